From an optimization exercise on the open Yosys and OpenROAD flow, aimed at small area; shortcuts taken in it are not production practice.
The RTL was checked by simulation tests, not by an equivalence proof against the original design.
Order is by start time. A run may have started before the one above it ended, and the first run may already hold edits.
Not every run is shown, and edits may drop behaviour that the tests do not exercise.
Power and IR drop assume default switching activity.

## design/flow/config.mk

```make
export PLATFORM = sky130hd
export DESIGN_NAME = cpu
export DESIGN_NICKNAME = cpu
export VERILOG_FILES = /design/flow/design.v
export SDC_FILE = /design/flow/constraint.sdc
export NUM_CORES = 4
export LEC_CHECK = 0
export CAP_MARGIN = 20
export CORE_MARGIN = 2
export CORE_UTILIZATION = 45
export PLACE_DENSITY = 0.6
export SLEW_MARGIN = 20
```

## design/flow/constraint.sdc

```tcl
create_clock -name core_clock -period 8.0 [get_ports {CLK}]
set_input_delay 1.6000 -clock core_clock [delete_from_list [all_inputs] [get_ports {CLK}]]
set_output_delay 1.6000 -clock core_clock [all_outputs]
set_load 0.01 [all_outputs]
```

## design/flow/design.v

```verilog
module sm (
  output reg [3:0] q,
  input [3:0] d,           
  input start,
  input stop,
  input CLK,
  input RSTN
  );
  always @(posedge CLK or negedge RSTN)
  begin
    if (!RSTN) begin
      q <= d;              
    end
    else begin
      casex ({q,start,stop})
      6'b0000_1_x: q <= 4'b0001;
      6'b0001_x_x: q <= 4'b0010;
      6'b0010_x_x: q <= 4'b0100;
      6'b0100_x_x: q <= 4'b1000;
      6'b1000_x_0: q <= 4'b0001;
      6'b1000_x_1: q <= 4'b0000;
      endcase
    end
  end
endmodule
module count16rle(
  output reg [15:0] q,
  input [15:0] def,     
  input [15:0] d,
  input load,
  input inc,
  input CLK,
  input RSTN
  );
  always @(posedge CLK or negedge RSTN)
  begin
    if (!RSTN) begin
      q <= def;         
    end
    else begin
      if (load) begin
        q <= d;
      end
      else if (inc) begin
        q <= q+1;
      end
    end
  end
endmodule
module reg16 (
  output reg [15:0] q,
  input [15:0] d,
  input load,
  input CLK,
  input RSTN
  );
  always @(posedge CLK or negedge RSTN)
  begin
    if (!RSTN) begin
      q <= 0;
    end
    else if (load) begin
      q <= d;
    end		
  end
endmodule
module regfile (
  output reg [15:0] q0,
  output reg [15:0] q1,
  output reg [15:0] q2,
  output reg [15:0] q3,
  output reg [15:0] q4,
  output reg [15:0] q5,
  output reg [15:0] q6,
  output reg [15:0] q7,
  input [15:0] d,
  input load,
  input [2:0] wsel,
  input CLK,
  input RSTN
  );
  always @(posedge CLK or negedge RSTN)
  begin
    if (!RSTN) begin
      {q0,q1,q2,q3,q4,q5,q6,q7} <= 128'b0;
    end
    else if (load) begin
      case (wsel)
      3'b000 : q0 <= d;
      3'b001 : q1 <= d;
      3'b010 : q2 <= d;
      3'b011 : q3 <= d;
      3'b100 : q4 <= d;
      3'b101 : q5 <= d;
      3'b110 : q6 <= d;
      3'b111 : q7 <= d;
      endcase
    end
  end
endmodule
module muxreg16 (
  output reg [15:0] q,
  input [15:0] d0,
  input [15:0] d1,
  input [15:0] d2,
  input [15:0] d3,
  input [15:0] d4,
  input [15:0] d5,
  input [15:0] d6,
  input [15:0] d7,
  input load,
  input [2:0] sel,
  input CLK,
  input RSTN
  );
  always @(posedge CLK or negedge RSTN)
  begin
    if (!RSTN) begin
      q <= 0;
    end
    else if (load) begin
      case (sel)
      3'b000 : q <= d0;
      3'b001 : q <= d1;
      3'b010 : q <= d2;
      3'b011 : q <= d3;
      3'b100 : q <= d4;
      3'b101 : q <= d5;
      3'b110 : q <= d6;
      3'b111 : q <= d7;
      endcase
    end		
  end
endmodule
module alu (
  output reg [15:0] q,
  input [15:0] sr1,
  input [15:0] sr2,
  input [15:0] pc,
  input [15:0] ir,
  input CLK,
  input RSTN
  );
  wire [15:0] imm = {{8{ir[7]}},ir[7:0]};
  always @(posedge CLK or negedge RSTN)
  begin
    if (!RSTN) begin
      q <= 0;
    end
    else begin
      casex (ir)
		16'b11_xxx_xxx_xxxxxxxx:  
		  q <= sr1 + imm; 
		16'b00_xxx_xxx_xxx_00100:  
		  q <= (sr1>sr2) ? 16'b1111111111111111 : 16'b0000000000000000;
		16'b00_xxx_xxx_xxx_00101:  
		  q <= sr1 * sr2;
		16'b10_010_xxx_xxxxxxxx:  
		  q <= (sr1) ? pc : imm + pc;
		16'b00_xxx_xxx_xxx_00010:  
		  q <= sr1 + sr2;
		16'b01_xxx_000_xxxxxxxx:   
        q <= imm;
      16'b10_000_000_xxxxxxxx:    
        q <= pc + imm;
		16'b10_001_xxx_xxxxxxxx:
		  q <= (!sr1) ? pc : imm + pc;  
      endcase
    end
  end
endmodule
module cpu (
  output [7:0]  led,
  output [15:0] seg0,
  output [15:0] seg1,
  output [15:0] seg2,
  output [15:0] seg3,
  output [15:0] seg4,
  output [15:0] seg5,
  output [15:0] seg6,
  output [15:0] seg7,
  output [15:0] seg8,
  output [15:0] seg9,
  output [15:0] sega,
  output [15:0] segb,
  output [15:0] segc,
  output [15:0] segd,
  output [15:0] sege,
  output [15:0] segf,
  output [7:0]  imem_addr,    
  input  [15:0] imem_rdata,   
  output [7:0]  dmem_addr,    
  output [15:0] dmem_wdata,   
  output        dmem_we,      
  input  [15:0] dmem_rdata,   
  input  start,
  input  stop,
  input  CLK,
  input  RSTN
  );
  wire [3:0] ph0;
  wire  [15:0] w_imem0;
  wire [15:0] w_dmem0;
  wire [15:0] w_pc0, w_ir0, w_sr1_0, w_sr2_0, w_alu0, w_dr0;
  wire [15:0] r0_0, r1_0, r2_0, r3_0, r4_0, r5_0, r6_0, r7_0;
  wire write_dr0, write_dmem0, write_pc0, write_reg0;
  wire [15:0] w_d0;
  wire [3:0] ph1;
  wire  [15:0] w_imem1;
  wire [15:0] w_dmem1;
  wire [15:0] w_pc1, w_ir1, w_sr1_1, w_sr2_1, w_alu1, w_dr1;
  wire [15:0] r0_1, r1_1, r2_1, r3_1, r4_1, r5_1, r6_1, r7_1;
  wire write_dr1, write_dmem1, write_pc1, write_reg1;
  wire [15:0] w_d1;
  wire [3:0] ph2;
  wire  [15:0] w_imem2;
  wire [15:0] w_dmem2;
  wire [15:0] w_pc2, w_ir2, w_sr1_2, w_sr2_2, w_alu2, w_dr2;
  wire [15:0] r0_2, r1_2, r2_2, r3_2, r4_2, r5_2, r6_2, r7_2;
  wire write_dr2, write_dmem2, write_pc2, write_reg2;
  wire [15:0] w_d2;
  wire [3:0] ph3;
  wire  [15:0] w_imem3;
  wire [15:0] w_dmem3; 
  wire [15:0] w_pc3, w_ir3, w_sr1_3, w_sr2_3, w_alu3, w_dr3;
  wire [15:0] r0_3, r1_3, r2_3, r3_3, r4_3, r5_3, r6_3, r7_3;
  wire write_dr3, write_dmem3, write_pc3, write_reg3;
  wire [15:0] w_d3;
  assign led = {4'b0000, ph3[3:0]};  
  assign seg0 = r0_3;
  assign seg1 = r1_3;
  assign seg2 = r2_3;
  assign seg3 = r3_3;
  assign seg4 = r4_3;
  assign seg5 = r5_3;
  assign seg6 = r6_3;
  assign seg7 = r7_3;
  assign seg8 = w_pc3;
  assign seg9 = w_ir3;
  assign sega = w_sr1_3;
  assign segb = w_sr2_3;
  assign segc = w_alu3;
  assign segd = w_d3;
  assign sege = 16'h0000;
  assign segf = 16'h0000;
  assign write_dr0 = ph0[2] && 
          (w_ir0[15:14]==2'b00) && (w_ir0[7:0]==8'b00000001);
  assign write_dmem0 = ph0[2] && 
          (w_ir0[15:11]==5'b00000) && (w_ir0[4:0]==5'b00000); 
  assign write_pc0 = ph0[3] && 
          ((w_ir0[15:8]==8'b10000000)
			 || (w_ir0[15:11]==5'b10010)
          || (w_ir0[15:11]==5'b10001)); 
  assign write_reg0 = ph0[3] && (
          ((w_ir0[15:14]==2'b00) && (w_ir0[7:0]==8'b00000001))
          || ((w_ir0[15:14]==2'b00) && (w_ir0[4:0]==5'b00010))
			 || ((w_ir0[15:14]==2'b00) && (w_ir0[4:0]==5'b00100)) 
			 || ((w_ir0[15:14]==2'b00) && (w_ir0[4:0]==5'b00101))
			 || (w_ir0[15:14]==2'b11)
			 || ((w_ir0[15:14]==2'b01) && (w_ir0[10:8]==3'b000))); 
  assign w_d0 = ((w_ir0[15:14]==2'b00) && 
          (w_ir0[7:0]==8'b00000001)) ? w_dr0 : w_alu0; 
  assign write_dr1 = ph1[2] && (w_ir1[15:14]==2'b00) && (w_ir1[7:0]==8'b00000001);  
  assign write_dmem1 = ph1[2] && (w_ir1[15:11]==5'b00000) && (w_ir1[4:0]==5'b00000);  
  assign write_pc1 = ph1[3] && ((w_ir1[15:8]==8'b10000000)
                     || (w_ir1[15:11]==5'b10010)
                     || (w_ir1[15:11]==5'b10001));  
  assign write_reg1 = ph1[3] && (
                        ((w_ir1[15:14]==2'b00) && (w_ir1[7:0]==8'b00000001))
                     || ((w_ir1[15:14]==2'b00) && (w_ir1[4:0]==5'b00010))
							|| ((w_ir1[15:14]==2'b00) && (w_ir1[4:0]==5'b00100)) 
							|| ((w_ir1[15:14]==2'b00) && (w_ir1[4:0]==5'b00101))
							|| (w_ir1[15:14]==2'b11)
							|| ((w_ir1[15:14]==2'b01) && (w_ir1[10:8]==3'b000)));  
  assign w_d1 = ((w_ir1[15:14]==2'b00) && (w_ir1[7:0]==8'b00000001)) ? w_dr1 : w_alu1;  
  assign write_dr2 = ph2[2] && (w_ir2[15:14]==2'b00) && (w_ir2[7:0]==8'b00000001);  
  assign write_dmem2 = ph2[2] && (w_ir2[15:11]==5'b00000) && (w_ir2[4:0]==5'b00000);  
  assign write_pc2 = ph2[3] && ((w_ir2[15:8]==8'b10000000)
                     || (w_ir2[15:11]==5'b10010)
                     || (w_ir2[15:11]==5'b10001));  
  assign write_reg2 = ph2[3] && (
                        ((w_ir2[15:14]==2'b00) && (w_ir2[7:0]==8'b00000001))
                     || ((w_ir2[15:14]==2'b00) && (w_ir2[4:0]==5'b00010))
							|| ((w_ir2[15:14]==2'b00) && (w_ir2[4:0]==5'b00100)) 
							|| ((w_ir2[15:14]==2'b00) && (w_ir2[4:0]==5'b00101))
							|| (w_ir2[15:14]==2'b11)
							|| ((w_ir2[15:14]==2'b01) && (w_ir2[10:8]==3'b000)));  
  assign w_d2 = ((w_ir2[15:14]==2'b00) && (w_ir2[7:0]==8'b00000001)) ? w_dr2 : w_alu2;  
  assign write_dr3 = ph3[2] && (w_ir3[15:14]==2'b00) && (w_ir3[7:0]==8'b00000001);  
  assign write_dmem3 = ph3[2] && (w_ir3[15:11]==5'b00000) && (w_ir3[4:0]==5'b00000);  
  assign write_pc3 = ph3[3] && ((w_ir3[15:8]==8'b10000000)
                     || (w_ir3[15:11]==5'b10010)
                     || (w_ir3[15:11]==5'b10001));  
  assign write_reg3 = ph3[3] && (
                        ((w_ir3[15:14]==2'b00) && (w_ir3[7:0]==8'b00000001))
                     || ((w_ir3[15:14]==2'b00) && (w_ir3[4:0]==5'b00010))
							|| ((w_ir3[15:14]==2'b00) && (w_ir3[4:0]==5'b00100)) 
							|| ((w_ir3[15:14]==2'b00) && (w_ir3[4:0]==5'b00101))
							|| (w_ir3[15:14]==2'b11)
							|| ((w_ir3[15:14]==2'b01) && (w_ir3[10:8]==3'b000)));  
  assign w_d3 = ((w_ir3[15:14]==2'b00) && (w_ir3[7:0]==8'b00000001)) ? w_dr3 : w_alu3;  
  wire [15:0] w_pc;         
  wire [15:0] w_imem;       
  wire [15:0] w_sr1,w_sr2;  
  wire [15:0] w_dmem;       
  wire write_dmem;          
  assign w_pc = (ph0[0]) ? w_pc0 :         
                (ph1[0]) ? w_pc1 : 
					 (ph2[0]) ? 
                 w_pc2 : w_pc3;
  assign write_dmem = (write_dmem0) || 
                      (write_dmem1) || 
                      (write_dmem2) || 
							 (write_dmem3);
  assign w_sr1 = (write_dmem0) ? w_sr1_0 : 
                 (write_dmem1) ? w_sr1_1 : 
                 (write_dmem2) ? w_sr1_2 : 
                 (write_dmem3) ? w_sr1_3 : 
                 (write_dr0) ? w_sr1_0 :    
                 (write_dr1) ? w_sr1_1 : 
                 (write_dr2) ? w_sr1_2 : 
                  w_sr1_3;
  assign w_sr2 = (write_dmem0) ? w_sr2_0 : 
                 (write_dmem1) ? w_sr2_1 : 
					  (write_dmem2) ? 
                  w_sr2_2 : w_sr2_3;       
  assign imem_addr  = w_pc[7:0];
  assign w_imem     = imem_rdata;
  assign dmem_addr  = w_sr1[7:0];
  assign dmem_wdata = w_sr2;
  assign dmem_we    = write_dmem;
  assign w_dmem     = dmem_rdata;
  sm sm0 (
    .q(ph0), 
	 .d(4'b0000),        
    .start(start), 
    .stop(stop), 
    .CLK(CLK), 
    .RSTN(RSTN)
  );
  sm sm1 (
    .q(ph1),            
	 .d(4'b1000),
    .start(start), 
    .stop(stop), 
    .CLK(CLK), 
    .RSTN(RSTN)
  );
  sm sm2 (
    .q(ph2), 
	 .d(4'b0100),        
    .start(start), 
    .stop(stop), 
    .CLK(CLK), 
    .RSTN(RSTN)
  );
  sm sm3 (
    .q(ph3), 
	 .d(4'b0010),        
    .start(start), 
    .stop(stop), 
    .CLK(CLK), 
    .RSTN(RSTN)
  );
  count16rle pc0 (
    .q(w_pc0),
	 .def(16'b0000000000001000),  
    .load(write_pc0),
    .inc(ph0[0]),
    .d(w_alu0), 
    .CLK(CLK),
    .RSTN(RSTN)
  );
  count16rle pc1 (
    .q(w_pc1),
	 .def(16'b0000000000010000),  
    .load(write_pc1),
    .inc(ph1[0]),
    .d(w_alu1), 
    .CLK(CLK),
    .RSTN(RSTN)
  );
  count16rle pc2 (
    .q(w_pc2),
	 .def(16'b0000000000011000),  
    .load(write_pc2),
    .inc(ph2[0]),
    .d(w_alu2), 
    .CLK(CLK),
    .RSTN(RSTN)
  );
  count16rle pc3 (
    .q(w_pc3),
	 .def(16'b0000000000000000),  
    .load(write_pc3),
    .inc(ph3[0]),
    .d(w_alu3), 
    .CLK(CLK),
    .RSTN(RSTN)
  );
  reg16 ir0 ( 
    .q(w_ir0),  
    .load(ph0[0]), 
    .d(w_imem), 
    .CLK(CLK),
    .RSTN(RSTN)
  );
  reg16 ir1 ( 
    .q(w_ir1),  
    .load(ph1[0]), 
    .d(w_imem), 
    .CLK(CLK),
    .RSTN(RSTN)
  );
  reg16 ir2 ( 
    .q(w_ir2),  
    .load(ph2[0]), 
    .d(w_imem), 
    .CLK(CLK),
    .RSTN(RSTN)
  );
  reg16 ir3 ( 
    .q(w_ir3),  
    .load(ph3[0]), 
    .d(w_imem), 
    .CLK(CLK),
    .RSTN(RSTN)
  );
  regfile regfile0 (
    .q0(r0_0),
    .q1(r1_0),
    .q2(r2_0),
    .q3(r3_0),
    .q4(r4_0),
    .q5(r5_0),
    .q6(r6_0),
    .q7(r7_0),
    .load(write_reg0), 
    .wsel(w_ir0[13:11]), 
    .d(w_d0), 
    .CLK(CLK),
    .RSTN(RSTN)
  );
  regfile regfile1 (
    .q0(r0_1),
    .q1(r1_1),
    .q2(r2_1),
    .q3(r3_1),
    .q4(r4_1),
    .q5(r5_1),
    .q6(r6_1),
    .q7(r7_1),
    .load(write_reg1), 
    .wsel(w_ir1[13:11]), 
    .d(w_d1), 
    .CLK(CLK),
    .RSTN(RSTN)
  );
  regfile regfile2 (
    .q0(r0_2),
    .q1(r1_2),
    .q2(r2_2),
    .q3(r3_2),
    .q4(r4_2),
    .q5(r5_2),
    .q6(r6_2),
    .q7(r7_2),
    .load(write_reg2), 
    .wsel(w_ir2[13:11]), 
    .d(w_d2), 
    .CLK(CLK),
    .RSTN(RSTN)
  );
  regfile regfile3 (
    .q0(r0_3),
    .q1(r1_3),
    .q2(r2_3),
    .q3(r3_3),
    .q4(r4_3),
    .q5(r5_3),
    .q6(r6_3),
    .q7(r7_3),
    .load(write_reg3), 
    .wsel(w_ir3[13:11]), 
    .d(w_d3), 
    .CLK(CLK),
    .RSTN(RSTN)
  );
  muxreg16 sr1_0 (
    .q(w_sr1_0),
    .load(ph0[1]),
    .d0(r0_0),
    .d1(r1_0),
    .d2(r2_0),
    .d3(r3_0),
    .d4(r4_0),
    .d5(r5_0),
    .d6(r6_0),
    .d7(r7_0),
    .sel(w_ir0[10:8]),
    .CLK(CLK),
    .RSTN(RSTN)
  );
  muxreg16 sr1_1 (
    .q(w_sr1_1),
    .load(ph1[1]),
    .d0(r0_1),
    .d1(r1_1),
    .d2(r2_1),
    .d3(r3_1),
    .d4(r4_1),
    .d5(r5_1),
    .d6(r6_1),
    .d7(r7_1),
    .sel(w_ir1[10:8]),
    .CLK(CLK),
    .RSTN(RSTN)
  );
  muxreg16 sr1_2 (
    .q(w_sr1_2),
    .load(ph2[1]),
    .d0(r0_2),
    .d1(r1_2),
    .d2(r2_2),
    .d3(r3_2),
    .d4(r4_2),
    .d5(r5_2),
    .d6(r6_2),
    .d7(r7_2),
    .sel(w_ir2[10:8]),
    .CLK(CLK),
    .RSTN(RSTN)
  );
  muxreg16 sr1_3 (
    .q(w_sr1_3),
    .load(ph3[1]),
    .d0(r0_3),
    .d1(r1_3),
    .d2(r2_3),
    .d3(r3_3),
    .d4(r4_3),
    .d5(r5_3),
    .d6(r6_3),
    .d7(r7_3),
    .sel(w_ir3[10:8]),
    .CLK(CLK),
    .RSTN(RSTN)
  );
  muxreg16 sr2_0 (
    .q(w_sr2_0),
    .load(ph0[1]),
    .d0(r0_0),
    .d1(r1_0),
    .d2(r2_0),
    .d3(r3_0),
    .d4(r4_0),
    .d5(r5_0),
    .d6(r6_0),
    .d7(r7_0),
    .sel(w_ir0[7:5]),
    .CLK(CLK),
    .RSTN(RSTN)
  );
  muxreg16 sr2_1 (
    .q(w_sr2_1),
    .load(ph1[1]),
    .d0(r0_1),
    .d1(r1_1),
    .d2(r2_1),
    .d3(r3_1),
    .d4(r4_1),
    .d5(r5_1),
    .d6(r6_1),
    .d7(r7_1),
    .sel(w_ir1[7:5]),
    .CLK(CLK),
    .RSTN(RSTN)
  );
  muxreg16 sr2_2 (
    .q(w_sr2_2),
    .load(ph2[1]),
    .d0(r0_2),
    .d1(r1_2),
    .d2(r2_2),
    .d3(r3_2),
    .d4(r4_2),
    .d5(r5_2),
    .d6(r6_2),
    .d7(r7_2),
    .sel(w_ir2[7:5]),
    .CLK(CLK),
    .RSTN(RSTN)
  );
  muxreg16 sr2_3 (
    .q(w_sr2_3),
    .load(ph3[1]),
    .d0(r0_3),
    .d1(r1_3),
    .d2(r2_3),
    .d3(r3_3),
    .d4(r4_3),
    .d5(r5_3),
    .d6(r6_3),
    .d7(r7_3),
    .sel(w_ir3[7:5]),
    .CLK(CLK),
    .RSTN(RSTN)
  );
  alu alu0 (
    .q(w_alu0),
    .sr1(w_sr1_0),
    .sr2(w_sr2_0),
    .pc(w_pc0),
    .ir(w_ir0),
    .CLK(CLK),
    .RSTN(RSTN)
  );
  alu alu1 (
    .q(w_alu1),
    .sr1(w_sr1_1),
    .sr2(w_sr2_1),
    .pc(w_pc1),
    .ir(w_ir1),
    .CLK(CLK),
    .RSTN(RSTN)
  );
  alu alu2 (
    .q(w_alu2),
    .sr1(w_sr1_2),
    .sr2(w_sr2_2),
    .pc(w_pc2),
    .ir(w_ir2),
    .CLK(CLK),
    .RSTN(RSTN)
  );
  alu alu3 (
    .q(w_alu3),
    .sr1(w_sr1_3),
    .sr2(w_sr2_3),
    .pc(w_pc3),
    .ir(w_ir3),
    .CLK(CLK),
    .RSTN(RSTN)
  );
  reg16 dr0 ( 
    .q(w_dr0),
    .load(write_dr0),
    .d(w_dmem),
    .CLK(CLK),
    .RSTN(RSTN)
  );
  reg16 dr1 ( 
    .q(w_dr1),
    .load(write_dr1),
    .d(w_dmem),
    .CLK(CLK),
    .RSTN(RSTN)
  );
  reg16 dr2 ( 
    .q(w_dr2),
    .load(write_dr2),
    .d(w_dmem),
    .CLK(CLK),
    .RSTN(RSTN)
  );
  reg16 dr3 ( 
    .q(w_dr3),
    .load(write_dr3), 
    .d(w_dmem),
    .CLK(CLK),
    .RSTN(RSTN)
  );
endmodule
```

## design/flow/run.sh

```bash
#!/bin/bash
# synth_recipe.tcl (not shown) runs the flow's synth.tcl, then flattens the netlist and writes it again
# the make line also repeats each setting of config.mk as NAME=value (left out here)
make -C /OpenROAD-flow-scripts/flow DESIGN_CONFIG=/design/flow/config.mk WORK_HOME=/design/flow/orfs CLKGATE_MAP_FILE= SYNTH_SCRIPT=/design/flow/synth_recipe.tcl finish
```

==> run_results.csv, run 1 <==
group,metric,value,unit
detailed_routing,routedWlPerCell,27.6,µm
sta,finalHoldViolCount,0,
sta,slew_headroom,0.0917,
setup_path,path_class,"reg -> reg",
setup_path,worstPathArrival,7680,ps
layout,areaGrowthSynthToFinish,12.5,%
detailed_routing,final_antenna_net_count,0,
detailed_routing,drt_pre_antenna_iters,8,
logic_synthesis,ys_top_cells_by_area,"dfrtp_1 33%, fa_1 9.5%, ha_1 7.6%",
sta,setup_violations,0,
worst_hold_path,holdCritPathClass,"reg -> reg",
place,place_hpwl,202,mm
logic_synthesis,synth-seq-area-share,0.331,
sta,finalSetupTns,0,ps
grt,grt_start_max_net_pins,160,
grt,antenna_found_initial,26,
setup_path,crit_path_end_kind,"flip-flop",
sta,fmax,141,MHz
layout,fin_nets,8690,
worst_hold_path,hold_start,"regfile2.q4[15]",
detailed_routing,drc,0,
detailed_routing,drtIter0Drc,7072,
setup_path,reg2reg_depth,18,
clocking,cts_hold_buffers,0,
sta,finalCritPeriodShare,0.884,
pwr,powerDensity,538,mW/mm²
layout,drive_gt1_frac,0.0800,
layout,final_area,0.0776,mm²
detailed_routing,routed_wirelength,278,mm
detailed_routing,avgViaCountPerCell,6.08,
floorplanning,die_w,395,µm
pwr,peakVddDrop,0.426,mV
logic_synthesis,ys.flop_type,"dfrtp_1",
setup_path,cp.required,8610,ps
place,dp_cells,9829,
clocking,path_clk_slew,70,ps
setup_path,worstSetupStartpointType,"flip-flop",
pwr,total_power,0.0418,W
logic_synthesis,synthDistinctLibCells,87,
grt,grt_overflow,0,
clocking,cts.sinks,912,
clocking,clkLatencyLatePin,790,ps
setup_path,timing.rr.end,"alu3.q[15]",
clocking,post_cts_buffers,0,
setup_path,rr_startpoint,"sr1_3.q[1]",
clocking,cts_buffer_depth,3,
sta,worstMarginPinSlew,1360,ps
layout,fin_cells,10000,
logic_synthesis,yosys.area.top_type,"dfrtp_1",
clocking,cts_tree,"built",
grt,grtUsageTotal,0.349,
detailed_routing,vias,61100,
layout,fill_cells,14400,
pwr,cellLeakagePower,34.8,nW
place,portBuffers,296,
floorplanning,ioPinCount,333,
place,place_area,0.0738,mm²
logic_synthesis,syn-cell-area,0.0689,mm²
logic_synthesis,synth_cells,7805,
logic_synthesis,yosysTopAreaCellShare,0.329,
setup_path,cp_max_fo,14,
logic_synthesis,synth_edf_count,0,
grt,grt_pass1_wl,405,mm
worst_hold_path,hold_depth,2,
floorplanning,rows,143,
sta,slew_viol_final,0,
grt,grt_pass1_vias,59100,
clocking,clockRootBuffer,"clkbuf_16",
floorplanning,start_util,0.453,
outcome,status,"complete, no violations",
logic_synthesis,synth.avg_cell_area,8.83,µm²
clocking,ctsResizeCount,0,
floorplanning,die_h,395,µm
floorplanning,coreArea,0.152,mm²
clocking,htreeDepth,3,
sta,fin_crit,7070,ps
logic_synthesis,yosys_warnings,8,
floorplanning,die_area,0.156,mm²
setup_path,r2r_slack,930,ps
place,gp_congestion,0.988,
logic_synthesis,synth-seq-cells,912,
logic_synthesis,async_flop_share,1.00,
sta,rsz0062_at_grt,"false",
job,cap_violations,0,
clocking,numCtsBuffers,107,
sta,skew,73.4,ps
worst_hold_path,min_to,"regfile2.q4[15]",
critical path, cell delays in order, from the launching register on:
cell and delay, ps:
dfrtp_1 1080, clkinv_1 920, nor2_1 340, fa_1 460, ha_1 200, fa_1 470, inv_1 50, fa_1 550
fa_1 430, fa_1 500, inv_1 40, ha_1 320, a21o_1 180, a221oi_1 420, o21ai_0 190, xnor2_1 170
a221o_1 350, a21oi_1 120, o22ai_1 90
stage by stage:
| step | utilization | hold WS, ps | worst slack [ps] |
|---|---|---|---|
| floorplan | - | 450 | 2320 |
| global placement | 0.485 | 467 | 1190 |
| detailed placement | 0.485 | 476 | 1170 |
| CTS | 0.510 | 489 | 1120 |
| global route | 0.510 | 516 | 767 |
| finish | 0.510 | 487 | 926 |
layout by cell type, fill, tap and decap left out, types with 24 or more instances in the layout:
master and instances:
a211oi_1 42, a21o_1 127, a21oi_1 659, a221o_1 24
a221oi_1 31, a222oi_1 31, a22o_1 46, a22oi_1 44
a31oi_1 37, and3_1 27, buf_4 138, clkbuf_1 25
clkbuf_16 107, clkbuf_8 24, clkdlybuf4s50_1 295, clkinv_1 25
conb_1 36, dfrtp_1 884, fa_1 328, ha_1 416
inv_1 680, mux2_2 169, mux2i_1 186, mux4_2 62
nand2_1 938, nand2b_1 36, nand3_1 82, nand4_1 34
nor2_1 807, nor2b_1 58, nor3_1 50, o211ai_1 102
o21a_1 33, o21ai_0 643, o221ai_1 52, o22ai_1 49
xnor2_1 192, xor2_1 117
routing by layer:
layer / GRT usage / routed length [µm]
met1: 0.462 / 112000
met2: 0.522 / 120000
met3: 0.0882 / 28100
met4: 0.193 / 17300
met5: 0 / 128
how the worst max path moves through the flow:
| stage | from | to | slack, ps | cells after the start |
|---|---|---|---|---|
| global route | sr1_3.q[1] | alu3.q[15] | 770 | 19 |
| floorplan | sr2_3.q[1] | alu3.q[15] | 2320 | 19 |
| global placement | sr1_3.q[1] | alu3.q[15] | 1190 | 18 |
| CTS | sr1_3.q[1] | alu3.q[15] | 1120 | 18 |
| finish | sr1_3.q[1] | alu3.q[15] | 930 | 18 |
| detailed placement | sr1_3.q[1] | alu3.q[15] | 1170 | 18 |
where the power goes:
group          internal, W  switching [W]  leakage, nW
Sequential         0.00667        0.00350         11.4
Clock              0.00296        0.00222         1.78
Combinational       0.0105         0.0159         21.6
synth_stat cells, drive strengths merged, types with 25 or more instances:
library cell / number
nor2: 816
o22ai: 49
nand4: 34
ha: 416
buf: 142
a222oi: 31
clkbuf: 337
o211ai: 102
o21a: 33
dfrtp: 905
a211oi: 43
inv: 682
xor2: 117
a22oi: 44
fa: 328
a31oi: 37
a21o: 127
a221oi: 31
nor3: 54
and2: 25
nand3: 84
a22o: 46
mux2i: 190
a21oi: 661
clkinv: 25
nand2: 938
nor2b: 62
nand2b: 37
o221ai: 52
xnor2: 192
mux4: 62
and3: 28
o21ai: 651
mux2: 169
final cells by class:
type,instances,area [µm²],area share
antenna,16,40.0,0.000516
inverter,707,2650,0.0342
tap,2030,2540,0.0327
sequential,912,22900,0.295
timing repair buffer,440,4110,0.0530
clock buffer,156,3100,0.0400
multi-input combinational,5742,41700,0.537
clock inverter,43,583,0.00752
logic make-up (layout without fill, tap and decap cells):
logic type / count (synthesis) / after routing / synth area share
AND/OR/NAND/NOR: 2182 / 2182 / 0.135
AO/OA/AOI/OAI: 2050 / 2050 / 0.180
other: 1 / 52 / 0.0000544
adder cells (fa/ha/maj): 744 / 744 / 0.171
XOR/XNOR: 309 / 309 / 0.0393
multiplexers: 421 / 421 / 0.0755
flip-flops: 912 / 912 / 0.331
buffers and inverters: 1186 / 1346 / 0.0677
==> run 2: changes to the inputs <==
==> design/flow/design.v (replaced) <==
module sm (
  output reg [3:0] q,
  input [3:0] d,           
  input start,
  input stop,
  input CLK,
  input RSTN
  );
  always @(posedge CLK or negedge RSTN)
  begin
    if (!RSTN) begin
      q <= d;              
    end
    else begin
      casex ({q,start,stop})
      6'b0000_1_x: q <= 4'b0001;
      6'b0001_x_x: q <= 4'b0010;
      6'b0010_x_x: q <= 4'b0100;
      6'b0100_x_x: q <= 4'b1000;
      6'b1000_x_0: q <= 4'b0001;
      6'b1000_x_1: q <= 4'b0000;
      endcase
    end
  end
endmodule
module count16rle(
  output reg [15:0] q,
  input [15:0] def,     
  input [15:0] d,
  input load,
  input inc,
  input CLK,
  input RSTN
  );
  always @(posedge CLK or negedge RSTN)
  begin
    if (!RSTN) begin
      q <= def;         
    end
    else begin
      if (load) begin
        q <= d;
      end
      else if (inc) begin
        q <= q+1;
      end
    end
  end
endmodule
module reg16 (
  output reg [15:0] q,
  input [15:0] d,
  input load,
  input CLK,
  input RSTN
  );
  always @(posedge CLK or negedge RSTN)
  begin
    if (!RSTN) begin
      q <= 0;
    end
    else if (load) begin
      q <= d;
    end		
  end
endmodule
module regfile (
  output reg [15:0] q0,
  output reg [15:0] q1,
  output reg [15:0] q2,
  output reg [15:0] q3,
  output reg [15:0] q4,
  output reg [15:0] q5,
  output reg [15:0] q6,
  output reg [15:0] q7,
  input [15:0] d,
  input load,
  input [2:0] wsel,
  input CLK,
  input RSTN
  );
  always @(posedge CLK or negedge RSTN)
  begin
    if (!RSTN) begin
      {q0,q1,q2,q3,q4,q5,q6,q7} <= 128'b0;
    end
    else if (load) begin
      case (wsel)
      3'b000 : q0 <= d;
      3'b001 : q1 <= d;
      3'b010 : q2 <= d;
      3'b011 : q3 <= d;
      3'b100 : q4 <= d;
      3'b101 : q5 <= d;
      3'b110 : q6 <= d;
      3'b111 : q7 <= d;
      endcase
    end
  end
endmodule
module muxreg16 (
  output reg [15:0] q,
  input [15:0] d0,
  input [15:0] d1,
  input [15:0] d2,
  input [15:0] d3,
  input [15:0] d4,
  input [15:0] d5,
  input [15:0] d6,
  input [15:0] d7,
  input load,
  input [2:0] sel,
  input CLK,
  input RSTN
  );
  always @(posedge CLK or negedge RSTN)
  begin
    if (!RSTN) begin
      q <= 0;
    end
    else if (load) begin
      case (sel)
      3'b000 : q <= d0;
      3'b001 : q <= d1;
      3'b010 : q <= d2;
      3'b011 : q <= d3;
      3'b100 : q <= d4;
      3'b101 : q <= d5;
      3'b110 : q <= d6;
      3'b111 : q <= d7;
      endcase
    end		
  end
endmodule
module mul16 (input [15:0] a, input [15:0] b, output [15:0] y);
  wire p1;
  assign p1 = a[0] & b[0];
  wire p2;
  assign p2 = a[1] & b[0];
  wire p3;
  assign p3 = a[2] & b[0];
  wire p4;
  assign p4 = a[3] & b[0];
  wire p5;
  assign p5 = a[4] & b[0];
  wire p6;
  assign p6 = a[5] & b[0];
  wire p7;
  assign p7 = a[6] & b[0];
  wire p8;
  assign p8 = a[7] & b[0];
  wire p9;
  assign p9 = a[8] & b[0];
  wire p10;
  assign p10 = a[9] & b[0];
  wire p11;
  assign p11 = a[10] & b[0];
  wire p12;
  assign p12 = a[11] & b[0];
  wire p13;
  assign p13 = a[12] & b[0];
  wire p14;
  assign p14 = a[13] & b[0];
  wire p15;
  assign p15 = a[14] & b[0];
  wire p16;
  assign p16 = a[15] & b[0];
  wire p17;
  assign p17 = a[0] & b[1];
  wire p18;
  assign p18 = a[1] & b[1];
  wire p19;
  assign p19 = a[2] & b[1];
  wire p20;
  assign p20 = a[3] & b[1];
  wire p21;
  assign p21 = a[4] & b[1];
  wire p22;
  assign p22 = a[5] & b[1];
  wire p23;
  assign p23 = a[6] & b[1];
  wire p24;
  assign p24 = a[7] & b[1];
  wire p25;
  assign p25 = a[8] & b[1];
  wire p26;
  assign p26 = a[9] & b[1];
  wire p27;
  assign p27 = a[10] & b[1];
  wire p28;
  assign p28 = a[11] & b[1];
  wire p29;
  assign p29 = a[12] & b[1];
  wire p30;
  assign p30 = a[13] & b[1];
  wire p31;
  assign p31 = a[14] & b[1];
  wire p32;
  assign p32 = a[0] & b[2];
  wire p33;
  assign p33 = a[1] & b[2];
  wire p34;
  assign p34 = a[2] & b[2];
  wire p35;
  assign p35 = a[3] & b[2];
  wire p36;
  assign p36 = a[4] & b[2];
  wire p37;
  assign p37 = a[5] & b[2];
  wire p38;
  assign p38 = a[6] & b[2];
  wire p39;
  assign p39 = a[7] & b[2];
  wire p40;
  assign p40 = a[8] & b[2];
  wire p41;
  assign p41 = a[9] & b[2];
  wire p42;
  assign p42 = a[10] & b[2];
  wire p43;
  assign p43 = a[11] & b[2];
  wire p44;
  assign p44 = a[12] & b[2];
  wire p45;
  assign p45 = a[13] & b[2];
  wire p46;
  assign p46 = a[0] & b[3];
  wire p47;
  assign p47 = a[1] & b[3];
  wire p48;
  assign p48 = a[2] & b[3];
  wire p49;
  assign p49 = a[3] & b[3];
  wire p50;
  assign p50 = a[4] & b[3];
  wire p51;
  assign p51 = a[5] & b[3];
  wire p52;
  assign p52 = a[6] & b[3];
  wire p53;
  assign p53 = a[7] & b[3];
  wire p54;
  assign p54 = a[8] & b[3];
  wire p55;
  assign p55 = a[9] & b[3];
  wire p56;
  assign p56 = a[10] & b[3];
  wire p57;
  assign p57 = a[11] & b[3];
  wire p58;
  assign p58 = a[12] & b[3];
  wire p59;
  assign p59 = a[0] & b[4];
  wire p60;
  assign p60 = a[1] & b[4];
  wire p61;
  assign p61 = a[2] & b[4];
  wire p62;
  assign p62 = a[3] & b[4];
  wire p63;
  assign p63 = a[4] & b[4];
  wire p64;
  assign p64 = a[5] & b[4];
  wire p65;
  assign p65 = a[6] & b[4];
  wire p66;
  assign p66 = a[7] & b[4];
  wire p67;
  assign p67 = a[8] & b[4];
  wire p68;
  assign p68 = a[9] & b[4];
  wire p69;
  assign p69 = a[10] & b[4];
  wire p70;
  assign p70 = a[11] & b[4];
  wire p71;
  assign p71 = a[0] & b[5];
  wire p72;
  assign p72 = a[1] & b[5];
  wire p73;
  assign p73 = a[2] & b[5];
  wire p74;
  assign p74 = a[3] & b[5];
  wire p75;
  assign p75 = a[4] & b[5];
  wire p76;
  assign p76 = a[5] & b[5];
  wire p77;
  assign p77 = a[6] & b[5];
  wire p78;
  assign p78 = a[7] & b[5];
  wire p79;
  assign p79 = a[8] & b[5];
  wire p80;
  assign p80 = a[9] & b[5];
  wire p81;
  assign p81 = a[10] & b[5];
  wire p82;
  assign p82 = a[0] & b[6];
  wire p83;
  assign p83 = a[1] & b[6];
  wire p84;
  assign p84 = a[2] & b[6];
  wire p85;
  assign p85 = a[3] & b[6];
  wire p86;
  assign p86 = a[4] & b[6];
  wire p87;
  assign p87 = a[5] & b[6];
  wire p88;
  assign p88 = a[6] & b[6];
  wire p89;
  assign p89 = a[7] & b[6];
  wire p90;
  assign p90 = a[8] & b[6];
  wire p91;
  assign p91 = a[9] & b[6];
  wire p92;
  assign p92 = a[0] & b[7];
  wire p93;
  assign p93 = a[1] & b[7];
  wire p94;
  assign p94 = a[2] & b[7];
  wire p95;
  assign p95 = a[3] & b[7];
  wire p96;
  assign p96 = a[4] & b[7];
  wire p97;
  assign p97 = a[5] & b[7];
  wire p98;
  assign p98 = a[6] & b[7];
  wire p99;
  assign p99 = a[7] & b[7];
  wire p100;
  assign p100 = a[8] & b[7];
  wire p101;
  assign p101 = a[0] & b[8];
  wire p102;
  assign p102 = a[1] & b[8];
  wire p103;
  assign p103 = a[2] & b[8];
  wire p104;
  assign p104 = a[3] & b[8];
  wire p105;
  assign p105 = a[4] & b[8];
  wire p106;
  assign p106 = a[5] & b[8];
  wire p107;
  assign p107 = a[6] & b[8];
  wire p108;
  assign p108 = a[7] & b[8];
  wire p109;
  assign p109 = a[0] & b[9];
  wire p110;
  assign p110 = a[1] & b[9];
  wire p111;
  assign p111 = a[2] & b[9];
  wire p112;
  assign p112 = a[3] & b[9];
  wire p113;
  assign p113 = a[4] & b[9];
  wire p114;
  assign p114 = a[5] & b[9];
  wire p115;
  assign p115 = a[6] & b[9];
  wire p116;
  assign p116 = a[0] & b[10];
  wire p117;
  assign p117 = a[1] & b[10];
  wire p118;
  assign p118 = a[2] & b[10];
  wire p119;
  assign p119 = a[3] & b[10];
  wire p120;
  assign p120 = a[4] & b[10];
  wire p121;
  assign p121 = a[5] & b[10];
  wire p122;
  assign p122 = a[0] & b[11];
  wire p123;
  assign p123 = a[1] & b[11];
  wire p124;
  assign p124 = a[2] & b[11];
  wire p125;
  assign p125 = a[3] & b[11];
  wire p126;
  assign p126 = a[4] & b[11];
  wire p127;
  assign p127 = a[0] & b[12];
  wire p128;
  assign p128 = a[1] & b[12];
  wire p129;
  assign p129 = a[2] & b[12];
  wire p130;
  assign p130 = a[3] & b[12];
  wire p131;
  assign p131 = a[0] & b[13];
  wire p132;
  assign p132 = a[1] & b[13];
  wire p133;
  assign p133 = a[2] & b[13];
  wire p134;
  assign p134 = a[0] & b[14];
  wire p135;
  assign p135 = a[1] & b[14];
  wire p136;
  assign p136 = a[0] & b[15];
  wire s137;
  assign s137 = p14 ^ p29;
  wire c138;
  assign c138 = p14 & p29;
  wire s139;
  assign s139 = p15 ^ p30 ^ p44;
  wire c140;
  assign c140 = (p15 & p30) | (p15 & p44) | (p30 & p44);
  wire s141;
  assign s141 = p57 ^ p69;
  wire c142;
  assign c142 = p57 & p69;
  wire s143;
  assign s143 = p16 ^ p31 ^ p45;
  wire s144;
  assign s144 = p58 ^ p70 ^ p81;
  wire s145;
  assign s145 = p91 ^ p100;
  wire s146;
  assign s146 = p10 ^ p25;
  wire c147;
  assign c147 = p10 & p25;
  wire s148;
  assign s148 = p11 ^ p26 ^ p40;
  wire c149;
  assign c149 = (p11 & p26) | (p11 & p40) | (p26 & p40);
  wire s150;
  assign s150 = p53 ^ p65;
  wire c151;
  assign c151 = p53 & p65;
  wire s152;
  assign s152 = p12 ^ p27 ^ p41;
  wire c153;
  assign c153 = (p12 & p27) | (p12 & p41) | (p27 & p41);
  wire s154;
  assign s154 = p54 ^ p66 ^ p77;
  wire c155;
  assign c155 = (p54 & p66) | (p54 & p77) | (p66 & p77);
  wire s156;
  assign s156 = p87 ^ p96;
  wire c157;
  assign c157 = p87 & p96;
  wire s158;
  assign s158 = p13 ^ p28 ^ p42;
  wire c159;
  assign c159 = (p13 & p28) | (p13 & p42) | (p28 & p42);
  wire s160;
  assign s160 = p55 ^ p67 ^ p78;
  wire c161;
  assign c161 = (p55 & p67) | (p55 & p78) | (p67 & p78);
  wire s162;
  assign s162 = p88 ^ p97 ^ p105;
  wire c163;
  assign c163 = (p88 & p97) | (p88 & p105) | (p97 & p105);
  wire s164;
  assign s164 = p112 ^ p118;
  wire c165;
  assign c165 = p112 & p118;
  wire s166;
  assign s166 = s137 ^ p43 ^ p56;
  wire c167;
  assign c167 = (s137 & p43) | (s137 & p56) | (p43 & p56);
  wire s168;
  assign s168 = p68 ^ p79 ^ p89;
  wire c169;
  assign c169 = (p68 & p79) | (p68 & p89) | (p79 & p89);
  wire s170;
  assign s170 = p98 ^ p106 ^ p113;
  wire c171;
  assign c171 = (p98 & p106) | (p98 & p113) | (p106 & p113);
  wire s172;
  assign s172 = p119 ^ p124 ^ p128;
  wire c173;
  assign c173 = (p119 & p124) | (p119 & p128) | (p124 & p128);
  wire s174;
  assign s174 = c138 ^ s139 ^ s141;
  wire c175;
  assign c175 = (c138 & s139) | (c138 & s141) | (s139 & s141);
  wire s176;
  assign s176 = p80 ^ p90 ^ p99;
  wire c177;
  assign c177 = (p80 & p90) | (p80 & p99) | (p90 & p99);
  wire s178;
  assign s178 = p107 ^ p114 ^ p120;
  wire c179;
  assign c179 = (p107 & p114) | (p107 & p120) | (p114 & p120);
  wire s180;
  assign s180 = p125 ^ p129 ^ p132;
  wire c181;
  assign c181 = (p125 & p129) | (p125 & p132) | (p129 & p132);
  wire s182;
  assign s182 = c140 ^ c142 ^ s143;
  wire s183;
  assign s183 = s144 ^ s145 ^ p108;
  wire s184;
  assign s184 = p115 ^ p121 ^ p126;
  wire s185;
  assign s185 = p130 ^ p133 ^ p135;
  wire s186;
  assign s186 = p7 ^ p22;
  wire c187;
  assign c187 = p7 & p22;
  wire s188;
  assign s188 = p8 ^ p23 ^ p37;
  wire c189;
  assign c189 = (p8 & p23) | (p8 & p37) | (p23 & p37);
  wire s190;
  assign s190 = p50 ^ p62;
  wire c191;
  assign c191 = p50 & p62;
  wire s192;
  assign s192 = p9 ^ p24 ^ p38;
  wire c193;
  assign c193 = (p9 & p24) | (p9 & p38) | (p24 & p38);
  wire s194;
  assign s194 = p51 ^ p63 ^ p74;
  wire c195;
  assign c195 = (p51 & p63) | (p51 & p74) | (p63 & p74);
  wire s196;
  assign s196 = p84 ^ p93;
  wire c197;
  assign c197 = p84 & p93;
  wire s198;
  assign s198 = s146 ^ p39 ^ p52;
  wire c199;
  assign c199 = (s146 & p39) | (s146 & p52) | (p39 & p52);
  wire s200;
  assign s200 = p64 ^ p75 ^ p85;
  wire c201;
  assign c201 = (p64 & p75) | (p64 & p85) | (p75 & p85);
  wire s202;
  assign s202 = p94 ^ p102 ^ p109;
  wire c203;
  assign c203 = (p94 & p102) | (p94 & p109) | (p102 & p109);
  wire s204;
  assign s204 = c147 ^ s148 ^ s150;
  wire c205;
  assign c205 = (c147 & s148) | (c147 & s150) | (s148 & s150);
  wire s206;
  assign s206 = p76 ^ p86 ^ p95;
  wire c207;
  assign c207 = (p76 & p86) | (p76 & p95) | (p86 & p95);
  wire s208;
  assign s208 = p103 ^ p110 ^ p116;
  wire c209;
  assign c209 = (p103 & p110) | (p103 & p116) | (p110 & p116);
  wire s210;
  assign s210 = c149 ^ c151 ^ s152;
  wire c211;
  assign c211 = (c149 & c151) | (c149 & s152) | (c151 & s152);
  wire s212;
  assign s212 = s154 ^ s156 ^ p104;
  wire c213;
  assign c213 = (s154 & s156) | (s154 & p104) | (s156 & p104);
  wire s214;
  assign s214 = p111 ^ p117 ^ p122;
  wire c215;
  assign c215 = (p111 & p117) | (p111 & p122) | (p117 & p122);
  wire s216;
  assign s216 = c153 ^ c155 ^ c157;
  wire c217;
  assign c217 = (c153 & c155) | (c153 & c157) | (c155 & c157);
  wire s218;
  assign s218 = s158 ^ s160 ^ s162;
  wire c219;
  assign c219 = (s158 & s160) | (s158 & s162) | (s160 & s162);
  wire s220;
  assign s220 = s164 ^ p123 ^ p127;
  wire c221;
  assign c221 = (s164 & p123) | (s164 & p127) | (p123 & p127);
  wire s222;
  assign s222 = c159 ^ c161 ^ c163;
  wire c223;
  assign c223 = (c159 & c161) | (c159 & c163) | (c161 & c163);
  wire s224;
  assign s224 = c165 ^ s166 ^ s168;
  wire c225;
  assign c225 = (c165 & s166) | (c165 & s168) | (s166 & s168);
  wire s226;
  assign s226 = s170 ^ s172 ^ p131;
  wire c227;
  assign c227 = (s170 & s172) | (s170 & p131) | (s172 & p131);
  wire s228;
  assign s228 = c167 ^ c169 ^ c171;
  wire c229;
  assign c229 = (c167 & c169) | (c167 & c171) | (c169 & c171);
  wire s230;
  assign s230 = c173 ^ s174 ^ s176;
  wire c231;
  assign c231 = (c173 & s174) | (c173 & s176) | (s174 & s176);
  wire s232;
  assign s232 = s178 ^ s180 ^ p134;
  wire c233;
  assign c233 = (s178 & s180) | (s178 & p134) | (s180 & p134);
  wire s234;
  assign s234 = c175 ^ c177 ^ c179;
  wire s235;
  assign s235 = c181 ^ s182 ^ s183;
  wire s236;
  assign s236 = s184 ^ s185 ^ p136;
  wire s237;
  assign s237 = p5 ^ p20;
  wire c238;
  assign c238 = p5 & p20;
  wire s239;
  assign s239 = p6 ^ p21 ^ p35;
  wire c240;
  assign c240 = (p6 & p21) | (p6 & p35) | (p21 & p35);
  wire s241;
  assign s241 = p48 ^ p60;
  wire c242;
  assign c242 = p48 & p60;
  wire s243;
  assign s243 = s186 ^ p36 ^ p49;
  wire c244;
  assign c244 = (s186 & p36) | (s186 & p49) | (p36 & p49);
  wire s245;
  assign s245 = p61 ^ p72 ^ p82;
  wire c246;
  assign c246 = (p61 & p72) | (p61 & p82) | (p72 & p82);
  wire s247;
  assign s247 = c187 ^ s188 ^ s190;
  wire c248;
  assign c248 = (c187 & s188) | (c187 & s190) | (s188 & s190);
  wire s249;
  assign s249 = p73 ^ p83 ^ p92;
  wire c250;
  assign c250 = (p73 & p83) | (p73 & p92) | (p83 & p92);
  wire s251;
  assign s251 = c189 ^ c191 ^ s192;
  wire c252;
  assign c252 = (c189 & c191) | (c189 & s192) | (c191 & s192);
  wire s253;
  assign s253 = s194 ^ s196 ^ p101;
  wire c254;
  assign c254 = (s194 & s196) | (s194 & p101) | (s196 & p101);
  wire s255;
  assign s255 = c193 ^ c195 ^ c197;
  wire c256;
  assign c256 = (c193 & c195) | (c193 & c197) | (c195 & c197);
  wire s257;
  assign s257 = s198 ^ s200 ^ s202;
  wire c258;
  assign c258 = (s198 & s200) | (s198 & s202) | (s200 & s202);
  wire s259;
  assign s259 = c199 ^ c201 ^ c203;
  wire c260;
  assign c260 = (c199 & c201) | (c199 & c203) | (c201 & c203);
  wire s261;
  assign s261 = s204 ^ s206 ^ s208;
  wire c262;
  assign c262 = (s204 & s206) | (s204 & s208) | (s206 & s208);
  wire s263;
  assign s263 = c205 ^ c207 ^ c209;
  wire c264;
  assign c264 = (c205 & c207) | (c205 & c209) | (c207 & c209);
  wire s265;
  assign s265 = s210 ^ s212 ^ s214;
  wire c266;
  assign c266 = (s210 & s212) | (s210 & s214) | (s212 & s214);
  wire s267;
  assign s267 = c211 ^ c213 ^ c215;
  wire c268;
  assign c268 = (c211 & c213) | (c211 & c215) | (c213 & c215);
  wire s269;
  assign s269 = s216 ^ s218 ^ s220;
  wire c270;
  assign c270 = (s216 & s218) | (s216 & s220) | (s218 & s220);
  wire s271;
  assign s271 = c217 ^ c219 ^ c221;
  wire c272;
  assign c272 = (c217 & c219) | (c217 & c221) | (c219 & c221);
  wire s273;
  assign s273 = s222 ^ s224 ^ s226;
  wire c274;
  assign c274 = (s222 & s224) | (s222 & s226) | (s224 & s226);
  wire s275;
  assign s275 = c223 ^ c225 ^ c227;
  wire c276;
  assign c276 = (c223 & c225) | (c223 & c227) | (c225 & c227);
  wire s277;
  assign s277 = s228 ^ s230 ^ s232;
  wire c278;
  assign c278 = (s228 & s230) | (s228 & s232) | (s230 & s232);
  wire s279;
  assign s279 = c229 ^ c231 ^ c233;
  wire s280;
  assign s280 = s234 ^ s235 ^ s236;
  wire s281;
  assign s281 = p4 ^ p19;
  wire c282;
  assign c282 = p4 & p19;
  wire s283;
  assign s283 = s237 ^ p34 ^ p47;
  wire c284;
  assign c284 = (s237 & p34) | (s237 & p47) | (p34 & p47);
  wire s285;
  assign s285 = c238 ^ s239 ^ s241;
  wire c286;
  assign c286 = (c238 & s239) | (c238 & s241) | (s239 & s241);
  wire s287;
  assign s287 = c240 ^ c242 ^ s243;
  wire c288;
  assign c288 = (c240 & c242) | (c240 & s243) | (c242 & s243);
  wire s289;
  assign s289 = c244 ^ c246 ^ s247;
  wire c290;
  assign c290 = (c244 & c246) | (c244 & s247) | (c246 & s247);
  wire s291;
  assign s291 = c248 ^ c250 ^ s251;
  wire c292;
  assign c292 = (c248 & c250) | (c248 & s251) | (c250 & s251);
  wire s293;
  assign s293 = c252 ^ c254 ^ s255;
  wire c294;
  assign c294 = (c252 & c254) | (c252 & s255) | (c254 & s255);
  wire s295;
  assign s295 = c256 ^ c258 ^ s259;
  wire c296;
  assign c296 = (c256 & c258) | (c256 & s259) | (c258 & s259);
  wire s297;
  assign s297 = c260 ^ c262 ^ s263;
  wire c298;
  assign c298 = (c260 & c262) | (c260 & s263) | (c262 & s263);
  wire s299;
  assign s299 = c264 ^ c266 ^ s267;
  wire c300;
  assign c300 = (c264 & c266) | (c264 & s267) | (c266 & s267);
  wire s301;
  assign s301 = c268 ^ c270 ^ s271;
  wire c302;
  assign c302 = (c268 & c270) | (c268 & s271) | (c270 & s271);
  wire s303;
  assign s303 = c272 ^ c274 ^ s275;
  wire c304;
  assign c304 = (c272 & c274) | (c272 & s275) | (c274 & s275);
  wire s305;
  assign s305 = c276 ^ c278 ^ s279;
  wire s306;
  assign s306 = p3 ^ p18;
  wire c307;
  assign c307 = p3 & p18;
  wire s308;
  assign s308 = s281 ^ p33 ^ p46;
  wire c309;
  assign c309 = (s281 & p33) | (s281 & p46) | (p33 & p46);
  wire s310;
  assign s310 = c282 ^ s283 ^ p59;
  wire c311;
  assign c311 = (c282 & s283) | (c282 & p59) | (s283 & p59);
  wire s312;
  assign s312 = c284 ^ s285 ^ p71;
  wire c313;
  assign c313 = (c284 & s285) | (c284 & p71) | (s285 & p71);
  wire s314;
  assign s314 = c286 ^ s287 ^ s245;
  wire c315;
  assign c315 = (c286 & s287) | (c286 & s245) | (s287 & s245);
  wire s316;
  assign s316 = c288 ^ s289 ^ s249;
  wire c317;
  assign c317 = (c288 & s289) | (c288 & s249) | (s289 & s249);
  wire s318;
  assign s318 = c290 ^ s291 ^ s253;
  wire c319;
  assign c319 = (c290 & s291) | (c290 & s253) | (s291 & s253);
  wire s320;
  assign s320 = c292 ^ s293 ^ s257;
  wire c321;
  assign c321 = (c292 & s293) | (c292 & s257) | (s293 & s257);
  wire s322;
  assign s322 = c294 ^ s295 ^ s261;
  wire c323;
  assign c323 = (c294 & s295) | (c294 & s261) | (s295 & s261);
  wire s324;
  assign s324 = c296 ^ s297 ^ s265;
  wire c325;
  assign c325 = (c296 & s297) | (c296 & s265) | (s297 & s265);
  wire s326;
  assign s326 = c298 ^ s299 ^ s269;
  wire c327;
  assign c327 = (c298 & s299) | (c298 & s269) | (s299 & s269);
  wire s328;
  assign s328 = c300 ^ s301 ^ s273;
  wire c329;
  assign c329 = (c300 & s301) | (c300 & s273) | (s301 & s273);
  wire s330;
  assign s330 = c302 ^ s303 ^ s277;
  wire c331;
  assign c331 = (c302 & s303) | (c302 & s277) | (s303 & s277);
  wire s332;
  assign s332 = c304 ^ s305 ^ s280;
  wire [15:0] r0 = {c331, c329, c327, c325, c323, c321, c319, c317, c315, c313, c311, c309, c307, s306, p2, p1};
  wire [15:0] r1 = {s332, s330, s328, s326, s324, s322, s320, s318, s316, s314, s312, s310, s308, p32, p17, 1'b0};
  assign y = r0 + r1;
endmodule
module cpu (
  output [7:0]  led,
  output [15:0] seg0,
  output [15:0] seg1,
  output [15:0] seg2,
  output [15:0] seg3,
  output [15:0] seg4,
  output [15:0] seg5,
  output [15:0] seg6,
  output [15:0] seg7,
  output [15:0] seg8,
  output [15:0] seg9,
  output [15:0] sega,
  output [15:0] segb,
  output [15:0] segc,
  output [15:0] segd,
  output [15:0] sege,
  output [15:0] segf,
  output [7:0]  imem_addr,
  input  [15:0] imem_rdata,
  output [7:0]  dmem_addr,
  output [15:0] dmem_wdata,
  output        dmem_we,
  input  [15:0] dmem_rdata,
  input  start,
  input  stop,
  input  CLK,
  input  RSTN
  );
  reg  [3:0]  ph3;
  reg  [15:0] pc3, ir3, sr1_3, sr2_3, alu3, dr3;
  reg  [15:0] r3 [0:7];
  always @(posedge CLK or negedge RSTN) begin
    if (!RSTN)
      ph3 <= 4'b0010;
    else if (ph3 == 4'b0000)
      ph3 <= start ? 4'b0001 : 4'b0000;
    else if (ph3 == 4'b1000)
      ph3 <= stop ? 4'b0000 : 4'b0001;
    else
      ph3 <= {ph3[2:0], 1'b0};
  end
  wire c3_00   = (ir3[15:14] == 2'b00);
  wire c3_ld   = c3_00 && (ir3[7:0] == 8'b00000001);
  wire c3_st   = (ir3[15:11] == 5'b00000) && (ir3[4:0] == 5'b00000);
  wire c3_add  = c3_00 && (ir3[4:0] == 5'b00010);
  wire c3_cmp  = c3_00 && (ir3[4:0] == 5'b00100);
  wire c3_mlt  = c3_00 && (ir3[4:0] == 5'b00101);
  wire c3_addi = (ir3[15:14] == 2'b11);
  wire c3_li   = (ir3[15:14] == 2'b01) && (ir3[10:8] == 3'b000);
  wire c3_b    = (ir3[15:8] == 8'b10000000);
  wire c3_bnz  = (ir3[15:11] == 5'b10001);
  wire c3_bz   = (ir3[15:11] == 5'b10010);
  wire c3_br   = c3_b | c3_bnz | c3_bz;
  wire c3_wreg = c3_ld | c3_add | c3_cmp | c3_mlt | c3_addi | c3_li;
  wire [15:0] imm3  = {{8{ir3[7]}}, ir3[7:0]};
  wire        sr1z3 = (sr1_3 == 16'h0000);
  wire [15:0] ax3   = c3_br ? pc3 : sr1_3;
  wire [15:0] ay3   = c3_add ? sr2_3 : imm3;
  wire [15:0] sum3  = ax3 + ay3;
  wire [15:0] mul3;
  wire [15:0] d3    = c3_ld ? dr3 : alu3;
  mul16 m3 (.a(sr1_3), .b(sr2_3), .y(mul3));
  always @(posedge CLK or negedge RSTN) begin
    if (!RSTN) begin
      alu3 <= 16'h0000;
    end else begin
      if (c3_addi | c3_add | c3_b | (c3_bz & sr1z3) | (c3_bnz & !sr1z3))
        alu3 <= sum3;
      else if (c3_bz | c3_bnz)
        alu3 <= pc3;
      else if (c3_li)
        alu3 <= imm3;
      else if (c3_cmp)
        alu3 <= (sr1_3 > sr2_3) ? 16'hFFFF : 16'h0000;
      else if (c3_mlt)
        alu3 <= mul3;
    end
  end
  always @(posedge CLK or negedge RSTN) begin
    if (!RSTN) begin
      pc3 <= 16'h0000;
      ir3 <= 16'h0000;
      sr1_3 <= 16'h0000;
      sr2_3 <= 16'h0000;
      dr3 <= 16'h0000;
    end else begin
      if (ph3[3] & c3_br)
        pc3 <= alu3;
      else if (ph3[0])
        pc3 <= pc3 + 16'd1;
      if (ph3[0])
        ir3 <= imem_rdata;
      if (ph3[1]) begin
        sr1_3 <= r3[ir3[10:8]];
        sr2_3 <= r3[ir3[7:5]];
      end
      if (ph3[2] & c3_ld)
        dr3 <= dmem_rdata;
    end
  end
  genvar g;
  generate
    for (g = 0; g < 8; g = g + 1) begin : rf3
      always @(posedge CLK or negedge RSTN) begin
        if (!RSTN)
          r3[g] <= 16'h0000;
        else if (ph3[3] && c3_wreg && (ir3[13:11] == g))
          r3[g] <= d3;
      end
    end
  endgenerate
  assign led  = {4'b0000, ph3};
  assign seg0 = r3[0];
  assign seg1 = r3[1];
  assign seg2 = r3[2];
  assign seg3 = r3[3];
  assign seg4 = r3[4];
  assign seg5 = r3[5];
  assign seg6 = r3[6];
  assign seg7 = r3[7];
  assign seg8 = pc3;
  assign seg9 = ir3;
  assign sega = sr1_3;
  assign segb = sr2_3;
  assign segc = alu3;
  assign segd = d3;
  assign sege = 16'h0000;
  assign segf = 16'h0000;
  wire [3:0]  ph0, ph1, ph2;
  wire [7:0]  pc0, pc1, pc2;
  wire [15:0] ir0, ir1, ir2;
  wire [15:0] ra0, ra1, ra2, rb0, rb1, rb2;
  wire        alu0, alu1, alu2;         
  wire        dst0, dst1, dst2;         
  wire        dld0, dld1, dld2;         
  wire        done0, done1, done2;      
  reg  [2:0]  msel;                     
  reg  [2:0]  asel;                     
  wire [2:0]  sel = msel | asel;
  wire [15:0] res;                      
  wire        taken;                    
  hcore #(.PH(4'b0000), .PC(8'd8), .DONE(1'b0), .IRRST(1'b0)) hc0 (
    .ph(ph0), .pc(pc0), .ir(ir0), .ra(ra0), .rb(rb0), .isalu(alu0), .isst(dst0), .isld(dld0),
    .done(done0), .sel(sel[0]), .asel(asel[0]), .res(res), .taken(taken),
    .imem_rdata(imem_rdata), .dmem_rdata(dmem_rdata),
    .start(start), .stop(stop), .CLK(CLK), .RSTN(RSTN));
  hcore #(.PH(4'b1000), .PC(8'd16), .DONE(1'b1), .IRRST(1'b0)) hc1 (
    .ph(ph1), .pc(pc1), .ir(ir1), .ra(ra1), .rb(rb1), .isalu(alu1), .isst(dst1), .isld(dld1),
    .done(done1), .sel(sel[1]), .asel(asel[1]), .res(res), .taken(taken),
    .imem_rdata(imem_rdata), .dmem_rdata(dmem_rdata),
    .start(start), .stop(stop), .CLK(CLK), .RSTN(RSTN));
  hcore #(.PH(4'b0100), .PC(8'd24), .DONE(1'b1), .IRRST(1'b1)) hc2 (
    .ph(ph2), .pc(pc2), .ir(ir2), .ra(ra2), .rb(rb2), .isalu(alu2), .isst(dst2), .isld(dld2),
    .done(done2), .sel(sel[2]), .asel(asel[2]), .res(res), .taken(taken),
    .imem_rdata(imem_rdata), .dmem_rdata(dmem_rdata),
    .start(start), .stop(stop), .CLK(CLK), .RSTN(RSTN));
  wire st0 = ph0[2] & dst0, st1 = ph1[2] & dst1, st2 = ph2[2] & dst2, st3 = ph3[2] & c3_st;
  wire anyst = st0 | st1 | st2 | st3;
  wire nst0 = ph0[1] & dst0, nst1 = ph1[1] & dst1, nst2 = ph2[1] & dst2, nst3 = ph3[1] & c3_st;
  wire nld0 = ph0[1] & dld0, nld1 = ph1[1] & dld1, nld2 = ph2[1] & dld2;
  wire nanyst = nst0 | nst1 | nst2 | nst3;
  wire nm0 = nst0 | (!nanyst & nld0);
  wire nm1 = !nm0 & (nst1 | (!nanyst & nld1));
  wire nm2 = !nm0 & !nm1 & (nst2 | (!nanyst & nld2));
  wire nmslot = nm0 | nm1 | nm2;
  wire ialu = (imem_rdata[15:14] == 2'b11)
            | ((imem_rdata[15:14] == 2'b01) & (imem_rdata[10:8] == 3'b000))
            | ((imem_rdata[15:14] == 2'b00) & ((imem_rdata[4:0] == 5'b00010)
                                             | (imem_rdata[4:0] == 5'b00100)
                                             | (imem_rdata[4:0] == 5'b00101)))
            | (imem_rdata[15:8] == 8'b10000000)
            | (imem_rdata[15:11] == 5'b10001)
            | (imem_rdata[15:11] == 5'b10010);
  wire pj0 = alu0 & !done0 & !asel[0];
  wire pj1 = alu1 & !done1 & !asel[1];
  wire pj2 = alu2 & !done2 & !asel[2];
  wire nw0 = ph0[2] & pj0, nw1 = ph1[2] & pj1, nw2 = ph2[2] & pj2;
  wire ne0 = ph0[1] & pj0, ne1 = ph1[1] & pj1, ne2 = ph2[1] & pj2;
  wire nr0 = ph0[0] & ialu, nr1 = ph1[0] & ialu, nr2 = ph2[0] & ialu;
  wire nanyw = nw0 | nw1 | nw2;
  wire nanye = ne0 | ne1 | ne2;
  wire nu0 = nanyw ? nw0 : nanye ? ne0 : nr0;
  wire nu1 = nanyw ? nw1 : nanye ? ne1 : nr1;
  wire nu2 = nanyw ? nw2 : nanye ? ne2 : nr2;
  always @(posedge CLK or negedge RSTN) begin
    if (!RSTN) begin
      msel <= 3'b100;     
      asel <= 3'b000;
    end else begin
      msel <= {nm2, nm1, nm0};
      asel <= {!nmslot & !nu0 & !nu1 & nu2, !nmslot & !nu0 & nu1, !nmslot & nu0};
    end
  end
  wire [15:0] a  = ra0 | ra1 | ra2;
  wire [15:0] b  = rb0 | rb1 | rb2;
  wire [15:0] ir = ({16{sel[0]}} & ir0) | ({16{sel[1]}} & ir1) | ({16{sel[2]}} & ir2);
  wire [7:0]  pc = ({8{sel[0]}} & pc0) | ({8{sel[1]}} & pc1) | ({8{sel[2]}} & pc2);
  wire        s_add = (ir[15:14] == 2'b00) && (ir[4:0] == 5'b00010);
  wire        s_cmp = (ir[15:14] == 2'b00) && (ir[4:0] == 5'b00100);
  wire        s_mlt = (ir[15:14] == 2'b00) && (ir[4:0] == 5'b00101);
  wire        s_li  = (ir[15:14] == 2'b01);
  wire        s_br  = (ir[15:14] == 2'b10);
  wire        az    = (a == 16'h0000);
  wire [15:0] ax    = s_br ? {8'h00, pc} : s_li ? 16'h0000 : a;
  wire [15:0] ay    = s_add ? b : {{8{ir[7]}}, ir[7:0]};
  wire [15:0] sum   = ax + ay;
  wire [15:0] mul;
  mul16 ms (.a(a), .b(b), .y(mul));
  assign res   = s_mlt ? mul : s_cmp ? {16{a > b}} : sum;
  assign taken = (ir[12:11] == 2'b00) | (ir[11] & !az) | (ir[12] & az);
  assign imem_addr  = ph0[0] ? pc0 : ph1[0] ? pc1 : ph2[0] ? pc2 : pc3[7:0];
  assign dmem_we    = anyst;
  assign dmem_addr  = (msel != 3'b000) ? a[7:0] : sr1_3[7:0];
  assign dmem_wdata = (msel != 3'b000) ? b : sr2_3;
endmodule
module hcore #(
  parameter [3:0] PH = 4'b0000,    
  parameter [7:0] PC = 8'd0,       
  parameter       DONE = 1'b0,     
  parameter       IRRST = 1'b0     
  ) (
  output reg [3:0] ph,
  output reg [7:0] pc,
  output [15:0] ir,
  output [15:0] ra,           
  output [15:0] rb,           
  output        isalu,        
  output        isst,         
  output        isld,         
  output reg    done,         
  input         sel,
  input         asel,
  input  [15:0] res,
  input         taken,
  input  [15:0] imem_rdata,
  input  [15:0] dmem_rdata,
  input  start,
  input  stop,
  input  CLK,
  input  RSTN
  );
  reg  [15:0] r [0:7];
  reg  [7:0]  vld;
  reg  [4:0]  irh;      
  reg  [5:0]  irm;      
  reg  [4:0]  irl;      
  assign ir = {irh, irm, irl};
  always @(posedge CLK or negedge RSTN) begin
    if (!RSTN)
      ph <= PH;
    else if (ph == 4'b0000)
      ph <= start ? 4'b0001 : 4'b0000;
    else if (ph == 4'b1000)
      ph <= stop ? 4'b0000 : 4'b0001;
    else
      ph <= {ph[2:0], 1'b0};
  end
  wire i00  = (ir[15:14] == 2'b00);
  assign isld = i00 && (ir[7:0] == 8'b00000001);
  assign isst = (ir[15:11] == 5'b00000) && (ir[4:0] == 5'b00000);
  wire iswr = (i00 && ((ir[4:0] == 5'b00010) || (ir[4:0] == 5'b00100) || (ir[4:0] == 5'b00101)))
            || (ir[15:14] == 2'b11)
            || ((ir[15:14] == 2'b01) && (ir[10:8] == 3'b000));
  wire isbr = (ir[15:8] == 8'b10000000) || (ir[15:11] == 5'b10001) || (ir[15:11] == 5'b10010);
  assign isalu = iswr | isbr;
  wire [2:0] ia = ir[10:8];
  wire [2:0] ib = ir[7:5];
  wire [2:0] id = ir[13:11];
  reg [15:0] ra_r, rb_r;
  integer i;
  always @* begin
    ra_r = 16'h0000;
    rb_r = 16'h0000;
    for (i = 0; i < 8; i = i + 1) begin
      ra_r = ra_r | ({16{sel & vld[i] & (ia == i)}} & r[i]);
      rb_r = rb_r | ({16{sel & vld[i] & (ib == i)}} & r[i]);
    end
  end
  assign ra = ra_r;
  assign rb = rb_r;
  wire        wld = ph[2] & isld;
  wire        we  = wld | (asel & iswr);
  wire [15:0] wd  = wld ? dmem_rdata : res;
  genvar g;
  generate
    for (g = 0; g < 8; g = g + 1) begin : rf
      always @(posedge CLK) begin
        if (we && (id == g))
          r[g] <= wd;
      end
    end
  endgenerate
  always @(posedge CLK) begin
    if (ph[0])
      irm <= imem_rdata[10:5];
  end
  generate
    if (IRRST) begin : irr
      always @(posedge CLK or negedge RSTN) begin
        if (!RSTN) begin
          irh <= 5'b00000;
          irl <= 5'b00000;
        end else if (ph[0]) begin
          irh <= imem_rdata[15:11];
          irl <= imem_rdata[4:0];
        end
      end
    end else begin : irn
      always @(posedge CLK) begin
        if (ph[0]) begin
          irh <= imem_rdata[15:11];
          irl <= imem_rdata[4:0];
        end
      end
    end
  endgenerate
  always @(posedge CLK or negedge RSTN) begin
    if (!RSTN) begin
      vld  <= 8'h00;
      done <= DONE;
      pc   <= PC;
    end else begin
      if (we)
        vld[id] <= 1'b1;
      if (ph[0])
        done <= 1'b0;
      else if (asel)
        done <= 1'b1;
      if (ph[0])
        pc <= pc + 8'd1;
      else if (asel & isbr & taken)
        pc <= res[7:0];
    end
  end
endmodule
==> run_results.csv, run 2 <==
group,metric,value,unit
outcome,status,"complete, no violations",
sta,slew_viol_final,0,
floorplanning,ioPinCount,333,
place,gp_congestion,1.01,
setup_path,cp.required,8490,ps
setup_path,worstSetupStartpointType,"flip-flop",
sta,fin_ws,294,ps
pwr,total_power,0.0231,W
logic_synthesis,synth_edf_count,422,
sta,worstMarginPinSlew,1200,ps
clocking,cts_tree,"built",
pwr,p_int,0.0126,W
sta,finalHoldViolCount,0,
place,place_hpwl,157,mm
floorplanning,start_util,0.452,
place,dpl_worst_slack,81.7,ps
setup_path,crit_top_cell,"buf_4",
job,cap_violations,0,
logic_synthesis,synth_top_family_by_area,"compound AO/OA/AOI/OAI gates",
detailed_routing,avgViaCountPerCell,6.49,
layout,fin_nets,5280,
detailed_routing,final_antenna_net_count,0,
pwr,cellLeakagePower,22.0,nW
logic_synthesis,async_flop_share,0.421,
clocking,htreeDepth,3,
pwr,switchingPower,0.0104,W
clocking,path_clk_slew,60,ps
logic_synthesis,synthDistinctLibCells,89,
setup_path,path_class,"reg -> reg",
grt,grt_pass1_wl,300,mm
detailed_routing,vias,40900,
logic_synthesis,ys.flop_type,"edfxtp_1",
layout,drive_gt1_frac,0.137,
pwr,sw_frac_of_total,0.452,
floorplanning,die_area,0.103,mm²
sta,slew_headroom,0.201,
sta,rsz0062_at_grt,"false",
setup_path,cp_slowest_cell,"fa_1",
logic_synthesis,yosysTopAreaCellShare,0.281,
clocking,cts_buffer_depth,3,
logic_synthesis,synth-xor-area-share,0.0240,
place,dp_cells,6141,
layout,fill_cells,8878,
sta,skew,51.3,ps
layout,areaGrowthSynthToFinish,20.9,%
sta,finalCritPeriodShare,0.963,
grt,antenna_found_initial,6,
logic_synthesis,yosys.area.top_type,"edfxtp_1",
logic_synthesis,synth.area.mux_share,0.0363,
clocking,cts_hold_buffers,0,
detailed_routing,drtIter0Drc,6055,
place,portBuffers,296,
logic_synthesis,synth-seq-cells,729,
pwr,pwr-share-clk,0.170,
logic_synthesis,synth_cells,4462,
setup_path,cp_max_fo,10,
logic_synthesis,yosysMostFrequentCell,"edfxtp_1",
worst_hold_path,holdCritPathClass,"reg -> reg",
sta,finalSetupTns,0,ps
floorplanning,rows,116,
setup_path,worstPathArrival,8200,ps
layout,fin_cells,6302,
detailed_routing,drc,0,
floorplanning,die_w,320,µm
clocking,numCtsBuffers,83,
detailed_routing,routed_wirelength,214,mm
pwr,seq_power_share,0.313,
clocking,clkLatencyLatePin,710,ps
logic_synthesis,ys_top_cells_by_area,"edfxtp_1 28%, dfrtp_1 16%, fa_1 7.1%",
pwr,peakVddDrop,0.303,mV
logic_synthesis,synth_compound_area_frac,0.167,
setup_path,crit_path_end_kind,"flip-flop",
logic_synthesis,synth-simple-area-share,0.148,
logic_synthesis,syn-cell-area,0.0451,mm²
pwr,combPwrFrac,0.517,
layout,final_cell_mix,"422 x edfxtp_1, 393 x nor2_1, 376 x nand2_1, 367 x a21oi_1, 332 x buf_4",
logic_synthesis,ys_top_cells_by_count,"422 x edfxtp_1, 411 x nor2_1, 377 x nand2_1",
logic_synthesis,synth.avg_cell_area,10.1,µm²
grt,grt_overflow,0,
logic_synthesis,yosys_warnings,8,
layout,final_common_cell,"edfxtp_1",
logic_synthesis,synthAdderAreaFrac,0.114,
detailed_routing,routedWlPerCell,33.9,µm
logic_synthesis,synth-seq-area-share,0.452,
pwr,powerDensity,423,mW/mm²
clocking,cts.sinks,729,
floorplanning,coreArea,0.0997,mm²
floorplanning,die_h,320,µm
grt,grt_start_max_net_pins,133,
sta,setup_violations,0,
grt,grtUsageTotal,0.413,
clocking,clockRootBuffer,"clkbuf_16",
sta,fin_crit,7710,ps
grt,grt_pass1_vias,39600,
setup_path,cpPeakStageDelay,520,ps
sta,fmax,130,MHz
detailed_routing,drt_pre_antenna_iters,10,
sta,holdWs,464,ps
[run 2: changes by cell type after synthesis, sizes merged, moves of 289 or more]
cell	previous run	this run
a21oi	661	372
dfrtp	905	297
edfxtp	0	422
inv	682	315
nand2	938	379
nor2	816	411
o21ai	651	227
[run 2: cell type report]
cell class | count | area [µm²] | share of cell area
Timing Repair Buffer | 663 | 6160 | 0.113
Antenna cell | 4 | 10.0 | 0.000184
Inverter | 323 | 1210 | 0.0222
Clock inverter | 50 | 484 | 0.00888
Multi-Input combinational cell | 3130 | 22400 | 0.410
Sequential cell | 729 | 20400 | 0.374
Tap cell | 1298 | 1620 | 0.0298
Clock buffer | 105 | 2270 | 0.0417
[run 2: power by group through the flow]
stage               Sequential [W]  Clock (W)  Combinational, W
detailed placement         0.00722          0            0.0116
floorplan                  0.00678          0           0.00625
finish                     0.00721    0.00392            0.0119
global route               0.00726    0.00408            0.0127
CTS                        0.00716    0.00393            0.0117
global placement           0.00722          0            0.0115
[run 2: path summary, 6_finish.rpt]
check / from / to / slack [ps] / cells past startpoint
min in group asynchronous: RSTN / r3[7][4] / 990 / 1
min: hc2.ph[1] / hc2.ph[2] / 460 / 0
max in group asynchronous: RSTN / alu3[10] / 5530 / 2
max: asel[0] / hc1.r[2][15] / 290 / 29
max reg2reg: asel[0] / hc1.r[2][15] / 290 / 29
min reg2reg: hc2.ph[1] / hc2.ph[2] / 460 / 0
[run 2: logic make-up after synthesis]
group                      count (synthesis)
and+or+nand+nor                         1382
AOI/OAI and AO/OA                       1149
DFF                                      729
buffers and inverters                    638
adders and majority gates                314
muxes                                    130
xor gates and xnor gates                 119
other                                      1
[run 2: timing repair]
action,in CTS,in global routing
resized for setup,0,10
endpoints found under the setup margin,0,96
buffers inserted,0,0
endpoints found under the hold margin,0,0
[run 2: layer usage]
metal | global-route usage | vias to the layer above | wire length [µm]
li1 | - | 17000 | -
met1 | 0.507 | 20200 | 76700
met2 | 0.656 | 2917 | 98100
met3 | 0.0900 | 754 | 22400
met4 | 0.272 | 2 | 16700
met5 | 0 | - | 14
[run 2: stage by stage]
stage	instance area [µm²]	utilization
6_report	54500	0.547
5_1_grt	54500	0.547
4_1_cts	54400	0.546
3_5_place_dp	51700	0.518
3_3_place_gp	51700	0.518
2_1_floorplan	45200	-
[run 2: worst max-delay path, delay by kind of cell (launching register included)]
kind,cells,cell delay (ps)
adders and majority gates,6,2480
AOI/OAI and AO/OA,9,1850
and+or+nand+nor,5,1230
buffers and inverters,8,1180
DFF,1,510
xor gates and xnor gates,1,220
==> run 3: changes to the inputs <==
--- a/design/flow/design.v
+++ b/design/flow/design.v
@@ -860,5 +860,7 @@
   wire        sr1z3 = (sr1_3 == 16'h0000);
-  wire [15:0] ax3   = c3_br ? pc3 : sr1_3;
-  wire [15:0] ay3   = c3_add ? sr2_3 : imm3;
-  wire [15:0] sum3  = ax3 + ay3;
+  wire [15:0] ax3   = c3_br ? pc3 : c3_cmp ? ~sr1_3 : sr1_3;
+  wire [15:0] ay3   = (c3_add | c3_cmp) ? sr2_3 : imm3;
+  wire [17:0] add3  = {1'b0, ax3, 1'b1} + {1'b0, ay3, c3_cmp};
+  wire [15:0] sum3  = add3[16:1];
+  wire        gt3   = !add3[17];
   wire [15:0] mul3;
@@ -877,3 +879,3 @@
       else if (c3_cmp)
-        alu3 <= (sr1_3 > sr2_3) ? 16'hFFFF : 16'h0000;
+        alu3 <= {16{gt3}};
       else if (c3_mlt)
@@ -1007,8 +1009,10 @@
   wire        az    = (a == 16'h0000);
-  wire [15:0] ax    = s_br ? {8'h00, pc} : s_li ? 16'h0000 : a;
-  wire [15:0] ay    = s_add ? b : {{8{ir[7]}}, ir[7:0]};
-  wire [15:0] sum   = ax + ay;
+  wire [15:0] ax    = s_br ? {8'h00, pc} : s_li ? 16'h0000 : s_cmp ? ~a : a;
+  wire [15:0] ay    = (s_add | s_cmp) ? b : {{8{ir[7]}}, ir[7:0]};
+  wire [17:0] add   = {1'b0, ax, 1'b1} + {1'b0, ay, s_cmp};
+  wire [15:0] sum   = add[16:1];
+  wire        co    = add[17];
   wire [15:0] mul;
   mul16 ms (.a(a), .b(b), .y(mul));
-  assign res   = s_mlt ? mul : s_cmp ? {16{a > b}} : sum;
+  assign res   = s_mlt ? mul : s_cmp ? {16{!co}} : sum;
   assign taken = (ir[12:11] == 2'b00) | (ir[11] & !az) | (ir[12] & az);
--- a/design/flow/config.mk
+++ b/design/flow/config.mk
@@ -7,6 +7,7 @@
 export LEC_CHECK = 0
-export CAP_MARGIN = 20
+export CAP_MARGIN = 10
 export CORE_MARGIN = 2
 export CORE_UTILIZATION = 45
+export CTS_BUF_LIST = sky130_fd_sc_hd__clkbuf_8
 export PLACE_DENSITY = 0.6
-export SLEW_MARGIN = 20
+export SLEW_MARGIN = 10
==> run_results.csv, run 3 <==
group,metric,value,unit
sta,finalHoldViolCount,0,
floorplanning,start_util,0.455,
layout,areaGrowthSynthToFinish,19.8,%
sta,slew_headroom,0.0862,
pwr,peakVddDrop,0.400,mV
setup_path,worstPathArrival,8430,ps
clocking,cts.sinks,729,
grt,grt_overflow,0,
place,portBuffers,296,
place,dp_cells,6039,
layout,final_cell_mix,"422 x edfxtp_1, 383 x nand2_1, 364 x nor2_1, 347 x inv_1, 311 x buf_4",
clocking,clkLatencyLatePin,880,ps
logic_synthesis,async_flop_share,0.421,
setup_path,path_class,"reg -> reg",
grt,grt_pass1_wl,314,mm
grt,grt_start_max_net_pins,157,
clocking,path_clk_slew,60,ps
sta,skew,53.7,ps
sta,finalCritPeriodShare,0.978,
setup_path,crit_path_end_kind,"flip-flop",
outcome,status,"complete, no violations",
clocking,cts_tree,"built",
worst_hold_path,holdCritPathClass,"reg -> reg",
sta,worstMarginPinSlew,1370,ps
logic_synthesis,yosys.area.top_type,"edfxtp_1",
pwr,cellLeakagePower,21.8,nW
setup_path,worstSetupStartpointType,"flip-flop",
place,gp_congestion,1.09,
setup_path,cp_max_fo,9,
layout,fin_cells,6280,
layout,fin_nets,5190,
detailed_routing,drc,0,
sta,fin_ws,175,ps
grt,grt_pass1_vias,40800,
setup_path,cp.required,8600,ps
place,place_hpwl,163,mm
place,dpl_worst_slack,-133,ps
sta,holdWs,437,ps
detailed_routing,avgViaCountPerCell,6.57,
logic_synthesis,ys_top_cells_by_area,"edfxtp_1 28%, dfrtp_1 17%, fa_1 7.1%",
logic_synthesis,yosysTopAreaCellShare,0.282,
detailed_routing,final_antenna_net_count,0,
logic_synthesis,synth_edf_count,422,
job,cap_violations,0,
sta,fmax,128,MHz
clocking,numCtsBuffers,131,
clocking,cts_hold_buffers,0,
floorplanning,coreArea,0.0987,mm²
detailed_routing,routed_wirelength,225,mm
logic_synthesis,synth.avg_cell_area,10.2,µm²
sta,fin_crit,7820,ps
logic_synthesis,synthDistinctLibCells,92,
floorplanning,die_h,320,µm
logic_synthesis,synth-seq-cells,729,
detailed_routing,vias,41300,
detailed_routing,drt_pre_antenna_iters,9,
grt,antenna_found_initial,11,
logic_synthesis,ys.flop_type,"edfxtp_1",
floorplanning,ioPinCount,333,
pwr,powerDensity,454,mW/mm²
clocking,cts_buffer_depth,3,
setup_path,cpPeakStageDelay,660,ps
logic_synthesis,synth-seq-area-share,0.454,
sta,setup_violations,0,
sta,slew_viol_final,0,
logic_synthesis,ys_top_cells_by_count,"422 x edfxtp_1, 384 x nand2_1, 373 x nor2_1",
logic_synthesis,yosys_warnings,8,
floorplanning,rows,115,
layout,drive_gt1_frac,0.142,
floorplanning,die_area,0.102,mm²
logic_synthesis,synth_cells,4406,
layout,fin_util,0.545,
logic_synthesis,syn-cell-area,0.0449,mm²
logic_synthesis,yosysMostFrequentCell,"edfxtp_1",
clocking,htreeDepth,4,
floorplanning,die_w,320,µm
pwr,total_power,0.0244,W
clocking,clockRootBuffer,"clkbuf_8",
detailed_routing,drtIter0Drc,6220,
grt,grtUsageTotal,0.437,
setup_path,cp_slowest_cell,"and2_1",
detailed_routing,routedWlPerCell,35.8,µm
layout,final_common_cell,"edfxtp_1",
-- run 3: changes by cell type after synthesis, moves of 16 or more --
cell	change
mux2_2	-18
a21oi_1	-70
a22o_1	-33
ha_1	-46
a222oi_1	-17
a2111oi_0	+16
nor2_1	-38
clkbuf_1	+18
and3_1	+35
a32oi_1	+43
a221oi_1	-30
nor3_1	+17
buf_2	-18
-- run 3: layout make-up --
cell class	count	area [µm²]
repair buffers	623	5620
clock buffers	142	1950
fillers	8913	44900
clock inverters	91	667
diodes	7	17.5
inverters	306	1150
flip-flops and latches	729	20400
well taps	1287	1610
multi-input cells	3095	22400
-- run 3: repair_timing --
item / in CTS / in global routing
resized for setup: 5 / 23
buffers inserted: 0 / 1
pin swaps: 0 / 1
endpoints found under the setup margin: 40 / 88
gates cloned: 0 / 0
-- run 3: final timing paths --
path                            startpoint      endpoint  slack, ps  depth (start not counted)
worst max-delay path            hc1.irm[0]  hc0.r[3][12]        180                         28
min in group asynchronous             RSTN        pc3[9]        790                          1
max in group asynchronous             RSTN     hc2.ph[0]       5670                          2
worst max register to register  hc1.irm[0]  hc0.r[3][12]        180                         28
worst min register to register   hc2.ph[2]     hc2.ph[3]        440                          0
worst min-delay path             hc2.ph[2]     hc2.ph[3]        440                          0
-- run 3: critical path: cells and delay by family, from the launching register on --
kind	cells	cell delay (ps)
adder cells (fa/ha/maj)	5	2420
AND/OR/NAND/NOR	7	1860
AO/OA/AOI/OAI	7	1600
buffers and inverters	8	1050
flip-flops	1	540
XOR/XNOR	1	70
-- run 3: where the power goes --
part | total [W] | internal [W] | switching, W | leakage (nW)
logic | 0.0134 | 0.00523 | 0.00817 | 12.6
clock network | 0.00364 | 0.00192 | 0.00173 | 1.50
registers | 0.00736 | 0.00588 | 0.00148 | 7.67
total | 0.0244 | 0.0130 | 0.0114 | 21.8
-- run 3: metrics by stage --
step | setup TNS [ps] | instance area, µm²
6_report | 0 | 53800
5_1_grt | -3.38 | 53800
2_1_floorplan | 0 | 45000
3_3_place_gp | -765 | 51000
3_5_place_dp | -2960 | 51000
4_1_cts | 0 | 53700
-- run 3: metal layers --
metal | share of wire | track usage
met5 | 0.00032 | 0
met4 | 0.089 | 0.314
met3 | 0.12 | 0.133
met2 | 0.43 | 0.663
met1 | 0.36 | 0.528
-- run 3: logic make-up (layout without fill, tap and decap cells) --
| family | count (synthesis) | in the layout | share of synthesized area |
|---|---|---|---|
| xor+xnor | 148 | 148 | 0.0301 |
| compound gates | 1097 | 1097 | 0.163 |
| simple gates | 1410 | 1410 | 0.155 |
| flops | 729 | 729 | 0.454 |
| fa+ha+maj | 268 | 268 | 0.101 |
| other cells | 1 | 43 | 0.0000835 |
| buf+inv | 617 | 1162 | 0.0558 |
| mux | 136 | 136 | 0.0415 |
==> run 4: changes to the inputs <==
--- a/design/flow/design.v
+++ b/design/flow/design.v
@@ -1021,3 +1021,3 @@
   assign dmem_addr  = (msel != 3'b000) ? a[7:0] : sr1_3[7:0];
-  assign dmem_wdata = (msel != 3'b000) ? b : sr2_3;
+  assign dmem_wdata = (st0 | st1 | st2) ? b : sr2_3;
 endmodule
--- a/design/flow/config.mk
+++ b/design/flow/config.mk
@@ -10,3 +10,3 @@
 export CORE_UTILIZATION = 45
-export CTS_BUF_LIST = sky130_fd_sc_hd__clkbuf_8
+export GPL_TIMING_DRIVEN = 0
 export PLACE_DENSITY = 0.6
==> run_results.csv, run 4 <==
group,metric,value,unit
clocking,numCtsBuffers,85,
place,dpl_worst_slack,-2370,ps
place,portBuffers,296,
logic_synthesis,ys_top_cells_by_area,"edfxtp_1 28%, dfrtp_1 16%, fa_1 7.1%",
floorplanning,die_area,0.103,mm²
place,gp_congestion,1.08,
logic_synthesis,yosys.area.top_type,"edfxtp_1",
clocking,clkLatencyLatePin,690,ps
clocking,cts_buffer_depth,3,
floorplanning,rows,116,
sta,fmax,124,MHz
worst_hold_path,hold_start,"hc0.done",
sta,fin_ws,-56.1,ps
sta,slew_viol_final,0,
setup_path,cp_slowest_cell,"nor4b_4",
setup_path,cp.required,8460,ps
pwr,peakVddDrop,0.391,mV
layout,areaGrowthSynthToFinish,21.6,%
logic_synthesis,synth_cells,4430,
grt,grt_start_max_net_pins,98,
detailed_routing,drc,0,
grt,grt_overflow,0,
grt,grt_pass1_vias,40900,
setup_path,timing.rr.end,"hc0.r[0][15]",
grt,grt_use_met1,0.551,
clocking,clockRootBuffer,"clkbuf_16",
layout,fin_util,0.550,
clocking,path_clk_slew,60,ps
layout,final_common_cell,"edfxtp_1",
layout,fill_cells,9001,
sta,skew,26.1,ps
sta,holdWs,484,ps
grt,grtUsageTotal,0.468,
grt,grt_pass1_wl,332,mm
clocking,cts_hold_buffers,0,
grt,met2_usage,0.704,
worst_hold_path,holdCritPathClass,"reg -> reg",
setup_path,crit_path_end_kind,"flip-flop",
detailed_routing,drtIter0Drc,7002,
logic_synthesis,synth-seq-area-share,0.451,
detailed_routing,drt_pre_antenna_iters,9,
sta,finalHoldViolCount,0,
logic_synthesis,synth-seq-cells,729,
logic_synthesis,synth.avg_cell_area,10.2,µm²
detailed_routing,routedWlPerCell,38.7,µm
setup_path,cpPeakStageDelay,590,ps
detailed_routing,vias,42900,
floorplanning,die_h,321,µm
detailed_routing,avgViaCountPerCell,6.79,
layout,fin_nets,5250,
floorplanning,ioPinCount,333,
worst_hold_path,min_to,"hc0.done",
floorplanning,start_util,0.453,
pwr,powerDensity,459,mW/mm²
logic_synthesis,synthDistinctLibCells,102,
detailed_routing,final_antenna_net_count,0,
grt,antenna_found_initial,23,
clocking,cts.sinks,729,
floorplanning,coreArea,0.0999,mm²
layout,drive_gt1_frac,0.126,
clocking,htreeDepth,3,
sta,fin_crit,8060,ps
logic_synthesis,yosys_warnings,8,
logic_synthesis,synth_edf_count,422,
outcome,status,"finished with violations",
logic_synthesis,ys_top_cells_by_count,"422 x edfxtp_1, 399 x nand2_1, 351 x nor2_1",
sta,worstMarginPinSlew,1400,ps
layout,final_cell_mix,"422 x edfxtp_1, 398 x nand2_1, 344 x nor2_1, 296 x dfrtp_1, 295 x clkdlybuf4s50_1",
floorplanning,die_w,321,µm
setup_path,r2r_slack,-60,ps
logic_synthesis,yosysTopAreaCellShare,0.280,
setup_path,path_class,"reg -> reg",
logic_synthesis,async_flop_share,0.421,
detailed_routing,routed_wirelength,245,mm
sta,finalCritPeriodShare,1.01,
layout,fin_cells,6324,
grt,busiest_layer,"met2",
logic_synthesis,yosysMostFrequentCell,"edfxtp_1",
outcome,violations,"negative setup slack",
pwr,cellLeakagePower,21.8,nW
setup_path,rr_startpoint,"hc1.irm[3]",
setup_path,cp_max_fo,10,
place,dp_cells,6121,
layout,regArea,0.0204,mm²
setup_path,worstPathArrival,8520,ps
worst_hold_path,hold_depth,2,
grt,grtUsageMet3,0.139,
sta,slew_headroom,0.0644,
logic_synthesis,ys.flop_type,"edfxtp_1",
layout,multi_input_area,0.0232,mm²
clocking,cts_tree,"built",
setup_path,reg2reg_depth,26,
job,cap_violations,0,
logic_synthesis,syn-cell-area,0.0452,mm²
place,place_hpwl,180,mm
setup_path,worstSetupStartpointType,"flip-flop",
sta,setup_violations,24,
-- run 4: changes by cell type in the layout (fill, tap and decap cells not counted), moves of 21 or more --
cell,delta
a222oi_1,+21
nand3_1,-25
clkbuf_1,+160
clkbuf_4,+21
a21oi_1,-29
inv_1,-54
buf_4,-180
clkbuf_16,+90
clkbuf_8,-132
a32oi_1,-42
buf_6,+34
-- run 4: where the power goes --
part           switching, W  internal, W
logic               0.00887      0.00470
clock network       0.00173      0.00230
registers           0.00149      0.00612
total                0.0121       0.0131
-- run 4: worst max-delay path by stage --
stage	depth (start not counted)	to	from
global route	27	hc0.r[0][15]	hc1.irm[5]
CTS	27	hc0.r[5][15]	msel[0]
global placement	1	alu3[3]	RSTN
detailed placement	24	hc0.r[1][15]	hc2.irm[2]
finish	26	hc0.r[0][15]	hc1.irm[3]
floorplan	27	hc0.r[0][15]	asel[2]
-- run 4: what timing repair did --
item                       in CTS  in global routing
pin swaps                       7                 20
setup endpoints to repair     399                337
setup buffers                  21                 34
gates resized for setup       143                161
hold endpoints to repair        0                  0
-- run 4: layout make-up --
| class | instances | area share |
|---|---|---|
| multi-input cells | 3132 | 0.422 |
| flip-flops and latches | 729 | 0.371 |
| repair buffers | 413 | 0.0780 |
| clock buffers | 116 | 0.0444 |
| well taps | 1298 | 0.0296 |
| plain buffers | 287 | 0.0281 |
| inverters | 298 | 0.0204 |
| clock inverters | 41 | 0.00672 |
| diodes | 10 | 0.000456 |
-- run 4: critical path: cells and delay by family (launching register included) --
kind	cells	cell delay, ps
flip-flops	1	560
AO/OA/AOI/OAI	3	780
AND/OR/NAND/NOR	5	1340
XOR/XNOR	8	1650
buffers and inverters	5	1260
adder cells (fa/ha/maj)	5	2210
-- run 4: logic make-up after synthesis --
| kind of cell | synth area share |
|---|---|
| other | 0.0000830 |
| adder cells (fa/ha/maj) | 0.101 |
| AND/OR/NAND/NOR | 0.161 |
| flip-flops | 0.451 |
| multiplexers | 0.0387 |
| buffers and inverters | 0.0557 |
| XOR/XNOR | 0.0301 |
| AO/OA/AOI/OAI | 0.163 |
-- run 4: routing by layer --
| metal | share of wire | vias to the layer above |
|---|---|---|
| met4 | 0.11 | 12 |
| li1 | - | 17100 |
| met3 | 0.12 | 1097 |
| met1 | 0.34 | 21100 |
| met2 | 0.43 | 3671 |
| met5 | 0.00031 | - |
-- run 4: per-stage QoR --
stage	setup TNS, ps	instance area [µm²]	total power (W)
detailed placement	-418760	51000	0.0202
finish	-618	54900	0.0252
global route	-20.5	54900	0.0259
CTS	-3170	54300	0.0245
global placement	-3521150	49900	0.0200
floorplan	0	45300	0.0139
==> run 5: changes to the inputs <==
--- a/design/flow/design.v
+++ b/design/flow/design.v
@@ -944,2 +944,3 @@
   reg  [2:0]  asel;                     
+  reg         ldbus;                    
   wire [2:0]  sel = msel | asel;
@@ -949,4 +950,4 @@
     .ph(ph0), .pc(pc0), .ir(ir0), .ra(ra0), .rb(rb0), .isalu(alu0), .isst(dst0), .isld(dld0),
-    .done(done0), .sel(sel[0]), .asel(asel[0]), .res(res), .taken(taken),
-    .imem_rdata(imem_rdata), .dmem_rdata(dmem_rdata),
+    .done(done0), .sel(sel[0]), .asel(asel[0]), .wd(wd), .taken(taken),
+    .imem_rdata(imem_rdata),
     .start(start), .stop(stop), .CLK(CLK), .RSTN(RSTN));
@@ -954,4 +955,4 @@
     .ph(ph1), .pc(pc1), .ir(ir1), .ra(ra1), .rb(rb1), .isalu(alu1), .isst(dst1), .isld(dld1),
-    .done(done1), .sel(sel[1]), .asel(asel[1]), .res(res), .taken(taken),
-    .imem_rdata(imem_rdata), .dmem_rdata(dmem_rdata),
+    .done(done1), .sel(sel[1]), .asel(asel[1]), .wd(wd), .taken(taken),
+    .imem_rdata(imem_rdata),
     .start(start), .stop(stop), .CLK(CLK), .RSTN(RSTN));
@@ -959,4 +960,4 @@
     .ph(ph2), .pc(pc2), .ir(ir2), .ra(ra2), .rb(rb2), .isalu(alu2), .isst(dst2), .isld(dld2),
-    .done(done2), .sel(sel[2]), .asel(asel[2]), .res(res), .taken(taken),
-    .imem_rdata(imem_rdata), .dmem_rdata(dmem_rdata),
+    .done(done2), .sel(sel[2]), .asel(asel[2]), .wd(wd), .taken(taken),
+    .imem_rdata(imem_rdata),
     .start(start), .stop(stop), .CLK(CLK), .RSTN(RSTN));
@@ -971,2 +972,4 @@
   wire nmslot = nm0 | nm1 | nm2;
+  wire nldany = nld0 | nld1 | nld2;
+  wire nbusy  = nmslot | nldany;
   wire ialu = (imem_rdata[15:14] == 2'b11)
@@ -994,5 +997,7 @@
       asel <= 3'b000;
+      ldbus <= 1'b0;
     end else begin
       msel <= {nm2, nm1, nm0};
-      asel <= {!nmslot & !nu0 & !nu1 & nu2, !nmslot & !nu0 & nu1, !nmslot & nu0};
+      asel <= {!nbusy & !nu0 & !nu1 & nu2, !nbusy & !nu0 & nu1, !nbusy & nu0};
+      ldbus <= nldany;
     end
@@ -1017,2 +1022,3 @@
   assign res   = s_mlt ? mul : s_cmp ? {16{!co}} : sum;
+  wire [15:0] wd = ldbus ? dmem_rdata : res;
   assign taken = (ir[12:11] == 2'b00) | (ir[11] & !az) | (ir[12] & az);
@@ -1040,6 +1046,5 @@
   input         asel,
-  input  [15:0] res,
+  input  [15:0] wd,           
   input         taken,
   input  [15:0] imem_rdata,
-  input  [15:0] dmem_rdata,
   input  start,
@@ -1090,3 +1095,2 @@
   wire        we  = wld | (asel & iswr);
-  wire [15:0] wd  = wld ? dmem_rdata : res;
   genvar g;
@@ -1139,3 +1143,3 @@
       else if (asel & isbr & taken)
-        pc <= res[7:0];
+        pc <= wd[7:0];
     end
==> design/flow/flow/run.sh (new file) <==
#!/bin/bash
# The standard layout, with two changes:
#  - port buffers are the smallest buffer cell (buf_1) instead of the
#    cell buffer_ports picks by default (clkdlybuf4s50_1); every input and
#    output still gets its own buffer;
#  - clock tree synthesis inserts no dummy loads.
set -euo pipefail
bash standard.sh \
  "BUFFER_PORTS_ARGS=-buffer_cell sky130_fd_sc_hd__buf_1" \
  "CTS_ARGS=-sink_clustering_enable -repair_clock_nets -dont_use_dummy_load" \
  finish > flow_make.log 2>&1
==> design/flow/standard.sh (new file) <==
#!/bin/bash
# synth_recipe.tcl (not shown) runs the flow's synth.tcl, then flattens the netlist and writes it again
# the make line also repeats each setting of config.mk as NAME=value (left out here)
make -C /OpenROAD-flow-scripts/flow DESIGN_CONFIG=/design/flow/config.mk WORK_HOME=/design/flow/orfs CLKGATE_MAP_FILE= SYNTH_SCRIPT=/design/flow/synth_recipe.tcl "${@:-finish}"
--- a/design/flow/config.mk
+++ b/design/flow/config.mk
@@ -10,4 +10,4 @@
 export CORE_UTILIZATION = 45
-export GPL_TIMING_DRIVEN = 0
 export PLACE_DENSITY = 0.6
+export SETUP_SLACK_MARGIN = 0.1
 export SLEW_MARGIN = 10
removed: design/flow/run.sh
==> run_results.csv, run 5 <==
group,metric,value,unit
pwr,powerDensity,444,mW/mm²
sta,rsz0062_at_grt,"false",
logic_synthesis,ys_top_cells_by_count,"422 x edfxtp_1, 376 x nand2_1, 361 x nor2_1",
detailed_routing,routed_wirelength,202,mm
layout,areaGrowthSynthToFinish,12.9,%
sta,fin_crit,7720,ps
layout,multi_input_area,0.0219,mm²
setup_path,path_class,"reg -> reg",
setup_path,worstSetupStartpointType,"flip-flop",
clocking,clockRootBuffer,"clkbuf_16",
logic_synthesis,synth.avg_cell_area,10.4,µm²
place,gp_congestion,0.996,
detailed_routing,avgViaCountPerCell,6.63,
logic_synthesis,async_flop_share,0.422,
layout,regArea,0.0204,mm²
layout,drive_gt1_frac,0.113,
sta,fmax,130,MHz
sta,slew_viol_final,0,
floorplanning,die_area,0.101,mm²
floorplanning,die_w,318,µm
logic_synthesis,yosys.area.top_type,"edfxtp_1",
layout,fin_nets,4936,
setup_path,cpPeakStageDelay,540,ps
floorplanning,coreArea,0.0980,mm²
sta,worstMarginPinSlew,1290,ps
grt,antenna_found_initial,5,
sta,slew_headroom,0.112,
sta,fin_ws,284,ps
sta,finalHoldViolCount,0,
pwr,peakVddDrop,0.320,mV
floorplanning,die_h,318,µm
grt,grtUsageTotal,0.393,
logic_synthesis,synth-seq-cells,730,
detailed_routing,drtIter0Drc,6138,
job,cap_violations,0,
setup_path,cp_slowest_cell,"fa_1",
setup_path,cp_max_fo,24,
logic_synthesis,yosysTopAreaCellShare,0.286,
clocking,clkLatencyLatePin,690,ps
logic_synthesis,synth_cells,4277,
clocking,cts.sinks,730,
detailed_routing,final_antenna_net_count,0,
layout,fill_cells,8940,
sta,holdWs,403,ps
clocking,htreeDepth,3,
clocking,numCtsBuffers,83,
sta,skew,104,ps
logic_synthesis,syn-cell-area,0.0443,mm²
pwr,cellLeakagePower,20.2,nW
logic_synthesis,ys.flop_type,"edfxtp_1",
grt,grt_pass1_vias,37300,
layout,final_common_cell,"edfxtp_1",
logic_synthesis,yosys_warnings,8,
logic_synthesis,synthDistinctLibCells,106,
place,dpl_worst_slack,203,ps
floorplanning,rows,115,
logic_synthesis,synth_edf_count,422,
detailed_routing,routedWlPerCell,34.1,µm
sta,finalSetupTns,0,ps
logic_synthesis,synth-seq-area-share,0.460,
grt,grt_overflow,0,
setup_path,crit_chain,"nor2b_1 -> and3_1 -> buf_4 -> a222oi_1 -> nand4_1 -> or3_4 -> and2_1 -> fa_1 -> inv_1 -> fa_1 -> fa_1 -> fa_1 -> fa_1 -> xor2_1 -> xnor2_1 -> xnor2_1 -> xnor2_1 -> xnor3_1 -> xnor2_2 -> xnor3_1 -> xnor2_1 -> nor2_1 -> o31ai_4 -> buf_12",
grt,grt_pass1_wl,284,mm
worst_hold_path,hold_depth,0,
detailed_routing,drt_pre_antenna_iters,9,
clocking,cts_tree,"built",
detailed_routing,drc,0,
layout,final_cell_mix,"422 x edfxtp_1, 376 x nand2_1, 358 x nor2_1, 303 x inv_1, 295 x buf_1",
sta,finalCritPeriodShare,0.964,
floorplanning,start_util,0.453,
setup_path,worstPathArrival,8150,ps
outcome,status,"complete, no violations",
clocking,cts_buffer_depth,3,
sta,setup_violations,0,
setup_path,cp.required,8440,ps
pwr,total_power,0.0222,W
floorplanning,ioPinCount,333,
clocking,path_clk_slew,60,ps
place,place_hpwl,147,mm
place,portBuffers,296,
clocking,cts_hold_buffers,0,
grt,grt_start_max_net_pins,83,
logic_synthesis,yosysMostFrequentCell,"edfxtp_1",
logic_synthesis,ys_top_cells_by_area,"edfxtp_1 29%, dfrtp_1 17%, fa_1 7.2%",
setup_path,reg2reg_depth,24,
setup_path,crit_path_end_kind,"flip-flop",
detailed_routing,vias,39300,
setup_path,crit_top_cell,"fa_1",
worst_hold_path,holdCritPathClass,"reg -> reg",
==> run 5: path summary, 6_finish.rpt <==
path	start	endpoint	slack, ps
setup / recovery	hc1.irm[0]	hc1.r[2][15]	280
hold / removal	hc0.ph[0]	hc0.ph[1]	400
setup reg to reg	hc1.irm[0]	hc1.r[2][15]	280
hold reg to reg	hc0.ph[0]	hc0.ph[1]	400
max in group asynchronous	RSTN	dr3[11]	5330
min in group asynchronous	RSTN	hc0.ph[2]	1020
==> run 5: logic make-up after synthesis <==
family	after synthesis	share of synthesized area
simple gates	1354	0.151
compound gates	1044	0.162
flops	730	0.460
buf+inv	599	0.0552
fa+ha+maj	268	0.103
xor+xnor	152	0.0311
mux	129	0.0377
other cells	1	0.0000846
==> run 5: layer usage <==
layer / vias up / GRT usage / routed length, µm
li1: 16100 / - / -
met1: 19700 / 0.553 / 81700
met2: 2863 / 0.580 / 85800
met3: 562 / 0.0892 / 23300
met4: 6 / 0.175 / 11200
met5: - / 0 / 36
==> run 5: worst max-delay path, delay by kind of cell (launching register included) <==
family,cells,cell delay [ps]
adders and majority gates,5,2370
xor gates and xnor gates,8,1770
and+or+nand+nor,6,1540
AOI/OAI and AO/OA,2,760
buffers and inverters,3,510
DFF,1,500
==> run 5: timing repair <==
action / 4_1_cts / 5_1_grt
pin swaps: 0 / 5
setup endpoints to repair: 7 / 68
setup buffers: 0 / 13
resized for setup: 1 / 42
==> run 5: power breakdown <==
| part | leakage (nW) | switching (W) | internal [W] |
|---|---|---|---|
| Sequential | 7.68 | 0.00133 | 0.00613 |
| Combinational | 11.5 | 0.00773 | 0.00376 |
| Clock | 1.02 | 0.00146 | 0.00181 |
==> run 5: final cells by class <==
type | instances | area share
Multi-Input combinational cell | 2983 | 0.437
Inverter | 308 | 0.0231
Antenna cell | 4 | 0.000200
Timing Repair Buffer | 526 | 0.0587
Sequential cell | 730 | 0.407
Clock buffer | 83 | 0.0415
Tap cell | 1287 | 0.0322
==> run 5: metrics by stage <==
stage | instance area [µm²] | util | cells
5_1_grt | 50100 | 0.511 | 5919
2_1_floorplan | 44500 | - | 4312
6_report | 50100 | 0.511 | 5921
4_1_cts | 49900 | 0.509 | 5904
3_5_place_dp | 47800 | 0.488 | 5821
3_3_place_gp | 47800 | 0.488 | 5821
==> run 6: changes to the inputs <==
==> design/flow/flow/run.sh (replaced) <==
#!/bin/bash
# The standard layout, with three changes:
#  - port buffers are the smallest buffer cell (buf_1) instead of the
#    cell buffer_ports picks by default (clkdlybuf4s50_1); every input and
#    output still gets its own buffer;
#  - timing-driven global placement uses its resizer runs only to weight
#    nets (GPL_KEEP_OVERFLOW=0 keeps none of their buffers); the later
#    repair steps still fix every electrical and timing violation;
#  - clock tree synthesis inserts no dummy loads.
set -euo pipefail
bash standard.sh \
  "BUFFER_PORTS_ARGS=-buffer_cell sky130_fd_sc_hd__buf_1" \
  "GPL_KEEP_OVERFLOW=0" \
  "CTS_ARGS=-sink_clustering_enable -repair_clock_nets -dont_use_dummy_load" \
  finish > flow_make.log 2>&1
==> run_results.csv, run 6 <==
group,metric,value,unit
logic_synthesis,ys_top_cells_by_count,"422 x edfxtp_1, 376 x nand2_1, 361 x nor2_1",
place,portBuffers,296,
grt,antenna_found_initial,9,
clocking,clockRootBuffer,"clkbuf_16",
logic_synthesis,synthDistinctLibCells,106,
logic_synthesis,syn-cell-area,0.0443,mm²
detailed_routing,routed_wirelength,195,mm
grt,grt_pass1_wl,277,mm
logic_synthesis,synth_edf_count,422,
floorplanning,rows,115,
grt,grt_pass1_vias,37000,
sta,fmax,129,MHz
clocking,path_clk_slew,50,ps
setup_path,cp_slowest_cell,"a2111oi_2",
worst_hold_path,hold_start,"hc2.ph[2]",
sta,setup_violations,0,
layout,final_cell_mix,"422 x edfxtp_1, 374 x nand2_1, 352 x nor2_1, 301 x inv_1, 295 x buf_1",
pwr,peakVddDrop,0.312,mV
setup_path,cp_max_fo,13,
clocking,cts_buffer_depth,3,
setup_path,cpPeakStageDelay,610,ps
logic_synthesis,yosys.area.top_type,"edfxtp_1",
worst_hold_path,min_to,"hc2.ph[3]",
clocking,cts_tree,"built",
job,cap_violations,0,
sta,rsz0062_at_grt,"false",
setup_path,path_buf_inv,6,
place,gp_congestion,0.984,
grt,grt_overflow,0,
logic_synthesis,synth-seq-cells,730,
grt,grt_start_max_net_pins,65,
layout,areaGrowthSynthToFinish,13.4,%
setup_path,reg2reg_depth,26,
place,place_hpwl,136,mm
clocking,cts.sinks,730,
detailed_routing,drt_pre_antenna_iters,13,
sta,skew,73.3,ps
setup_path,timing.rr.end,"hc1.r[2][15]",
setup_path,worstPathArrival,8250,ps
detailed_routing,drtIter0Drc,6481,
setup_path,r2r_slack,250,ps
sta,slew_headroom,0.134,
clocking,numCtsBuffers,83,
layout,final_common_cell,"edfxtp_1",
outcome,status,"complete, no violations",
pwr,cellLeakagePower,19.9,nW
layout,fin_nets,4841,
sta,finalHoldViolCount,0,
logic_synthesis,ys.flop_type,"edfxtp_1",
logic_synthesis,synth.avg_cell_area,10.4,µm²
clocking,clkLatencyLatePin,680,ps
floorplanning,die_w,318,µm
grt,grtUsageTotal,0.379,
detailed_routing,drc,0,
logic_synthesis,synth_cells,4277,
logic_synthesis,ys_top_cells_by_area,"edfxtp_1 29%, dfrtp_1 17%, fa_1 7.2%",
setup_path,cpLargestDelayFamily,"compound AO/OA/AOI/OAI gates",
detailed_routing,routedWlPerCell,33.6,µm
worst_hold_path,holdCritPathClass,"reg -> reg",
logic_synthesis,yosysTopAreaCellShare,0.286,
detailed_routing,vias,39000,
detailed_routing,avgViaCountPerCell,6.69,
setup_path,cp.required,8490,ps
place,place_area,0.0471,mm²
sta,holdWs,456,ps
setup_path,rr_startpoint,"asel[2]",
setup_path,crit_top_cell,"fa_1",
layout,drive_gt1_frac,0.111,
logic_synthesis,yosys_warnings,8,
sta,finalCritPeriodShare,0.969,
sta,worstMarginPinSlew,1260,ps
sta,finalSetupTns,0,ps
floorplanning,ioPinCount,333,
sta,fin_crit,7750,ps
sta,slew_viol_final,0,
detailed_routing,final_antenna_net_count,0,
clocking,cts_hold_buffers,0,
worst_hold_path,hold_depth,0,
floorplanning,coreArea,0.0980,mm²
floorplanning,die_h,318,µm
floorplanning,die_area,0.101,mm²
logic_synthesis,async_flop_share,0.422,
setup_path,worstSetupStartpointType,"flip-flop",
pwr,total_power,0.0225,W
floorplanning,start_util,0.453,
pwr,powerDensity,447,mW/mm²
logic_synthesis,synth-seq-area-share,0.460,
setup_path,path_class,"reg -> reg",
layout,final_area,0.0503,mm²
clocking,htreeDepth,3,
setup_path,crit_path_end_kind,"flip-flop",
logic_synthesis,yosysMostFrequentCell,"edfxtp_1",
run 6: cell counts after synthesis:
No cell type changed its count.
run 6: cell type report:
type | instances | area [µm²]
fill | 8863 | 47700
multi-input combinational | 2984 | 22300
sequential | 730 | 20400
timing repair buffer | 430 | 2650
clock buffer | 83 | 2080
tap | 1287 | 1610
inverter | 308 | 1170
antenna | 4 | 10.0
run 6: stage by stage:
| stage | setup slack (ps) | util | cells |
|---|---|---|---|
| finish | 249 | 0.513 | 5826 |
| global route | 87.8 | 0.513 | 5823 |
| CTS | 105 | 0.507 | 5772 |
| detailed placement | -1630 | 0.481 | 5663 |
| global placement | -10920 | 0.469 | 5604 |
| floorplan | 286 | - | 4312 |
run 6: metal layers:
metal  global-route usage  vias up  share of wire
met5                    0        -        0.00021
met3               0.0985      601           0.13
li1                     -    15900              -
met1                0.527    19500           0.39
met2                0.552     2923           0.42
met4                0.186        6          0.058
run 6: logic make-up after synthesis:
group / Yosys count / synth area share
flip-flops: 730 / 0.460
multiplexers: 129 / 0.0377
XOR/XNOR: 152 / 0.0311
AO/OA/AOI/OAI: 1044 / 0.162
other: 1 / 0.0000846
adder cells (fa/ha/maj): 268 / 0.103
AND/OR/NAND/NOR: 1354 / 0.151
buffers and inverters: 599 / 0.0552
run 6: worst register-to-register path, delay by kind of cell (launching register included):
| family | cells | cell delay [ps] |
|---|---|---|
| flip-flops | 1 | 490 |
| buffers and inverters | 6 | 1080 |
| AND/OR/NAND/NOR | 6 | 1180 |
| XOR/XNOR | 1 | 190 |
| adder cells (fa/ha/maj) | 5 | 2220 |
| AO/OA/AOI/OAI | 8 | 2430 |
run 6: power breakdown:
group          internal, W  total, W  switching, W  leakage [nW]
Sequential         0.00614   0.00777       0.00164          7.67
Clock              0.00181   0.00329       0.00148          1.02
Combinational      0.00393    0.0114       0.00747          11.2
run 6: what timing repair did:
action	CTS	global route
resized for setup	79	52
cloned	1	0
endpoints found under the setup margin	146	93
setup buffers	25	49
pin swaps	10	13
run 6: how the worst max path moves through the flow:
stage / from / cells past startpoint / end / slack [ps]
finish: asel[2] / 26 / hc1.r[2][15] / 250
CTS: hc1.irm[3] / 22 / hc0.r[2][15] / 100
floorplan: msel[1] / 26 / hc0.r[0][14] / 290
detailed placement: hc1.irm[5] / 23 / hc1.r[2][15] / -1630
global route: hc2.irm[5] / 27 / hc0.r[2][15] / 90
global placement: RSTN / 1 / pc3[8] / -10920
==> run 7: changes to the inputs <==
==> design/flow/flow/run.sh (replaced) <==
#!/bin/bash
# The standard layout, with three changes:
#  - port buffers are the smallest buffer cell (buf_1) instead of the
#    cell buffer_ports picks by default (clkdlybuf4s50_1); every input and
#    output still gets its own buffer;
#  - clock tree synthesis inserts no dummy loads;
#  - clock tree synthesis clusters up to 30 sinks per leaf buffer.
set -euo pipefail
bash standard.sh \
  "BUFFER_PORTS_ARGS=-buffer_cell sky130_fd_sc_hd__buf_1" \
  "CTS_ARGS=-sink_clustering_enable -repair_clock_nets -dont_use_dummy_load -sink_clustering_size 30 -sink_clustering_max_diameter 80" \
  finish > flow_make.log 2>&1
==> run_results.csv, run 7 <==
group,metric,value,unit
floorplanning,rows,115,
clocking,cts_hold_buffers,0,
setup_path,worstPathArrival,8260,ps
clocking,path_clk_slew,120,ps
sta,finalHoldViolCount,0,
pwr,total_power,0.0212,W
sta,setup_violations,0,
logic_synthesis,yosysTopAreaCellShare,0.286,
logic_synthesis,yosys_warnings,8,
clocking,cts.sinks,730,
sta,finalCritPeriodShare,0.971,
clocking,htreeDepth,2,
pwr,powerDensity,432,mW/mm²
grt,grt_pass1_wl,282,mm
setup_path,crit_path_end_kind,"flip-flop",
pwr,cellLeakagePower,19.7,nW
detailed_routing,routedWlPerCell,34.2,µm
sta,rsz0062_at_grt,"false",
sta,worstMarginPinSlew,1260,ps
grt,grt_overflow,0,
sta,finalSetupTns,0,ps
detailed_routing,vias,39000,
logic_synthesis,async_flop_share,0.422,
pwr,peakVddDrop,0.420,mV
place,portBuffers,296,
layout,fin_nets,4901,
place,gp_congestion,0.996,
layout,final_common_cell,"edfxtp_1",
layout,drive_gt1_frac,0.105,
pwr,p_int,0.0108,W
layout,fill_cells,9019,
grt,antenna_found_initial,10,
logic_synthesis,synth_cells,4277,
pwr,pwr-share-clk,0.104,
floorplanning,die_h,318,µm
logic_synthesis,synthDistinctLibCells,106,
layout,areaGrowthSynthToFinish,10.7,%
setup_path,cp_max_fo,24,
floorplanning,start_util,0.453,
pwr,switchingPower,0.0104,W
setup_path,crit_chain,"nor2b_1 -> and3_1 -> buf_4 -> a222oi_1 -> nand4_1 -> or3_1 -> and2_1 -> fa_1 -> inv_1 -> fa_1 -> fa_1 -> fa_1 -> fa_1 -> xor2_1 -> xnor2_1 -> xnor2_1 -> xnor2_1 -> xnor3_1 -> xnor2_2 -> xnor3_1 -> xnor2_1 -> nor2_1 -> o31ai_4 -> buf_12",
grt,grt_start_max_net_pins,83,
sta,fmax,129,MHz
pwr,seq_power_share,0.351,
sta,skew,143,ps
detailed_routing,drt_pre_antenna_iters,8,
logic_synthesis,ys_top_cells_by_area,"edfxtp_1 29%, dfrtp_1 17%, fa_1 7.2%",
clocking,clockRootBuffer,"clkbuf_16",
logic_synthesis,ys.flop_type,"edfxtp_1",
logic_synthesis,ys_top_cells_by_count,"422 x edfxtp_1, 376 x nand2_1, 361 x nor2_1",
clocking,numCtsBuffers,42,
sta,slew_viol_final,0,
pwr,sw_frac_of_total,0.489,
clocking,cts_buffer_depth,3,
pwr,combPwrFrac,0.544,
grt,grtUsageTotal,0.390,
detailed_routing,drc,0,
sta,slew_headroom,0.138,
setup_path,cp_slowest_cell,"or3_1",
place,place_hpwl,147,mm
sta,holdWs,367,ps
detailed_routing,final_antenna_net_count,0,
layout,fin_cells,5889,
detailed_routing,routed_wirelength,201,mm
detailed_routing,drtIter0Drc,6402,
logic_synthesis,syn-cell-area,0.0443,mm²
grt,grt_pass1_vias,36900,
floorplanning,coreArea,0.0980,mm²
logic_synthesis,synth_edf_count,422,
setup_path,crit_top_cell,"fa_1",
clocking,clkLatencyLatePin,690,ps
layout,final_cell_mix,"422 x edfxtp_1, 376 x nand2_1, 358 x nor2_1, 303 x inv_1, 295 x buf_1",
worst_hold_path,holdCritPathClass,"reg -> reg",
detailed_routing,avgViaCountPerCell,6.63,
floorplanning,ioPinCount,333,
setup_path,cp.required,8500,ps
floorplanning,die_area,0.101,mm²
logic_synthesis,synth.avg_cell_area,10.4,µm²
layout,final_area,0.0491,mm²
setup_path,worstSetupStartpointType,"flip-flop",
logic_synthesis,yosysMostFrequentCell,"edfxtp_1",
floorplanning,die_w,318,µm
setup_path,cpPeakStageDelay,560,ps
clocking,cts_tree,"built",
outcome,status,"complete, no violations",
place,place_area,0.0478,mm²
place,dp_cells,5821,
logic_synthesis,synth-seq-cells,730,
logic_synthesis,yosys.area.top_type,"edfxtp_1",
job,cap_violations,0,
sta,fin_crit,7770,ps
setup_path,path_class,"reg -> reg",
logic_synthesis,synth-seq-area-share,0.460,
## run 7: cell types whose count changed in the layout (fill, tap and decap cells not counted), sizes merged, moves of 3 or more
cell,previous run,this run
buf,429,531
clkbuf,84,43
clkinvlp,4,0
diode,4,7
inv,302,305
## run 7: critical path: cells and delay by family, from the launching register on
family	cells	cell delay (ps)
adder cells (fa/ha/maj)	5	2370
XOR/XNOR	8	1760
AO/OA/AOI/OAI	2	770
flip-flops	1	520
AND/OR/NAND/NOR	6	1600
buffers and inverters	3	510
## run 7: power groups by stage
stage                     registers [W]  clock network (W)  logic (W)
after floorplan                 0.00708                  0    0.00645
after global placement          0.00745                  0     0.0110
after detailed placement        0.00746                  0     0.0111
after CTS                       0.00739            0.00222     0.0112
after global routing            0.00750            0.00234     0.0123
final                           0.00745            0.00221     0.0115
## run 7: stage by stage
step / util / setup slack (ps)
after CTS: 0.499 / 108
after global routing: 0.501 / 91.8
final: 0.501 / 233
after floorplan: - / 286
after global placement: 0.488 / 292
after detailed placement: 0.488 / 203
## run 7: kinds of logic (layout without fill, tap and decap cells)
group	after synthesis	after routing	synth area share
and+or+nand+nor	1354	1354	0.151
DFF	730	730	0.460
buffers and inverters	599	882	0.0552
AOI/OAI and AO/OA	1044	1044	0.162
adders and majority gates	268	268	0.103
xor gates and xnor gates	152	152	0.0311
muxes	129	129	0.0377
other	1	43	0.0000846
## run 7: worst paths after layout
| path | startpoint | to | slack, ps | depth (start not counted) |
|---|---|---|---|---|
| worst max-delay path | hc1.irm[0] | hc0.r[3][15] | 230 | 24 |
| worst min-delay path | hc2.ph[0] | hc2.ph[1] | 370 | 0 |
| worst max register to register | hc1.irm[0] | hc0.r[3][15] | 230 | 24 |
| worst min register to register | hc2.ph[0] | hc2.ph[1] | 370 | 0 |
| max in group asynchronous | RSTN | dr3[11] | 5180 | 3 |
| min in group asynchronous | RSTN | hc2.irh[4] | 1010 | 1 |
## run 7: routing by layer
layer	part of all wire	wire length, µm	up-vias	GRT usage
met5	0.00031	63	-	0
met4	0.053	10600	10	0.165
met3	0.11	22000	524	0.0774
met2	0.43	86000	2769	0.579
met1	0.41	82500	19700	0.558
li1	-	-	16100	-
## run 7: area by class of cell
type	count	area [µm²]	area share
Inverter	308	1160	0.0236
Clock buffer	42	1050	0.0214
Antenna cell	7	17.5	0.000357
Timing Repair Buffer	532	2980	0.0608
Multi-Input combinational cell	2983	21900	0.445
Sequential cell	730	20400	0.416
Tap cell	1287	1610	0.0328
## run 7: timing repair
action                     4_1_cts  5_1_grt
setup endpoints to repair        0       70
setup buffers                    0       19
gates resized for setup          0       38
==> run 8: changes to the inputs <==
--- a/design/flow/config.mk
+++ b/design/flow/config.mk
@@ -9,4 +9,4 @@
 export CORE_MARGIN = 2
-export CORE_UTILIZATION = 45
-export PLACE_DENSITY = 0.6
+export CORE_UTILIZATION = 60
+export PLACE_DENSITY = 0.75
 export SETUP_SLACK_MARGIN = 0.1
==> run_results.csv, run 8 <==
group,metric,value,unit
outcome,status,"complete, no violations",
clocking,clkLatencyLatePin,660,ps
pwr,peakVddDrop,0.438,mV
sta,slew_viol_final,0,
floorplanning,start_util,0.607,
logic_synthesis,yosys_warnings,8,
grt,grt_pass1_vias,37500,
logic_synthesis,ys_top_cells_by_area,"edfxtp_1 29%, dfrtp_1 17%, fa_1 7.2%",
setup_path,cp.required,8330,ps
layout,fin_nets,4894,
logic_synthesis,synth_cells,4277,
clocking,cts_tree,"built",
logic_synthesis,ys.flop_type,"edfxtp_1",
detailed_routing,final_antenna_net_count,0,
detailed_routing,vias,39900,
clocking,cts_buffer_depth,3,
detailed_routing,drtIter0Drc,7738,
detailed_routing,drt_pre_antenna_iters,20,
sta,fmax,129,MHz
sta,fin_crit,7720,ps
sta,setup_violations,0,
logic_synthesis,syn-cell-area,0.0443,mm²
detailed_routing,routed_wirelength,191,mm
place,place_hpwl,139,mm
place,gp_congestion,1.07,
sta,finalSetupTns,0,ps
floorplanning,die_area,0.0761,mm²
grt,antenna_found_initial,4,
setup_path,worstPathArrival,8060,ps
setup_path,cpPeakStageDelay,550,ps
setup_path,path_class,"reg -> reg",
clocking,path_clk_slew,110,ps
layout,final_area,0.0485,mm²
layout,final_common_cell,"edfxtp_1",
setup_path,worstSetupEndpoint,"hc1.r[2][14]",
clocking,cts.sinks,730,
floorplanning,die_w,276,µm
setup_path,worstSetupStartpointType,"flip-flop",
logic_synthesis,synthDistinctLibCells,106,
sta,skew,144,ps
place,place_area,0.0475,mm²
logic_synthesis,ys_top_cells_by_count,"422 x edfxtp_1, 376 x nand2_1, 361 x nor2_1",
layout,fin_cells,5548,
detailed_routing,drc,0,
setup_path,cp_max_fo,24,
logic_synthesis,yosysMostFrequentCell,"edfxtp_1",
clocking,clockRootBuffer,"clkbuf_16",
pwr,cellLeakagePower,19.7,nW
floorplanning,rows,99,
clocking,htreeDepth,2,
layout,areaGrowthSynthToFinish,9.46,%
logic_synthesis,async_flop_share,0.422,
logic_synthesis,synth-seq-area-share,0.460,
logic_synthesis,synth_edf_count,422,
grt,grt_start_max_net_pins,152,
clocking,numCtsBuffers,37,
detailed_routing,routedWlPerCell,34.5,µm
grt,grtUsageTotal,0.498,
layout,final_cell_mix,"422 x edfxtp_1, 376 x nand2_1, 358 x nor2_1, 303 x inv_1, 295 x buf_1",
floorplanning,ioPinCount,333,
sta,worstMarginPinSlew,1360,ps
sta,rsz0062_at_grt,"false",
detailed_routing,avgViaCountPerCell,7.19,
setup_path,rr_startpoint,"asel[0]",
job,cap_violations,0,
setup_path,r2r_slack,280,ps
grt,grt_overflow,0,
floorplanning,die_h,276,µm
layout,fill_cells,5776,
worst_hold_path,holdCritPathClass,"reg -> reg",
place,portBuffers,296,
logic_synthesis,synth.avg_cell_area,10.4,µm²
sta,slew_headroom,0.0816,
place,dp_cells,5500,
logic_synthesis,yosys.area.top_type,"edfxtp_1",
pwr,powerDensity,436,mW/mm²
setup_path,reg2reg_depth,26,
sta,finalCritPeriodShare,0.965,
floorplanning,coreArea,0.0731,mm²
logic_synthesis,synth-seq-cells,730,
setup_path,crit_path_start,"asel[0]",
sta,finalHoldViolCount,0,
setup_path,timing.rr.end,"hc1.r[2][14]",
setup_path,crit_path_end_kind,"flip-flop",
grt,grt_pass1_wl,269,mm
layout,drive_gt1_frac,0.0998,
logic_synthesis,yosysTopAreaCellShare,0.286,
setup_path,cp_slowest_cell,"fa_1",
-- run 8: cell counts after synthesis --
Identical to the previous run, type by type.
-- run 8: cell type report --
class	instances	area [µm²]	area share
tap	959	1200	0.0247
sequential	730	20400	0.420
clock buffer	37	926	0.0191
inverter	308	1160	0.0238
antenna	1	2.50	0.0000516
multi-input combinational	2983	21800	0.449
timing repair buffer	530	3050	0.0628
-- run 8: report_power, final --
part           internal [W]  total, W  leakage [nW]  switching (W)
Combinational       0.00378    0.0116          11.5        0.00786
Sequential          0.00612   0.00747          7.69        0.00135
Clock              0.000830   0.00205         0.456        0.00122
Total                0.0107    0.0212          19.7         0.0104
-- run 8: per-layer routing --
metal / vias to the layer above / part of all wire / GRT usage
met2: 3811 / 0.40 / 0.680
met5: - / 0.00014 / 0
li1: 16000 / - / -
met3: 801 / 0.17 / 0.195
met4: 4 / 0.067 / 0.243
met1: 19300 / 0.36 / 0.692
-- run 8: how the worst min path moves through the flow --
| stage | start | end | slack [ps] | cells past startpoint |
|---|---|---|---|---|
| global placement | hc0.ph[0] | hc0.ph[1] | 390 | 0 |
| detailed placement | hc0.ph[0] | hc0.ph[1] | 410 | 0 |
| floorplan | hc2.vld[1] | hc2.vld[1] | 440 | 1 |
| finish | hc0.ph[0] | hc0.ph[1] | 420 | 0 |
| global route | hc0.ph[0] | hc0.ph[1] | 460 | 0 |
| CTS | hc0.ph[0] | hc0.ph[1] | 430 | 0 |
-- run 8: cell families (layout without fill, tap and decap cells) --
logic type | count (synthesis) | count (layout) | synth area share
xor gates and xnor gates | 152 | 152 | 0.0311
muxes | 129 | 129 | 0.0377
and+or+nand+nor | 1354 | 1354 | 0.151
AOI/OAI and AO/OA | 1044 | 1044 | 0.162
DFF | 730 | 730 | 0.460
buffers and inverters | 599 | 875 | 0.0552
adders and majority gates | 268 | 268 | 0.103
other | 1 | 37 | 0.0000846
-- run 8: what timing repair did --
item | 4_1_cts | 5_1_grt
hold buffers | 0 | 0
setup endpoints to repair | 0 | 48
buffers inserted | 0 | 10
gates resized for setup | 0 | 25
-- run 8: critical path, delay by kind of cell (launching register included) --
family	cells	cell delay, ps
and+or+nand+nor	6	1590
DFF	1	490
buffers and inverters	6	1150
AOI/OAI and AO/OA	9	1940
adders and majority gates	4	1860
xor gates and xnor gates	1	370
-- run 8: stage by stage --
| stage | power (W) | util | worst slack (ps) | hold slack [ps] |
|---|---|---|---|---|
| floorplan | 0.0135 | - | 286 | 442 |
| global placement | 0.0183 | 0.650 | 434 | 391 |
| detailed placement | 0.0185 | 0.650 | 350 | 413 |
| CTS | 0.0205 | 0.662 | 260 | 430 |
| global route | 0.0220 | 0.664 | 97.1 | 460 |
| finish | 0.0212 | 0.664 | 277 | 423 |

## afterwards: timing with drivers on the ports
How much do the figures lean on ideal ports? The routed layouts below were timed once more, with nothing changed but the port constraints. Step 1 assumes that a clkbuf_16 drives the clock port and a buf_2 every other input. Step 2 also shifts input and output timing later by t, the mid clock arrival at the registers, as if the neighbouring blocks saw the same clock. Slacks: ideal / step 1 / step 2; pairs: ideal / step 1.
| run | shift t [ns] | slack for setup (ns) | slew at the worst register clock pin (ns) |
|---|---|---|---|
| run 1 | 0.841 | 0.926 / 0.926 / 0.926 | 0.07 / 0.07 |
| run 2 | 0.761 | 0.294 / 0.294 / 0.294 | 0.07 / 0.07 |
| run 3 | 0.923 | 0.175 / 0.175 / 0.175 | 0.08 / 0.08 |
| run 4 | 0.753 | -0.056 / -0.056 / -0.056 | 0.07 / 0.07 |
| run 5 | 0.722 | 0.284 / 0.284 / 0.284 | 0.06 / 0.06 |
| run 6 | 0.719 | 0.249 / 0.249 / 0.249 | 0.07 / 0.07 |
| run 7 | 0.698 | 0.233 / 0.233 / 0.233 | 0.12 / 0.12 |
| run 8 | 0.663 | 0.277 / 0.277 / 0.277 | 0.12 / 0.12 |
